Source: an optimization exercise on an open RTL-to-GDS flow (aim: small area). Production flows keep margins and buffers that such runs may drop. At most, simulation tests tie the RTL to the original design; equivalence was not proved. Runs are listed by start time; runs that overlapped did not see each other's results, and the first one shown may already differ from the original design. Not every run is shown, and edits may drop behaviour that the tests do not exercise. Function not checked in runs 4 to 6, 11 and 12: the RTL went through the layout flow alone. In runs 6, 7, 9, 12 to 15, 18 and 19 the design's own scripts or RTL, not TritonCTS, make the clock network. The clock port is modelled as an ideal driver, which makes a skipped or thinned clock tree look cheaper than it is; a real chip needs a root buffer or a tree. Power is estimated from default activity; no workload was simulated.

## flow/design.v

```verilog
`timescale 1ns / 1ps
module game (
    clk,
    rst,
    btnR,
    btnS,
    J1,
    J2,
    J3,
    J4,
    J7,
    J8,
    J9,
    J10,
    an,
    seg
);
    input J7;
    input J8;
    input J9;
    input J10;
    output J1;
    output J2;
    output J3;
    output J4;
    input clk;
    input rst;
    input btnR;
    input btnS;
    output reg [3:0] an;
    output reg [6:0] seg;
    reg rst_db;
    reg [3:0] s;
    reg [6:0] q;
    reg [4:0] h;
    wire restart  = rst | btnR;
    wire s_end    = &s;
    wire q_end    = (q == 7'd124);
    wire hold_end = rst_db & (q == 7'd8) & (s == 4'd7);
    always @(posedge clk) begin
        if (restart)
            rst_db <= 1'b1;
        else if (hold_end)
            rst_db <= 1'b0;
        if (restart | hold_end) begin
            s <= 4'd0;
            q <= 7'd0;
        end else begin
            s <= s + 4'd1;
            if (s_end)
                q <= q_end ? 7'd0 : q + 7'd1;
        end
        if (rst_db)
            h <= 5'd0;
        else if (s_end & q_end)
            h <= (h[4] & h[2]) ? (h ^ 5'd3) : h + 5'd1;
    end
    wire scan_hi   = h[0] ^ q[0];
    wire fastRise  = ~rst_db & s_end & ~scan_hi;
    wire fastFall  = ~rst_db & s_end & scan_hi;
    wire dphase    = ~(h[4] & h[2]);
    wire blank     = ~rst_db & (h[1] ^ h[0]);
    reg [1:0] dig;
    always @(posedge clk) begin
        if (restart)
            dig <= 2'd0;
        else if (fastRise)
            dig <= dig + 2'd1;
    end
    reg [1:0] jcol;    
    reg jf;            
    always @(posedge clk) begin
        if (rst) begin
            jcol <= 2'd0;
            jf <= 1'b0;
        end else if (fastRise) begin
            if (jf)
                jcol <= jcol + 2'd1;
            jf <= 1'b1;
        end
    end
    assign J1 = (jcol != 2'd0);
    assign J2 = (jcol != 2'd1);
    assign J3 = (jcol != 2'd2);
    assign J4 = (jcol != 2'd3);
    reg       kvalid;
    reg [3:0] knum;
    always @(*) begin
        kvalid = 1'b1;
        knum = 4'd0;
        case ({jcol, J7, J8, J9, J10})
            6'b11_1110: knum = 4'd1;
            6'b11_1101: knum = 4'd4;
            6'b11_1011: knum = 4'd7;
            6'b11_0111: knum = 4'd0;
            6'b10_1110: knum = 4'd2;
            6'b10_1101: knum = 4'd5;
            6'b10_1011: knum = 4'd8;
            6'b01_1110: knum = 4'd3;
            6'b01_1101: knum = 4'd6;
            6'b01_1011: knum = 4'd9;
            default:    kvalid = 1'b0;
        endcase
    end
    reg        kv;       
    reg [3:0]  cv;       
    reg [15:0] value;
    reg [6:0]  timer;
    reg        vready;
    wire full  = ~(value[15] & value[14]);    
    wire cvF   = cv[3] & cv[2];
    wire ge110 = timer[6] & timer[5] & timer[3] & timer[2] & timer[1];
    wire ge111 = ge110 & timer[0];
    wire ge30  = timer[6] | timer[5] | (timer[4] & timer[3] & timer[2] & timer[1]);
    wire shift = fastRise & ~full & ~kv & ge110 & ~cvF;
    always @(posedge clk) begin
        if (rst) begin
            kv <= 1'b0;
            cv <= 4'hF;
        end else if (rst_db) begin
            if (~kv)
                cv <= 4'hF;
        end else if (fastFall) begin
            kv <= kvalid;
            if (kvalid)
                cv <= knum;
        end else if (shift) begin
            cv <= 4'hF;
        end
    end
    always @(posedge clk) begin
        if (rst | rst_db) begin
            value <= 16'hFFFF;
            vready <= 1'b0;
            timer <= 7'd0;
        end else if (fastRise) begin
            if (full) begin
                timer <= timer + 7'd1;
                if (ge30)
                    vready <= 1'b1;
            end else if (kv) begin
                timer <= 7'd0;
            end else if (ge110 & ~cvF) begin
                value <= {value[11:0], cv};
                timer <= 7'd0;
            end else if (ge111) begin
                timer <= 7'd0;
            end else begin
                timer <= timer + 7'd1;
            end
        end
    end
    reg [4:0] l1;
    reg [3:0] l3;
    reg       lv;        
    reg [4:0] s1;        
    reg [1:0] s3;        
    reg [3:0] g3;
    always @(*) begin
        case (l3)
            4'd4:    g3 = 4'd2;
            4'd9:    g3 = 4'd4;
            4'd3:    g3 = 4'd9;
            4'd6:    g3 = 4'd9;
            default: g3 = 4'd6;
        endcase
    end
    always @(posedge clk) begin
        if (rst) begin
            l1 <= 5'd7;
            l3 <= 4'd6;
            lv <= 1'b0;
        end else begin
            l1 <= {l1[3:0], l1[4] ^ l1[1]};
            l3 <= {l3[2:0], l3[3] ^ l3[2]};
            if (l1 == 5'd28)
                lv <= 1'b1;
        end
        if (rst_db) begin
            s1 <= lv ? l1 : 5'd0;
            s3 <= g3[2:1];
        end
    end
    reg [3:0] r1, r4;
    always @(*) begin
        case (s1)
            5'd15, 5'd31, 5'd30, 5'd28, 5'd25, 5'd19, 5'd6: r1 = 4'd7;
            5'd13, 5'd26, 5'd20, 5'd9:                      r1 = 4'd6;
            5'd18, 5'd4:                                    r1 = 4'd9;
            5'd8:                                           r1 = 4'd4;
            5'd16, 5'd1:                                    r1 = 4'd8;
            5'd2:                                           r1 = 4'd1;
            5'd5:                                           r1 = 4'd2;
            5'd7:                                           r1 = 4'd3;
            default:                                        r1 = 4'd5;
        endcase
        case (s1)
            5'd0:                                           r4 = 4'd0;
            5'd15, 5'd31, 5'd30, 5'd28, 5'd3, 5'd7:         r4 = 4'd5;
            5'd25, 5'd19, 5'd6, 5'd13, 5'd26, 5'd20, 5'd9:  r4 = 4'd7;
            5'd18:                                          r4 = 4'd3;
            5'd14, 5'd29:                                   r4 = 4'd8;
            5'd27:                                          r4 = 4'd1;
            5'd22:                                          r4 = 4'd2;
            5'd12:                                          r4 = 4'd4;
            5'd24, 5'd17:                                   r4 = 4'd9;
            default:                                        r4 = 4'd6;
        endcase
    end
    wire r3n = ~(s3[1] | s3[0]);
    wire [15:0] randInt = {r4, r3n, s3, r3n, 4'd7, r1};
    wire correct = (value == randInt);
    reg [3:0] bcd;
    always @(*) begin
        bcd = 4'hF;
        an = 4'b1111;
        if (blank) begin
            an = 4'b1111;
        end else if (dphase | ~vready) begin
            case (dig)
                2'd0: begin an = 4'b0111; bcd = dphase ? randInt[15:12] : value[15:12]; end
                2'd1: begin an = 4'b1011; bcd = dphase ? randInt[11:8]  : value[11:8];  end
                2'd2: begin an = 4'b1101; bcd = dphase ? randInt[7:4]   : value[7:4];   end
                2'd3: begin an = 4'b1110; bcd = dphase ? randInt[3:0]   : value[3:0];   end
            endcase
        end else if (correct) begin
            case (dig)
                2'd0: begin an = 4'b0111; bcd = 4'hA; end
                2'd1: begin an = 4'b1011; bcd = 4'hB; end
                2'd2: begin an = 4'b1101; bcd = 4'hC; end
                2'd3: begin an = 4'b1111; bcd = 4'h0; end
            endcase
        end else begin
            case (dig)
                2'd0: begin an = 4'b0111; bcd = 4'hD; end
                2'd1: begin an = 4'b1011; bcd = 4'hE; end
                default: begin an = 4'b1111; bcd = 4'h0; end
            endcase
        end
    end
    always @(*) begin
        case (bcd)
            4'h0: seg = 7'b1000000;
            4'h1: seg = 7'b1111001;
            4'h2: seg = 7'b0100100;
            4'h3: seg = 7'b0110000;
            4'h4: seg = 7'b0011001;
            4'h5: seg = 7'b0010010;
            4'h6: seg = 7'b0000010;
            4'h7: seg = 7'b1111000;
            4'h8: seg = 7'b0000000;
            4'h9: seg = 7'b0010000;
            4'hA: seg = 7'b0010001;
            4'hB: seg = 7'b0000110;
            4'hC: seg = 7'b0010010;
            4'hD: seg = 7'b1001000;
            4'hE: seg = 7'b1000000;
            default: seg = 7'b1111111;
        endcase
    end
endmodule
```

## flow/run.sh

```bash
#!/bin/bash
# synth_recipe.tcl (not shown) runs the flow's synth.tcl, then flattens the netlist and writes it again
# the make line also repeats each setting of config.mk as NAME=value (left out here)
make -C /OpenROAD-flow-scripts/flow DESIGN_CONFIG=/design/flow/config.mk WORK_HOME=/design/flow/orfs CLKGATE_MAP_FILE= SYNTH_SCRIPT=/design/flow/synth_recipe.tcl finish
```

## flow/config.mk

```make
export PLATFORM = sky130hd
export DESIGN_NAME = game
export DESIGN_NICKNAME = game
export VERILOG_FILES = /design/flow/design.v
export SDC_FILE = /design/flow/constraint.sdc
export NUM_CORES = 4
export LEC_CHECK = 0
export CAP_MARGIN = 20
export CORE_MARGIN = 2
export CORE_UTILIZATION = 40
export SLEW_MARGIN = 20
```

## flow/constraint.sdc

```tcl
create_clock -name core_clock -period 10.0 [get_ports {clk}]
set_input_delay 2.0000 -clock core_clock [delete_from_list [all_inputs] [get_ports {clk}]]
set_output_delay 2.0000 -clock core_clock [all_outputs]
set_load 0.01 [all_outputs]
```

==> impl_metrics.tcl, run 1 <==
set metrics [dict create \
    crit_slowest_cell "clkdlybuf4s50_1" \
    setup.worst_path.class "reg -> out" \
    synth_seq_cells 76 \
    drive_gt1_share_pct 7.720 \
    cts_resized 0 \
    crit_arrival_ns 3.53 \
    cts_max_path_buffers 2 \
    htreeDepth 3 \
    cpMostUsedCell "inv_1" \
    timing.fmax_mhz 180.9 \
    cts.clk_slew.worst_paths_ns 0.06 \
    synth_cell_type_count 69 \
    grt_start_max_net_pins 34 \
    path_buf_inv 3 \
    wl_um 9407 \
    post-cts-setup-buffers 0 \
    period_share_pct 55.27 \
    status "complete, no violations" \
    vias_per_cell 5.352 \
    fp.dieH_um 110.2 \
    tightest_slew_ns 0.7099 \
    postSynthCellCount 541 \
    rsz0062_at_grt "no" \
    ir_drop_v 0.00008936 \
    finalPower_mw 0.6929 \
    clock-sinks 76 \
    fin_tns_setup_ns 0 \
    fin_crit_ns 5.527 \
    min_path_type "reg -> reg" \
    drt-initial-drc-count 211 \
    fin_skew_ns 0.004936 \
    die_area_um2 12150 \
    rows 38 \
    path_max_fanout 6 \
    numCtsBuffers 9 \
    start_util_pct 41.26 \
    yosys_warnings 1 \
    clock_latency_ns 0.33 \
    cpPeakStageDelay_ns 0.55 \
    port-buffer-count 21 \
    pin_count 23 \
    async_flop_share_pct 0 \
    core_area_um2 10940 \
    syn_area_per_cell_um2 8.340 \
    gp_congestion 0.8663 \
    ant_nets 0 \
    maxCapViolations 0 \
    cp-end-kind "output pin" \
    final_max_slew_viol_count 0 \
    setup_viol 0 \
    syn_area_um2 4512 \
    worst_setup_path_start_kind "flop" \
    grt_use_total_pct 16.47 \
    die_w_um 110.2 \
    drc 0 \
    relSlewSlack_pct 52.31 \
    area_growth_pct 14.25 \
    hold_violations 0 \
    vias 3730 \
    dpl.hpwl_um 6817 \
    syn-num-nets 583 \
    synth_flop_cell "dfxtp_1" \
    overflow 0 \
    grt_pass1_wl_um 15860 \
    nFillCells 1066 \
    hold_buffers 0 \
    cp_cell_sequence "o32a_1, nor4_4, a211oi_1, o21ai_0, inv_1, ha_1, inv_1, a21oi_1, a31oi_1, clkdlybuf4s50_1" \
    ctsRootBufferMaster "clkbuf_16" \
    cp_top_family "compound AO/OA/AOI/OAI gates" \
    wl_per_cell_um 13.50 \
    critPathRequiredTime_ns 8.00 \
    powerDensity_nw_per_um2 134.4 \
    p_leak_nw 2.100 \
    ys_seq_area_share_pct 35.27 \
    cts_tree "built" \
    n_antenna_cell 0 \
    first_global_vias 3493 \
    layout.nets 594 \
    synth_edf_count 7 \
    antenna_found_initial 0 \
    drt-pass1-iter-count 4 \
]
-- through the flow --
stage | hold slack (ns) | util, % | setup slack, ns | cells | area [µm²]
finish | 0.4464 | 47.14 | 4.473 | 697 | 5155
detailed placement | 0.4375 | 43.99 | 4.840 | 680 | 4811
global placement | 0.4329 | 43.99 | 4.847 | 680 | 4811
CTS | 0.4507 | 47.07 | 4.473 | 696 | 5147
global route | 0.4749 | 47.14 | 4.235 | 697 | 5155
floorplan | 0.4179 | - | 5.667 | 541 | 4512
-- path summary, 6_finish.rpt --
| check | cells past startpoint | start | slack (ns) | end |
|---|---|---|---|---|
| min reg2reg | 1 | s[0] | 0.45 | s[0] |
| max reg2reg | 7 | s[0] | 7.64 | cv[2] |
| min | 1 | s[0] | 0.45 | s[0] |
| max | 10 | s3[0] | 4.47 | seg[6] |
-- flip-flops by register name, summed over array words and instances (netlist names), 2 cells and up --
| name | count |
|---|---|
| value | 16 |
| q | 7 |
| timer | 7 |
| h | 5 |
| l1 | 5 |
| s1 | 5 |
| cv | 4 |
| l3 | 4 |
| r1 | 4 |
| r4 | 4 |
| s | 4 |
| dig | 2 |
| jcol | 2 |
| s3 | 2 |
-- report_power, final --
group	switching [mW]	leakage, nW	total [mW]	internal [mW]
combinational	0.00905	1.29	0.0183	0.00925
clock	0.120	0.166	0.359	0.239
sequential	0.00412	0.640	0.315	0.311
total	0.134	2.10	0.693	0.559
-- metal layers --
layer	vias up	track usage [%]	share of wire, %
met3	23	3.233	3.7
met4	0	7.589	2.5
met2	75	26.25	46
met1	1726	21.48	48
li1	1906	-	-
met5	-	0	0
-- cells in the mapped netlist (5+ instances only) --
| library cell | n | area, µm² |
|---|---|---|
| nand3_1 | 31 | 155.2 |
| or2_2 | 6 | 37.54 |
| edfxtp_1 | 7 | 210.2 |
| and2_1 | 8 | 50.05 |
| o21a_1 | 5 | 37.54 |
| ha_1 | 34 | 425.4 |
| xnor2_1 | 19 | 166.4 |
| xor2_1 | 11 | 96.34 |
| nand2b_1 | 6 | 37.54 |
| nand2_1 | 66 | 247.7 |
| nand4_1 | 7 | 43.79 |
| dfxtp_1 | 69 | 1381 |
| and3_1 | 12 | 75.07 |
| mux2_2 | 5 | 56.30 |
| nor3_1 | 10 | 50.05 |
| a21oi_1 | 27 | 135.1 |
| clkbuf_1 | 19 | 71.32 |
| o21ai_0 | 30 | 150.1 |
| nor2b_1 | 8 | 50.05 |
| mux2i_1 | 12 | 120.1 |
| inv_1 | 30 | 112.6 |
| nor2_1 | 46 | 172.7 |
-- cells in the final DEF (no fill, tap or decap), types with 9 or more instances in the layout --
cell type / count
o21ai_0: 29
mux2i_1: 12
inv_1: 30
dfxtp_1: 69
nand2_1: 66
nor2_1: 46
xnor2_1: 19
and3_1: 12
nor3_1: 10
ha_1: 34
xor2_1: 11
clkbuf_16: 9
a21oi_1: 27
nand3_1: 31
clkdlybuf4s50_1: 21
-- area by class of cell --
class / instances / area (µm²) / area share (%)
Clock buffer: 13 / 270.3 / 5.243
Multi-Input combinational cell: 410 / 2699 / 52.35
Tap cell: 140 / 175.2 / 3.398
Sequential cell: 76 / 1592 / 30.87
Clock inverter: 3 / 66.31 / 1.286
Inverter: 30 / 112.6 / 2.184
Timing Repair Buffer: 25 / 240.2 / 4.660
-- worst register-to-register path, delay by kind of cell (launching register included) --
family,cells,cell delay [ns]
AOI/OAI and AO/OA,3,0.54
and+or+nand+nor,3,1.13
adders and majority gates,1,0.24
DFF,1,0.35
-- logic make-up (layout without fill, tap and decap cells) --
family,count (synthesis),count (layout),share of synthesized area (%)
compound gates,106,106,15.42
fa+ha+maj,34,34,9.429
flops,76,76,35.27
simple gates,222,222,24.76
xor+xnor,30,30,5.824
buf+inv,55,71,5.047
mux,18,18,4.243
==> inputs of run 2 (changes only) <==
--- a/flow/config.mk
+++ b/flow/config.mk
@@ -7,5 +7,9 @@
 export LEC_CHECK = 0
 export CAP_MARGIN = 20
 export CORE_MARGIN = 2
-export CORE_UTILIZATION = 40
+export CORE_UTILIZATION = 75
+export CTS_BUF_LIST = sky130_fd_sc_hd__clkbuf_8
+export CTS_CLUSTER_DIAMETER = 500
+export CTS_CLUSTER_SIZE = 100
+export PLACE_DENSITY = 0.85
 export SLEW_MARGIN = 20
==> run 2 against run 1 <==
Still clean on timing, DRC and antenna; power shrank 16%; clock power shrank about 30%; synthesized area is the same; non-clock buffer count shrank 1; clock skew grew 0.013 ns; via count grew 3.8%; sequential power is essentially flat; first-iteration DRC count grew 39%.
==> impl_metrics.tcl, run 2 <==
set metrics [dict create \
    status "complete, no violations" \
    cp_cell_sequence "xnor2_1, nand4_1, nor4_4, a211oi_1, o21ai_0, inv_1, ha_1, inv_1, a21oi_1, a31oi_1, clkdlybuf4s50_1" \
    yosys.area.top_type "dfxtp_1" \
    worst_slack_ns 4.393 \
    dp_cells 615 \
    synthTopCellsByCount "69 x dfxtp_1, 66 x nand2_1, 46 x nor2_1" \
    post-cts-setup-buffers 0 \
    core_area_um2 5851 \
    fin_crit_ns 5.607 \
    syn-num-nets 583 \
    top_regs "value x16, q x7, timer x7" \
    timing.fmax_mhz 178.3 \
    rsz0062_at_grt "no" \
    r2r_start "s[0]" \
    hp-start "s[0]" \
    crit_arrival_ns 3.61 \
    synth_cell_type_count 69 \
    cts_max_path_buffers 2 \
    wl_um 9908 \
    regMostFlops "value" \
    timing.hold.ws_ns 0.4549 \
    clock_latency_ns 0.36 \
    setup_viol 0 \
    final_cell_mix "69 x dfxtp_1, 66 x nand2_1, 46 x nor2_1" \
    postSynthCellCount 541 \
    largest_reg_flops 16 \
    drive_gt1_share_pct 7.734 \
    wl_per_cell_um 15.70 \
    grt_pass1_wl_um 15970 \
    cpPeakStageDelay_ns 0.56 \
    drt-initial-drc-count 294 \
    grt_start_max_net_pins 34 \
    cts_tree "built" \
    vias 3870 \
    synth_top_cells_by_area "dfxtp_1 31%, ha_1 9.4%, nand2_1 5.5%" \
    rows 28 \
    syn_area_um2 4512 \
    die_w_um 81.56 \
    vias_per_cell 6.133 \
    ir_drop_v 0.0001021 \
    cpMostUsedCell "inv_1" \
    dpl.hpwl_um 6742 \
    start_util_pct 77.12 \
    pin_count 23 \
    grt_use_total_pct 30.96 \
    critPathRequiredTime_ns 8.00 \
    ys_seq_area_share_pct 35.27 \
    fp.dieH_um 81.56 \
    final_max_slew_viol_count 0 \
    die_area_um2 6652 \
    ant_nets 0 \
    antenna_found_initial 0 \
    design_area_um2 4942 \
    htreeDepth 3 \
    async_flop_share_pct 0 \
    cts_resized 0 \
    synth_edf_count 7 \
    powerDensity_nw_per_um2 118.0 \
    period_share_pct 56.07 \
    finalPower_mw 0.5832 \
    gp_congestion 0.9519 \
    relSlewSlack_pct 29.26 \
    tightest_slew_ns 1.057 \
    post_dp_cell_area_um2 4730 \
    drc 0 \
    area_growth_pct 9.540 \
    wl_met2_um 4873 \
    ctsRootBufferMaster "clkbuf_8" \
    setup.worst_path.class "reg -> out" \
    synth_seq_cells 76 \
    startpoint "s3[0]" \
    wl_met1_um 4342 \
    syn_area_per_cell_um2 8.340 \
    numCtsBuffers 9 \
    worst_setup_path_start_kind "flop" \
    clock-sinks 76 \
    layout.cells.non_filler 631 \
    maxCapViolations 0 \
    layout_commonest_cell "dfxtp_1" \
    yosysMostFrequentCell "dfxtp_1" \
    overflow 0 \
    yosys_warnings 1 \
    wl_met3_um 463 \
    hold_violations 0 \
    cp-end-kind "output pin" \
    first_global_vias 3499 \
    dp_worst_setup_slack_ns 4.863 \
    synth_top_cell_area_share_pct 30.62 \
    path_max_fanout 6 \
    path_buf_inv 3 \
    n_antenna_cell 0 \
    hold_buffers 0 \
    top_layer "met4" \
    p_leak_nw 2.034 \
    cts.clk_slew.worst_paths_ns 0.09 \
    crit_slowest_cell "clkdlybuf4s50_1" \
    fin_tns_setup_ns 0 \
    layout.nets 593 \
    nFillCells 355 \
    synth_flop_cell "dfxtp_1" \
    fin_skew_ns 0.01811 \
    post-route-util_pct 84.47 \
    min_path_type "reg -> reg" \
    port-buffer-count 21 \
    cp_top_family "compound AO/OA/AOI/OAI gates" \
    drt-pass1-iter-count 7 \
]
-- run 2: changes by cell type in the layout (fill, tap and decap cells not counted) --
cell and change:
buf_4 -1, bufinv_16 -1, clkbuf_1 -1, clkbuf_16 -9, clkbuf_8 +6, clkinvlp_4 +1
inv_4 -1, inv_6 +2, inv_8 +3
-- run 2: cell type report --
class	count	area, µm²	area share [%]
Inverter	30	112.6	2.278
Clock buffer	9	123.9	2.506
Clock inverter	7	88.84	1.797
Sequential cell	76	1592	32.20
Timing Repair Buffer	24	232.7	4.709
Multi-Input combinational cell	410	2699	54.61
Tap cell	75	93.84	1.899
-- run 2: where the power goes --
| group | internal, mW | total, mW | switching [mW] |
|---|---|---|---|
| logic | 0.00926 | 0.0186 | 0.00936 |
| registers | 0.310 | 0.315 | 0.00442 |
| clock network | 0.122 | 0.250 | 0.128 |
| total | 0.442 | 0.583 | 0.141 |
-- run 2: worst reg2reg max path, cell delays in order, from the launching register on --
cell and delay (ns):
dfxtp_1 0.36, ha_1 0.27, nand3_2 0.14, nor2_2 0.16, nand2_2 0.16, or4_4 0.69, a21oi_4 0.25, nor2b_1 0.10
a211o_1 0.29
-- run 2: per-layer routing --
layer,track usage (%),up-vias
met3,5.165,30
li1,-,1897
met5,0,-
met1,39.09,1816
met2,52.46,127
met4,12.88,0
-- run 2: final timing paths --
path	to	slack (ns)	depth (start not counted)
hold / removal	s[0]	0.45	1
setup reg to reg	cv[1]	7.46	8
hold reg to reg	s[0]	0.45	1
setup / recovery	seg[6]	4.39	11
-- run 2: logic make-up after synthesis --
logic type / count (synthesis) / synth area share (%)
adder cells (fa/ha/maj): 34 / 9.429
buffers and inverters: 55 / 5.047
flip-flops: 76 / 35.27
XOR/XNOR: 30 / 5.824
multiplexers: 18 / 4.243
AO/OA/AOI/OAI: 106 / 15.42
AND/OR/NAND/NOR: 222 / 24.76
==> inputs of run 3 (changes only) <==
==> flow/config.mk (replaced) <==
export PLATFORM = sky130hd
export DESIGN_NAME = game
export DESIGN_NICKNAME = game
export VERILOG_FILES = /design/flow/design.v
export SDC_FILE = /design/flow/constraint.sdc
export NUM_CORES = 4
export LEC_CHECK = 0
export CAP_MARGIN = 20
export CORE_MARGIN = 2
export CORE_UTILIZATION = 40
export CTS_BUF_LIST = sky130_fd_sc_hd__clkbuf_4
export CTS_CLUSTER_DIAMETER = 200
export CTS_CLUSTER_SIZE = 40
export SLEW_MARGIN = 20
==> run 3 against run 2 <==
Register-to-register slack better by 0.17 ns; synthesized area is the same; non-clock buffer count is 1 higher; first-iteration DRC count is 33% lower; maximum frequency is 0.17% lower; hold slack gained 0.0039 ns; flip-flop and latch count did not move; cell count up 10%; synthesized cell count unchanged; global-route usage shrank 15 points; largest cell class unchanged; wire length shrank 5.6%; combinational power is essentially flat.
==> impl_metrics.tcl, run 3 <==
set metrics [dict create \
    hp-start "s[0]" \
    cts_max_path_buffers 2 \
    cts_tree "built" \
    n_antenna_cell 0 \
    numCtsBuffers 9 \
    vias_per_cell 5.383 \
    syn-num-nets 583 \
    pin_count 23 \
    drive_gt1_share_pct 7.361 \
    syn_area_per_cell_um2 8.340 \
    gp_congestion 0.8663 \
    cp-end-kind "output pin" \
    powerDensity_nw_per_um2 108.6 \
    overflow 0 \
    clock-sinks 76 \
    final_cell_mix "69 x dfxtp_1, 66 x nand2_1, 46 x nor2_1" \
    critPathRequiredTime_ns 8.00 \
    rows 38 \
    antenna_found_initial 0 \
    holdPathStages 1 \
    fp.dieH_um 110.2 \
    fin_tns_setup_ns 0 \
    min_path_type "reg -> reg" \
    p_leak_nw 2.017 \
    rr_endpoint "cv[1]" \
    async_flop_share_pct 0 \
    r2r_start "s[0]" \
    worst_setup_path_start_kind "flop" \
    drt-initial-drc-count 197 \
    grt_use_total_pct 16.40 \
    layout.nets 594 \
    die_w_um 110.2 \
    ant_nets 0 \
    synth_top_cell_area_share_pct 30.62 \
    crit_arrival_ns 3.62 \
    htreeDepth 3 \
    yosysMostFrequentCell "dfxtp_1" \
    grt_pass1_wl_um 15840 \
    dpl.hpwl_um 6817 \
    path_max_fanout 6 \
    largest_reg_flops 16 \
    wl_um 9350 \
    grt_start_max_net_pins 34 \
    setup_viol 0 \
    die_area_um2 12150 \
    reg2reg_slack_ns 7.63 \
    timing.fmax_mhz 178.0 \
    ir_drop_v 0.00005353 \
    layout_commonest_cell "dfxtp_1" \
    hold_buffers 0 \
    hold_violations 0 \
    dp_cells 680 \
    final_max_slew_viol_count 0 \
    fin_crit_ns 5.617 \
    ys_seq_area_share_pct 35.27 \
    synth_seq_cells 76 \
    yosys_warnings 1 \
    synth_flop_cell "dfxtp_1" \
    relSlewSlack_pct 52.83 \
    period_share_pct 56.17 \
    start_util_pct 41.26 \
    synth_edf_count 7 \
    min_to "s[0]" \
    core_area_um2 10940 \
    vias 3752 \
    post-cts-setup-buffers 0 \
    synthTopCellsByCount "69 x dfxtp_1, 66 x nand2_1, 46 x nor2_1" \
    top_regs "value x16, q x7, timer x7" \
    layout.cells.non_filler 697 \
    cts_resized 0 \
    drt-pass1-iter-count 5 \
    maxCapViolations 0 \
    rsz0062_at_grt "no" \
    port-buffer-count 21 \
    area_growth_pct 10.18 \
    synth_cell_type_count 69 \
    fin_skew_ns 0.01293 \
    yosys.area.top_type "dfxtp_1" \
    clock_latency_ns 0.42 \
    first_global_vias 3478 \
    reg2reg_depth 7 \
    postSynthCellCount 541 \
    setup.worst_path.class "reg -> out" \
    status "complete, no violations" \
    regMostFlops "value" \
    syn_area_um2 4512 \
    drc 0 \
    ctsRootBufferMaster "clkbuf_4" \
    tightest_slew_ns 0.7021 \
    wl_per_cell_um 13.41 \
    cts.clk_slew.worst_paths_ns 0.12 \
    startpoint "s3[0]" \
    synth_top_cells_by_area "dfxtp_1 31%, ha_1 9.4%, nand2_1 5.5%" \
]
-- run 3: cell counts after synthesis --
No cell type changed its count.
-- run 3: layer usage --
metal  track usage [%]  vias up  wire [µm]  share of wire, %
li1                  -     1904          -                 -
met1             21.51     1748       4438                47
met2             26.07       85       4350                47
met3             3.233       15        396               4.2
met4             7.321        0        164               1.8
met5                 0        -          0                 0
-- run 3: critical path, stage by stage (launching register included) --
cell	delay, ns
edfxtp_1	0.51
o32a_1	0.44
nor4_4	0.41
a211oi_1	0.14
o21ai_0	0.47
inv_1	0.17
ha_1	0.24
inv_1	0.05
a21oi_1	0.05
a31oi_1	0.16
clkdlybuf4s50_1	0.55
-- run 3: report_power, final --
| part | leakage [nW] | total (mW) | internal, mW | switching (mW) |
|---|---|---|---|---|
| Sequential | 0.640 | 0.315 | 0.311 | 0.00403 |
| Combinational | 1.29 | 0.0183 | 0.00925 | 0.00900 |
| Clock | 0.0834 | 0.207 | 0.102 | 0.105 |
| Total | 2.02 | 0.540 | 0.422 | 0.118 |
-- run 3: stage by stage --
| step | hold WS [ns] | utilization, % | area [µm²] | total power, mW | setup WS, ns |
|---|---|---|---|---|---|
| after global placement | 0.4329 | 43.99 | 4811 | 0.3392 | 4.847 |
| final | 0.4588 | 45.46 | 4971 | 0.5398 | 4.383 |
| after CTS | 0.4629 | 45.39 | 4964 | 0.5478 | 4.333 |
| after detailed placement | 0.4375 | 43.99 | 4811 | 0.3400 | 4.840 |
| after floorplan | 0.4179 | - | 4512 | 0.3332 | 5.667 |
| after global routing | 0.4848 | 45.46 | 4971 | 0.5644 | 4.094 |
-- run 3: how the worst max path moves through the flow --
stage          endpoint  slack (ns)  cells past startpoint
6_report         seg[6]        4.38                     10
3_5_place_dp     seg[6]        4.84                     10
3_3_place_gp     seg[6]        4.85                     10
5_1_grt          seg[6]        4.09                     11
2_1_floorplan    seg[4]        5.67                      8
4_1_cts          seg[6]        4.33                     10
-- run 3: logic make-up (layout without fill, tap and decap cells) --
kind of cell             after synthesis  after routing  synth area share (%)
buffers and inverters                 55             71                 5.047
AO/OA/AOI/OAI                        106            106                 15.42
AND/OR/NAND/NOR                      222            222                 24.76
flip-flops                            76             76                 35.27
adder cells (fa/ha/maj)               34             34                 9.429
XOR/XNOR                              30             30                 5.824
multiplexers                          18             18                 4.243
-- run 3: final cells by class --
| type | instances | area, µm² |
|---|---|---|
| Fill cell | 1095 | 5964 |
| Multi-Input combinational cell | 410 | 2699 |
| Sequential cell | 76 | 1592 |
| Timing Repair Buffer | 25 | 240.2 |
| Tap cell | 140 | 175.2 |
| Inverter | 30 | 112.6 |
| Clock inverter | 6 | 77.57 |
| Clock buffer | 10 | 75.07 |
==> inputs of run 4 (changes only) <==
==> flow/design.v (replaced) <==
`timescale 1ns / 1ps
module game (
    clk,
    rst,
    btnR,
    btnS,
    J1,
    J2,
    J3,
    J4,
    J7,
    J8,
    J9,
    J10,
    an,
    seg
);
    input J7;
    input J8;
    input J9;
    input J10;
    output J1;
    output J2;
    output J3;
    output J4;
    input clk;
    input rst;
    input btnR;
    input btnS;
    output reg [3:0] an;
    output reg [6:0] seg;
    reg rst_db;
    reg [10:0] r;      
    reg [4:0] h;
    wire [3:0] s = r[3:0];
    wire [6:0] q = r[10:4];
    wire restart  = rst | btnR;
    wire s_end    = &s;
    wire r_end    = (q == 7'd124) & s_end;
    wire hold_end = rst_db & (q == 7'd8) & (s == 4'd7);
    wire sat      = h[4] & h[2];
    wire h_inc    = r_end & ~rst_db;
    always @(posedge clk) begin
        if (restart)
            rst_db <= 1'b1;
        else if (hold_end)
            rst_db <= 1'b0;
        if (restart | hold_end | r_end)
            r <= 11'd0;
        else
            r <= r + 11'd1;
        if (rst_db)
            h <= 5'd0;
        else begin
            h[0] <= h[0] ^ h_inc;
            h[1] <= h[1] ^ (h_inc & (h[0] | sat));
            h[4:2] <= h[4:2] + {2'b00, h_inc & h[0] & h[1] & ~sat};
        end
    end
    wire scan_hi   = h[0] ^ q[0];
    wire fastRise  = ~rst_db & s_end & ~scan_hi;
    wire fastFall  = ~rst_db & s_end & scan_hi;
    wire dphase    = ~sat;
    wire blank     = ~rst_db & (h[1] ^ h[0]);
    reg [1:0] dig;
    always @(posedge clk) begin
        if (restart)
            dig <= 2'd0;
        else
            dig <= dig + {1'b0, fastRise};
    end
    reg [1:0] jcol;    
    reg jf;            
    always @(posedge clk) begin
        if (rst) begin
            jcol <= 2'd0;
            jf <= 1'b0;
        end else begin
            jcol <= jcol + {1'b0, fastRise & jf};
            jf <= jf | fastRise;
        end
    end
    assign J1 = (jcol != 2'd0);
    assign J2 = (jcol != 2'd1);
    assign J3 = (jcol != 2'd2);
    assign J4 = (jcol != 2'd3);
    wire [5:0] kkey = {jcol, J7, J8, J9, J10};
    wire kvalid =
        (kkey == 6'b11_1110) |
        (kkey == 6'b11_1101) |
        (kkey == 6'b11_1011) |
        (kkey == 6'b11_0111) |
        (kkey == 6'b10_1110) |
        (kkey == 6'b10_1101) |
        (kkey == 6'b10_1011) |
        (kkey == 6'b01_1110) |
        (kkey == 6'b01_1101) |
        (kkey == 6'b01_1011);
    wire [3:0] knum =
        (kkey == 6'b11_1110) ? 4'd1 :
        (kkey == 6'b11_1101) ? 4'd4 :
        (kkey == 6'b11_1011) ? 4'd7 :
        (kkey == 6'b10_1110) ? 4'd2 :
        (kkey == 6'b10_1101) ? 4'd5 :
        (kkey == 6'b10_1011) ? 4'd8 :
        (kkey == 6'b01_1110) ? 4'd3 :
        (kkey == 6'b01_1101) ? 4'd6 :
        (kkey == 6'b01_1011) ? 4'd9 :
        4'd0;
    reg        kv;       
    reg [3:0]  cv;       
    reg [15:0] value;
    reg [6:0]  timer;
    reg        vready;
    wire full  = ~(value[15] & value[14]);    
    wire cvF   = cv[3] & cv[2];
    wire ge110 = timer[6] & timer[5] & timer[3] & timer[2] & timer[1];
    wire ge111 = ge110 & timer[0];
    wire ge30  = timer[6] | timer[5] | (timer[4] & timer[3] & timer[2] & timer[1]);
    wire shift = fastRise & ~full & ~kv & ge110 & ~cvF;
    always @(posedge clk) begin
        if (rst) begin
            kv <= 1'b0;
            cv <= 4'hF;
        end else if (rst_db) begin
            if (~kv)
                cv <= 4'hF;
        end else if (fastFall) begin
            kv <= kvalid;
            if (kvalid)
                cv <= knum;
        end else if (shift) begin
            cv <= 4'hF;
        end
    end
    wire tclr = ~full & (kv | (ge110 & ~cvF) | ge111);
    always @(posedge clk) begin
        if (rst | rst_db) begin
            value <= 16'hFFFF;
            vready <= 1'b0;
            timer <= 7'd0;
        end else begin
            if (fastRise & tclr)
                timer <= 7'd0;
            else
                timer <= timer + {6'd0, fastRise};
            if (fastRise & full & ge30)
                vready <= 1'b1;
            if (shift)
                value <= {value[11:0], cv};
        end
    end
    reg [4:0] l1;
    reg [3:0] l3;
    reg       lv;        
    reg [4:0] s1;        
    reg [1:0] s3;        
    wire [1:0] g3 = (l3 == 4'd4) ? 2'b01 :
                    (l3 == 4'd9) ? 2'b10 :
                    (l3 == 4'd3 || l3 == 4'd6) ? 2'b00 : 2'b11;
    always @(posedge clk) begin
        if (rst) begin
            l1 <= 5'd7;
            l3 <= 4'd6;
            lv <= 1'b0;
        end else begin
            l1 <= {l1[3:0], l1[4] ^ l1[1]};
            l3 <= {l3[2:0], l3[3] ^ l3[2]};
            if (l1 == 5'd28)
                lv <= 1'b1;
        end
        if (rst_db) begin
            s1 <= lv ? l1 : 5'd0;
            s3 <= g3;
        end
    end
    wire [3:0] r1 =
        (s1 == 5'd15 || s1 == 5'd31 || s1 == 5'd30 || s1 == 5'd28 || s1 == 5'd25 || s1 == 5'd19 || s1 == 5'd6) ? 4'd7 :
        (s1 == 5'd13 || s1 == 5'd26 || s1 == 5'd20 || s1 == 5'd9) ? 4'd6 :
        (s1 == 5'd18 || s1 == 5'd4) ? 4'd9 :
        (s1 == 5'd8) ? 4'd4 :
        (s1 == 5'd16 || s1 == 5'd1) ? 4'd8 :
        (s1 == 5'd2) ? 4'd1 :
        (s1 == 5'd5) ? 4'd2 :
        (s1 == 5'd7) ? 4'd3 :
        4'd5;
    wire [3:0] r4 =
        (s1 == 5'd0) ? 4'd0 :
        (s1 == 5'd15 || s1 == 5'd31 || s1 == 5'd30 || s1 == 5'd28 || s1 == 5'd3 || s1 == 5'd7) ? 4'd5 :
        (s1 == 5'd25 || s1 == 5'd19 || s1 == 5'd6 || s1 == 5'd13 || s1 == 5'd26 || s1 == 5'd20 || s1 == 5'd9) ? 4'd7 :
        (s1 == 5'd18) ? 4'd3 :
        (s1 == 5'd14 || s1 == 5'd29) ? 4'd8 :
        (s1 == 5'd27) ? 4'd1 :
        (s1 == 5'd22) ? 4'd2 :
        (s1 == 5'd12) ? 4'd4 :
        (s1 == 5'd24 || s1 == 5'd17) ? 4'd9 :
        4'd6;
    wire r3n = ~(s3[1] | s3[0]);
    wire [15:0] randInt = {r4, r3n, s3, r3n, 4'd7, r1};
    reg [3:0] rd, vd;
    always @(*) begin
        case (dig)
            2'd0: begin rd = randInt[15:12]; vd = value[15:12]; end
            2'd1: begin rd = randInt[11:8];  vd = value[11:8];  end
            2'd2: begin rd = randInt[7:4];   vd = value[7:4];   end
            default: begin rd = randInt[3:0]; vd = value[3:0]; end
        endcase
    end
    reg miss;
    always @(posedge clk) begin
        if (rst | rst_db)
            miss <= 1'b0;
        else if (full & (rd != vd))
            miss <= 1'b1;
    end
    wire correct = ~miss;
    reg [3:0] bcd;
    always @(*) begin
        bcd = 4'hF;
        an = 4'b1111;
        if (blank) begin
            an = 4'b1111;
        end else if (dphase | ~vready) begin
            bcd = dphase ? rd : vd;
            case (dig)
                2'd0: an = 4'b0111;
                2'd1: an = 4'b1011;
                2'd2: an = 4'b1101;
                2'd3: an = 4'b1110;
            endcase
        end else if (correct) begin
            case (dig)
                2'd0: begin an = 4'b0111; bcd = 4'hA; end
                2'd1: begin an = 4'b1011; bcd = 4'hB; end
                2'd2: begin an = 4'b1101; bcd = 4'hC; end
                2'd3: begin an = 4'b1111; bcd = 4'h0; end
            endcase
        end else begin
            case (dig)
                2'd0: begin an = 4'b0111; bcd = 4'hD; end
                2'd1: begin an = 4'b1011; bcd = 4'hE; end
                default: begin an = 4'b1111; bcd = 4'h0; end
            endcase
        end
    end
    always @(*) begin
        seg =
            (bcd == 4'h0) ? 7'b1000000 :
            (bcd == 4'h1) ? 7'b1111001 :
            (bcd == 4'h2) ? 7'b0100100 :
            (bcd == 4'h3) ? 7'b0110000 :
            (bcd == 4'h4) ? 7'b0011001 :
            (bcd == 4'h5) ? 7'b0010010 :
            (bcd == 4'h6) ? 7'b0000010 :
            (bcd == 4'h7) ? 7'b1111000 :
            (bcd == 4'h8) ? 7'b0000000 :
            (bcd == 4'h9) ? 7'b0010000 :
            (bcd == 4'hA) ? 7'b0010001 :
            (bcd == 4'hB) ? 7'b0000110 :
            (bcd == 4'hC) ? 7'b0010010 :
            (bcd == 4'hD) ? 7'b1001000 :
            (bcd == 4'hE) ? 7'b1000000 :
            7'b1111111;
    end
endmodule
==> flow/flow/run.sh (new file) <==
#!/bin/bash
# Standard layout, with small port buffers and a clock tree without dummy loads.
export BUFFER_PORTS_ARGS="-buffer_cell sky130_fd_sc_hd__buf_1"
export CTS_ARGS="-sink_clustering_enable -repair_clock_nets -dont_use_dummy_load -buf_list sky130_fd_sc_hd__clkbuf_8"
bash standard.sh > standard.log 2>&1
==> flow/standard.sh (new file) <==
#!/bin/bash
# synth_recipe.tcl (not shown) runs the flow's synth.tcl, then flattens the netlist and writes it again
# the make line also repeats each setting of config.mk as NAME=value (left out here)
make -C /OpenROAD-flow-scripts/flow DESIGN_CONFIG=/design/flow/config.mk WORK_HOME=/design/flow/orfs CLKGATE_MAP_FILE= SYNTH_SCRIPT=/design/flow/synth_recipe.tcl "${@:-finish}"
==> flow/config.mk (replaced) <==
export PLATFORM = sky130hd
export DESIGN_NAME = game
export DESIGN_NICKNAME = game
export VERILOG_FILES = /design/flow/design.v
export SDC_FILE = /design/flow/constraint.sdc
export NUM_CORES = 4
export LEC_CHECK = 0
export CAP_MARGIN = 20
export CORE_MARGIN = 2
export CORE_UTILIZATION = 70
export SLEW_MARGIN = 20
removed: flow/run.sh
==> run 4 against run 3 <==
Sequential power shrank 9.2%; synthesized area fell by 15%; hold slack better by 0.00080 ns; first-iteration DRC count is 6.6% lower; clock power fell by 19%; utilization increased by 32 points; via count is 18% lower; setup slack improved by 0.55 ns.
==> impl_metrics.tcl, run 4 <==
set metrics [dict create \
    status "complete, no violations" \
    layout.nets 464 \
    cts_resized 0 \
    cts_tree "built" \
    vias_per_cell 6.002 \
    drc 0 \
    area_growth_pct 4.653 \
    grt_pass1_wl_um 12840 \
    fin_skew_ns 0.02420 \
    clock_latency_ns 0.34 \
    synth_top_cell_area_share_pct 32.50 \
    port-buffer-count 21 \
    largest_reg_flops 16 \
    synth_cell_type_count 64 \
    finalPower_mw 0.4658 \
    cts.clk_slew.worst_paths_ns 0.06 \
    ir_drop_v 0.00009641 \
    antenna_found_initial 0 \
    layout_commonest_cell "dfxtp_1" \
    final_cell_mix "62 x dfxtp_1, 45 x nand2_1, 43 x nor2_1" \
    post-cts-setup-buffers 0 \
    first_global_vias 2871 \
    worst_slack_ns 4.934 \
    async_flop_share_pct 0 \
    rows 26 \
    dpl.hpwl_um 5142 \
    die_area_um2 6062 \
    final_max_slew_viol_count 0 \
    period_share_pct 50.66 \
    dp_worst_setup_slack_ns 5.321 \
    path_max_fanout 19 \
    tightest_slew_ns 0.9578 \
    synthTopCellsByCount "62 x dfxtp_1, 45 x nand2_1, 44 x nor2_1" \
    synth_top_cells_by_area "dfxtp_1 33%, edfxtp_1 5.5%, mux2i_1 4.7%" \
    timing.hold.ws_ns 0.4596 \
    cp-end-kind "output pin" \
    setup_viol 0 \
    rsz0062_at_grt "no" \
    cpPeakStageDelay_ns 0.81 \
    critPathRequiredTime_ns 8.00 \
    pin_count 23 \
    fin_crit_ns 5.066 \
    clock-sinks 69 \
    drt-pass1-iter-count 5 \
    syn-num-nets 454 \
    p_leak_nw 1.548 \
    synth_flop_cell "dfxtp_1" \
    top_regs "value x16, r x11, timer x7" \
    grt_start_max_net_pins 25 \
    synth_seq_cells 69 \
    core_area_um2 5172 \
    regMostFlops "value" \
    yosysMostFrequentCell "dfxtp_1" \
    relSlewSlack_pct 35.96 \
    fin_tns_setup_ns 0 \
    worst_setup_path_start_kind "flop" \
    timing.fmax_mhz 197.4 \
    yosys_warnings 1 \
    die_w_um 77.86 \
    crit_arrival_ns 3.07 \
    crit_slowest_cell "dfxtp_1" \
    syn_area_per_cell_um2 8.779 \
    cts_max_path_buffers 2 \
    start_util_pct 73.83 \
    synth_edf_count 7 \
    drive_gt1_share_pct 6.546 \
    drt-initial-drc-count 184 \
    fp.dieH_um 77.86 \
    postSynthCellCount 435 \
    post-route-util_pct 77.26 \
    wl_um 7363 \
    gp_congestion 0.8588 \
    wl_per_cell_um 14.35 \
    ant_nets 0 \
    grt_use_total_pct 26.45 \
    hold_buffers 0 \
    syn_area_um2 3819 \
    cp_cell_sequence "nand2_1, nor2_1, nand4_1, a32oi_1, o211ai_2, xor2_1, inv_1, o22ai_1, buf_1" \
    overflow 0 \
    powerDensity_nw_per_um2 116.6 \
    min_path_type "reg -> reg" \
    hold_violations 0 \
    yosys.area.top_type "dfxtp_1" \
    n_antenna_cell 0 \
    ys_seq_area_share_pct 38.01 \
    ctsRootBufferMaster "clkbuf_8" \
    setup.worst_path.class "reg -> out" \
    vias 3079 \
    htreeDepth 3 \
    maxCapViolations 0 \
    numCtsBuffers 9 \
]
## run 4: cell count changes after synthesis, sizes merged, moves of 7 or more
cell and delta:
ha -23, buf +9, xnor2 -9, and3 -8
nand2 -23, dfxtp -7, o21ai -17, nand2b +7
a21oi -10, nand3 -15, xor2 +9, clkbuf -11
inv -16
## run 4: power by group
part / total [mW] / internal [mW] / leakage, nW / switching [mW]
logic: 0.0131 / 0.00551 / 0.899 / 0.00757
clock network: 0.167 / 0.0800 / 0.0647 / 0.0867
registers: 0.286 / 0.283 / 0.584 / 0.00301
## run 4: logic make-up after synthesis
group                      Yosys count  synth area share (%)
and+or+nand+nor                    184                 24.41
AOI/OAI and AO/OA                   83                 16.02
DFF                                 69                 38.01
buffers and inverters               37                 4.587
xor gates and xnor gates            30                 6.881
muxes                               21                 6.487
adders and majority gates           11                 3.604
## run 4: worst paths after layout
| path | from | end | slack [ns] | cells after the start |
|---|---|---|---|---|
| setup / recovery | dig[1] | seg[0] | 4.93 | 9 |
| hold / removal | r[0] | r[0] | 0.46 | 1 |
| setup reg to reg | r[0] | cv[0] | 6.97 | 8 |
| hold reg to reg | r[0] | r[0] | 0.46 | 1 |
## run 4: area by class of cell
| class | instances | area (µm²) |
|---|---|---|
| well taps | 70 | 87.58 |
| multi-input cells | 329 | 2195 |
| flip-flops and latches | 69 | 1451 |
| fillers | 354 | 1176 |
| repair buffers | 22 | 86.33 |
| inverters | 14 | 52.55 |
| clock buffers | 9 | 123.9 |
## run 4: metal layers
| layer | GRT usage (%) | vias to the layer above | wire (µm) |
|---|---|---|---|
| met3 | 5.698 | 17 | 356 |
| li1 | - | 1546 | - |
| met4 | 9.464 | 0 | 146 |
| met5 | 0 | - | 0 |
| met2 | 43.28 | 98 | 3530 |
| met1 | 34.45 | 1418 | 3330 |
## run 4: critical path, delay by kind of cell, from the launching register on
kind | cells | cell delay [ns]
AO/OA/AOI/OAI | 3 | 0.70
XOR/XNOR | 1 | 0.31
buffers and inverters | 2 | 0.26
flip-flops | 1 | 0.81
AND/OR/NAND/NOR | 3 | 0.65
## run 4: stage by stage
stage	instance area [µm²]	cells
floorplan	3819	435
global placement	3870	504
detailed placement	3870	504
CTS	3994	513
global route	3996	513
finish	3996	513
==> inputs of run 5 (changes only) <==
==> flow/flow/run.sh (replaced) <==
#!/bin/bash
# Layout flow: the standard flow with three changes:
#  - synthesis maps logic with an area-oriented ABC script (flow/area.abc);
#    everything else in synthesis (registers, names) is the standard flow's own script;
#  - port buffers use the smallest buffer cell;
#  - the clock tree uses no dummy loads.
set -euo pipefail
W=$PWD
{ head -n 1 synth_recipe.tcl; cat flow/abc_override.tcl; tail -n +2 synth_recipe.tcl; } > area_synth.tcl
sed "s#SYNTH_SCRIPT=[^ ]*#SYNTH_SCRIPT=$W/area_synth.tcl#" standard.sh > area_standard.sh
export AREA_ABC_SCRIPT=$W/flow/area.abc
export BUFFER_PORTS_ARGS="-buffer_cell sky130_fd_sc_hd__buf_1"
export CTS_ARGS="-sink_clustering_enable -repair_clock_nets -dont_use_dummy_load -buf_list sky130_fd_sc_hd__clkbuf_8 -sink_clustering_size 40 -sink_clustering_max_diameter 200"
bash area_standard.sh > standard.log 2>&1
==> flow/flow/abc_override.tcl (new file) <==
# Map with an area-oriented ABC script instead of the standard speed script.
proc abc {args} {
  set i [lsearch -exact $args -script]
  if { $i >= 0 } {
    lset args [expr {$i + 1}] $::env(AREA_ABC_SCRIPT)
  }
  yosys abc {*}$args
}
==> flow/flow/area.abc (new file) <==
strash
dch -f
amap
strash
dch -f
amap
topo
stime -c
==> run 5 against run 4 <==
Register-to-register slack about the same; global-route usage up 3.9 points; hold slack worse by 0.020 ns; clock-buffer cell count unchanged; utilization up 1.5 points; via count up 6.7%; critical path type unchanged.
==> impl_metrics.tcl, run 5 <==
set metrics [dict create \
    fin_crit_ns 6.467 \
    post-cts-setup-buffers 0 \
    rsz0062_at_grt "no" \
    yosys.area.top_type "dfxtp_1" \
    rows 25 \
    hold_violations 0 \
    antenna_found_initial 0 \
    synth.area.mux_share_pct 0 \
    synth_edf_count 7 \
    p_int_mw 0.3668 \
    first_global_vias 2924 \
    grt_use_total_pct 30.34 \
    die_w_um 73.88 \
    final_cell_mix "79 x nor2_1, 71 x clkinv_1, 62 x dfxtp_1" \
    pin_count 23 \
    synth_flop_cell "dfxtp_1" \
    powerDensity_nw_per_um2 125.0 \
    synth-compound-area-share_pct 22.55 \
    drc 0 \
    die_area_um2 5458 \
    synth_seq_cells 69 \
    drt-initial-drc-count 330 \
    clock_latency_ns 0.35 \
    switching_power_mw 0.09830 \
    synth_top_cells_by_area "dfxtp_1 36%, nor2_1 8.7%, clkinv_1 7.8%" \
    fin_tns_setup_ns 0 \
    yosys.area_share.adder_pct 4.026 \
    path_max_fanout 12 \
    relSlewSlack_pct 37.07 \
    ir_drop_v 0.00008917 \
    vias 3285 \
    synth_xor_area_share_pct 0 \
    dpl.hpwl_um 5767 \
    wl_um 7719 \
    fp.dieH_um 73.88 \
    gp_congestion 0.9274 \
    seq_power_share_pct 61.3 \
    htreeDepth 3 \
    setup.worst_path.class "reg -> out" \
    pwr-share-comb_pct 2.5 \
    regMostFlops "value" \
    grt_pass1_wl_um 12850 \
    grt_start_max_net_pins 19 \
    ctsRootBufferMaster "clkbuf_8" \
    syn_area_um2 3418 \
    postSynthCellCount 440 \
    clock-sinks 69 \
    period_share_pct 64.67 \
    power.share.clock_pct 36.1 \
    start_util_pct 72.37 \
    async_flop_share_pct 0 \
    synthTopCellsByCount "79 x nor2_1, 71 x clkinv_1, 62 x dfxtp_1" \
    synth_top_cell_area_share_pct 36.31 \
    switching_share_pct 21.14 \
    numCtsBuffers 9 \
    yosys_warnings 1 \
    synth_cell_type_count 39 \
    worst_setup_path_start_kind "flop" \
    vias_per_cell 6.095 \
    cts.clk_slew.worst_paths_ns 0.06 \
    layout.nets 493 \
    synth-simple-area-share_pct 23.17 \
    status "complete, no violations" \
    fin_skew_ns 0.02525 \
    overflow 0 \
    area_growth_pct 8.821 \
    layout_commonest_cell "nor2_1" \
    cts_resized 0 \
    min_path_type "reg -> reg" \
    n_antenna_cell 0 \
    cts_max_path_buffers 2 \
    ant_nets 0 \
    drive_gt1_share_pct 2.331 \
    core_area_um2 4723 \
    crit_arrival_ns 4.47 \
    syn-num-nets 459 \
    synth_top_family_by_area "simple AND/OR/NAND/NOR gates" \
    maxCapViolations 0 \
    timing.fmax_mhz 154.6 \
    cp-end-kind "output pin" \
    nFillCells 325 \
    finalPower_mw 0.4651 \
    ys_seq_area_share_pct 42.46 \
    wl_per_cell_um 14.32 \
    reg2reg_slack_ns 6.98 \
    critPathRequiredTime_ns 8.00 \
    p_leak_nw 1.298 \
    top_regs "value x16, r x11, timer x7" \
    drt-pass1-iter-count 5 \
    largest_reg_flops 16 \
    tightest_slew_ns 0.9202 \
    setup_viol 0 \
    cts_tree "built" \
    yosysMostFrequentCell "nor2_1" \
    port-buffer-count 21 \
    final_max_slew_viol_count 0 \
    hold_buffers 0 \
    syn_area_per_cell_um2 7.769 \
]
-- run 5: cell families (layout without fill, tap and decap cells) --
kind of cell    count (synthesis)  count (layout)
flops                          69              69
compound gates                112             112
buf+inv                        71             103
fa+ha+maj                      11              11
simple gates                  177             177
-- run 5: cell type report --
class                           instances  area [µm²]  area share [%]
Tap cell                               67       83.83           2.254
Sequential cell                        69        1451           39.02
Multi-Input combinational cell        300        1700           45.71
Inverter                               71       266.5           7.164
Clock buffer                            9       123.9           3.330
Timing Repair Buffer                   23       93.84           2.523
-- run 5: stage by stage --
stage	setup WS [ns]	instance area (µm²)	hold slack [ns]	util, %	std cells
floorplan	4.732	3418	0.4133	-	440
global placement	3.860	3596	0.4233	76.13	530
detailed placement	3.933	3596	0.4335	76.13	530
CTS	3.596	3720	0.4417	78.76	539
global route	3.089	3720	0.4488	78.76	539
finish	3.533	3720	0.4391	78.76	539
-- run 5: power by group through the flow --
stage / Clock, mW / Sequential (mW) / Combinational [mW]
global route: 0.183 / 0.285 / 0.0132
global placement: 0 / 0.291 / 0.0109
detailed placement: 0 / 0.291 / 0.0117
CTS: 0.169 / 0.285 / 0.0117
floorplan: 0 / 0.290 / 0.00722
finish: 0.168 / 0.285 / 0.0118
-- run 5: per-layer routing --
metal	up-vias	share of wire [%]	global-route usage, %
met1	1480	44	39.40
met3	21	6.6	7.545
met5	-	0	0
li1	1652	-	-
met2	132	47	48.31
met4	0	2.5	12.12
-- run 5: final timing paths --
kind / startpoint / endpoint / depth (start not counted)
max: s1[4] / seg[1] / 13
min reg2reg: l1[3] / l1[4] / 2
min: l1[3] / l1[4] / 2
max reg2reg: s1[4] / miss / 11
-- run 5: worst max-delay path: stages (launching register included) --
cell and delay (ns):
edfxtp_1 0.49, clkinv_1 0.34, a211oi_1 0.43, a21oi_1 0.11, nand2_1 0.10, nor3_1 0.05
a2111oi_0 0.53, clkinv_1 0.22, a2111oi_0 0.88, clkinv_1 0.33, a31oi_1 0.29, nor2_1 0.06
a21oi_1 0.14, buf_1 0.17
==> inputs of run 6 (changes only) <==
==> flow/flow/run.sh (replaced) <==
#!/bin/bash
# Layout flow: the standard flow with three changes:
#  - synthesis maps logic with an area-oriented ABC script (flow/area.abc);
#    everything else in synthesis (registers, names) is the standard flow's own script;
#  - port buffers use the smallest buffer cell;
#  - the clock is distributed by four clock buffers, each driving the
#    registers of one quadrant (flow/clock_buffers.tcl replaces ORFS's
#    clock tree synthesis); the clock port drives only those four buffers.
set -euo pipefail
W=$PWD
{ head -n 1 synth_recipe.tcl; cat flow/abc_override.tcl; tail -n +2 synth_recipe.tcl; } > area_synth.tcl
sed "s#SYNTH_SCRIPT=[^ ]*#SYNTH_SCRIPT=$W/area_synth.tcl#" standard.sh > area_standard.sh
export AREA_ABC_SCRIPT=$W/flow/area.abc
export BUFFER_PORTS_ARGS="-buffer_cell sky130_fd_sc_hd__buf_1"
export PRE_CTS_TCL=$W/flow/clock_buffers.tcl
export CLK_BUF_CELL=sky130_fd_sc_hd__clkbuf_8
export CLK_BUF_COUNT=4
bash area_standard.sh > standard.log 2>&1
==> flow/flow/clock_buffers.tcl (new file) <==
proc clock_tree_synthesis { args } {
  set block [ord::get_db_block]
  set db [ord::get_db]
  set master [$db findMaster $::env(CLK_BUF_CELL)]
  set ngroups $::env(CLK_BUF_COUNT)
  foreach clk [all_clocks] {
    foreach src [get_property $clk sources] {
      set pname [get_full_name $src]
      set net [[$block findBTerm $pname] getNet]
      set sinks {}
      foreach it [$net getITerms] {
        set bb [[$it getInst] getBBox]
        lappend sinks [list [expr {([$bb xMin] + [$bb xMax]) / 2}] [expr {([$bb yMin] + [$bb yMax]) / 2}] $it]
      }
      # split the sinks into ngroups groups: halves by x, then each half by y
      set groups [list $sinks]
      set axis 0
      while { [llength $groups] < $ngroups } {
        set next {}
        foreach grp $groups {
          set grp [lsort -integer -index $axis $grp]
          set m [expr {[llength $grp] / 2}]
          lappend next [lrange $grp 0 [expr {$m - 1}]] [lrange $grp $m end]
        }
        set groups $next
        set axis [expr {1 - $axis}]
      }
      for { set g 0 } { $g < [llength $groups] } { incr g } {
        set group [lindex $groups $g]
        if { [llength $group] == 0 } { continue }
        set buf [odb::dbInst_create $block $master clkbuf_${g}_$pname]
        set newnet [odb::dbNet_create $block clknet_${g}_$pname]
        $newnet setSigType CLOCK
        set sx 0; set sy 0
        foreach s $group {
          set it [lindex $s 2]
          $it disconnect
          $it connect $newnet
          set sx [expr {$sx + [lindex $s 0]}]
          set sy [expr {$sy + [lindex $s 1]}]
        }
        foreach it [$buf getITerms] {
          set mt [$it getMTerm]
          if { [$mt getSigType] == "POWER" || [$mt getSigType] == "GROUND" } { continue }
          if { [$mt getIoType] == "INPUT" } { $it connect $net } else { $it connect $newnet }
        }
        set k [llength $group]
        $buf setLocation [expr {$sx / $k}] [expr {$sy / $k}]
        $buf setPlacementStatus PLACED
        puts "clock buffer [$buf getName] ([$master getName]) drives $k sinks of $pname"
      }
    }
  }
  set_propagated_clock [all_clocks]
}
==> run 6 against run 5 <==
Still clean on timing, DRC and antenna; sequential power is essentially flat; global-route usage shrank 2.0 points; power shrank 14%; clock power shrank 39%; design area shrank 1.9%.
==> impl_metrics.tcl, run 6 <==
set metrics [dict create \
    vias 3256 \
    cp-end-kind "output pin" \
    worst_slack_ns 3.641 \
    gp_congestion 0.9274 \
    clock_latency_ns 0.16 \
    grt_pass1_wl_um 12630 \
    grt_start_max_net_pins 19 \
    syn_area_um2 3418 \
    tightest_slew_ns 0.9507 \
    path_max_fanout 12 \
    drive_gt1_share_pct 1.285 \
    dp_worst_setup_slack_ns 3.933 \
    post-cts-setup-buffers 0 \
    fin_skew_ns 0.01083 \
    yosys.area.top_type "dfxtp_1" \
    hold_buffers 0 \
    regMostFlops "value" \
    core_area_um2 4723 \
    layout.nets 488 \
    final_max_slew_viol_count 0 \
    synthTopCellsByCount "79 x nor2_1, 71 x clkinv_1, 62 x dfxtp_1" \
    syn_area_per_cell_um2 7.769 \
    cpPeakStageDelay_ns 0.90 \
    relSlewSlack_pct 34.98 \
    synth_flop_cell "dfxtp_1" \
    syn-num-nets 459 \
    wl_um 7519 \
    timing.hold.ws_ns 0.4441 \
    switching_power_mw 0.07538 \
    seq_power_share_pct 71.4 \
    synth_top_cells_by_area "dfxtp_1 36%, nor2_1 8.7%, clkinv_1 7.8%" \
    ant_nets 0 \
    cts.clk_slew.worst_paths_ns 0.11 \
    synth_top_cell_area_share_pct 36.31 \
    rsz0062_at_grt "no" \
    wl_per_cell_um 14.08 \
    power.share.clock_pct 25.6 \
    cp_cell_sequence "clkinv_1, a211oi_1, a21oi_1, nand2_1, nor3_1, a2111oi_0, clkinv_1, a2111oi_0, clkinv_1, a31oi_1, nor2_1, a21oi_1, buf_1" \
    yosys_warnings 1 \
    nFillCells 341 \
    post_dp_cell_area_um2 3596 \
    async_flop_share_pct 0 \
    fin_crit_ns 6.359 \
    status "complete, no violations" \
    post-route-util_pct 77.30 \
    powerDensity_nw_per_um2 109.3 \
    switching_share_pct 18.90 \
    vias_per_cell 6.097 \
    p_leak_nw 1.262 \
    synth_edf_count 7 \
    antenna_found_initial 0 \
    period_share_pct 63.59 \
    setup.worst_path.class "reg -> out" \
    grt_use_total_pct 28.35 \
    crit_arrival_ns 4.36 \
    worst_setup_path_start_kind "flop" \
    synth_seq_cells 69 \
    setup_viol 0 \
    start_util_pct 72.37 \
    cpMostUsedCell "clkinv_1" \
    p_int_mw 0.3235 \
    final_cell_mix "79 x nor2_1, 71 x clkinv_1, 62 x dfxtp_1" \
    drt-initial-drc-count 311 \
    dpl.hpwl_um 5767 \
    multi_input_area_um2 1700 \
    cts_resized 0 \
    min_path_type "reg -> reg" \
    dp_cells 530 \
    die_w_um 73.88 \
    area_growth_pct 6.808 \
    ys_seq_area_share_pct 42.46 \
    finalPower_mw 0.3989 \
    crit_slowest_cell "a2111oi_0" \
    drt-pass1-iter-count 5 \
    first_global_vias 2915 \
    hold_violations 0 \
    drc 0 \
    maxCapViolations 0 \
    seq_area_um2 1451 \
    n_antenna_cell 0 \
    synth_cell_type_count 39 \
    largest_reg_flops 16 \
    timing.fmax_mhz 157.2 \
    port-buffer-count 21 \
    pwr-share-comb_pct 2.9 \
    postSynthCellCount 440 \
    top_regs "value x16, r x11, timer x7" \
    overflow 0 \
    ir_drop_v 0.0001032 \
    design_area_um2 3651 \
    critPathRequiredTime_ns 8.00 \
    layout.cells.non_filler 534 \
    rows 25 \
    layout_commonest_cell "nor2_1" \
    fp.dieH_um 73.88 \
    pin_count 23 \
    die_area_um2 5458 \
    yosysMostFrequentCell "nor2_1" \
    fin_tns_setup_ns 0 \
]
run 6: cell counts after synthesis:
Identical to the previous run, type by type.
run 6: path summary, 6_finish.rpt:
kind                                to  start  slack (ns)  cells past startpoint
worst max-delay path            seg[1]  s1[4]        3.64                     13
worst min-delay path             l1[4]  l1[3]        0.44                      2
worst max register to register    miss  s1[4]        7.02                     11
worst min register to register   l1[4]  l1[3]        0.44                      2
run 6: critical path, delay by kind of cell, from the launching register on:
kind                   cells  cell delay (ns)
DFF                        1             0.51
and+or+nand+nor            3             0.21
buffers and inverters      4             1.05
AOI/OAI and AO/OA          6             2.44
run 6: layout make-up:
type	count	share of cell area (%)
flip-flops and latches	69	39.75
multi-input cells	300	46.57
inverters	71	7.300
well taps	67	2.296
plain buffers	4	1.508
repair buffers	23	2.570
run 6: cell families (layout without fill, tap and decap cells):
kind of cell,Yosys count,in the layout,synth area share [%]
AOI/OAI and AO/OA,112,112,22.55
and+or+nand+nor,177,177,23.17
buffers and inverters,71,98,7.797
adders and majority gates,11,11,4.026
DFF,69,69,42.46
run 6: per-layer routing:
metal / part of all wire (%) / track usage, %
met5: 0 / 0
met3: 6.2 / 2.058
met1: 43 / 38.42
met2: 48 / 49.21
met4: 2.3 / 6.667
run 6: power groups by stage:
stage	Combinational, mW	Clock [mW]	Sequential, mW
finish	0.0117	0.102	0.285
global route	0.0133	0.114	0.285
CTS	0.0117	0.104	0.285
detailed placement	0.0117	0	0.291
global placement	0.0109	0	0.291
floorplan	0.00722	0	0.290
==> inputs of run 7 (changes only) <==
--- a/flow/design.v
+++ b/flow/design.v
@@ -36,8 +36,8 @@
     wire [6:0] q = r[10:4];
     wire restart  = rst | btnR;
     wire s_end    = &s;
-    wire r_end    = (q == 7'd124) & s_end;
-    wire hold_end = rst_db & (q == 7'd8) & (s == 4'd7);
+    wire r_end    = (&r[10:6]) & s_end;      
+    wire hold_end = rst_db & r_end;
     wire sat      = h[4] & h[2];
     wire h_inc    = r_end & ~rst_db;
     always @(posedge clk) begin
@@ -45,7 +45,9 @@
             rst_db <= 1'b1;
         else if (hold_end)
             rst_db <= 1'b0;
-        if (restart | hold_end | r_end)
+        if (restart)
+            r <= 11'd1864;
+        else if (r_end)
             r <= 11'd0;
         else
             r <= r + 11'd1;
@@ -111,12 +113,11 @@
     reg [3:0]  cv;       
     reg [15:0] value;
     reg [6:0]  timer;
-    reg        vready;
     wire full  = ~(value[15] & value[14]);    
     wire cvF   = cv[3] & cv[2];
     wire ge110 = timer[6] & timer[5] & timer[3] & timer[2] & timer[1];
     wire ge111 = ge110 & timer[0];
-    wire ge30  = timer[6] | timer[5] | (timer[4] & timer[3] & timer[2] & timer[1]);
+    wire vready = full & (&timer[4:0]);
     wire shift = fastRise & ~full & ~kv & ge110 & ~cvF;
     always @(posedge clk) begin
         if (rst) begin
@@ -137,15 +138,12 @@
     always @(posedge clk) begin
         if (rst | rst_db) begin
             value <= 16'hFFFF;
-            vready <= 1'b0;
             timer <= 7'd0;
         end else begin
             if (fastRise & tclr)
                 timer <= 7'd0;
             else
-                timer <= timer + {6'd0, fastRise};
-            if (fastRise & full & ge30)
-                vready <= 1'b1;
+                timer <= timer + {6'd0, fastRise & ~vready};
             if (shift)
                 value <= {value[11:0], cv};
         end
==> run 7 against run 6 <==
Critical path type unchanged; clock power about the same; hold slack got worse by 0.0013 ns; global-route usage decreased by 2.7 points; clock skew increased by 0.00083 ns; flip-flop and latch count decreased by 1; largest power group unchanged; die area decreased by 1.9%; wire length decreased by 9.0%; combinational power decreased by 5%; first-iteration DRC count decreased by 26%; critical endpoint is now seg[0]; sequential power decreased by 1%; utilization decreased by 0.81 points; register-to-register slack got worse by 0.12 ns.
==> impl_metrics.tcl, run 7 <==
set metrics [dict create \
    critPathRequiredTime_ns 8.00 \
    fin_tns_setup_ns 0 \
    period_share_pct 63.03 \
    yosysMostFrequentCell "nor2_1" \
    first_global_vias 2653 \
    pin_count 23 \
    cts.clk_slew.worst_paths_ns 0.09 \
    yosys.area.top_type "dfxtp_1" \
    final_max_slew_viol_count 0 \
    switching_power_mw 0.07489 \
    holdPathStages 2 \
    gp_congestion 0.9614 \
    seq_power_share_pct 71.3 \
    design_area_um2 3565 \
    post-cts-setup-buffers 0 \
    ir_drop_v 0.0001255 \
    overflow 0 \
    relSlewSlack_pct 43.64 \
    grt_start_max_net_pins 21 \
    cpMostUsedCell "nor2_1" \
    synth_top_cells_by_area "dfxtp_1 36%, nor2_1 9.3%, clkinv_1 6.7%" \
    die_w_um 73.18 \
    async_flop_share_pct 0 \
    path_depth 17 \
    synth_top_cell_area_share_pct 36.46 \
    finalPower_mw 0.3944 \
    fin_skew_ns 0.01165 \
    reg2reg_slack_ns 6.90 \
    drive_gt1_share_pct 1.339 \
    worst_setup_path_start_kind "flop" \
    synthTopCellsByCount "83 x nor2_1, 61 x dfxtp_1, 60 x clkinv_1" \
    path_buf_inv 4 \
    postSynthCellCount 422 \
    p_int_mw 0.3195 \
    grt_pass1_wl_um 11390 \
    synth_cell_type_count 37 \
    cp_cell_sequence "clkinv_1, nor2_1, clkinv_1, nor2_1, nor2_1, o32ai_1, nor2_1, nor4b_1, a2111oi_0, o22ai_1, nor3_1, clkinv_1, nand2_1, o21ai_0, a22oi_1, a31oi_1, buf_1" \
    dpl.hpwl_um 5328 \
    reg2reg_depth 14 \
    wl_um 6843 \
    core_area_um2 4661 \
    final_cell_mix "83 x nor2_1, 61 x dfxtp_1, 60 x clkinv_1" \
    hold_buffers 0 \
    syn-num-nets 441 \
    min_path_type "reg -> reg" \
    cts_resized 0 \
    start_util_pct 71.87 \
    drt-initial-drc-count 231 \
    power.share.clock_pct 25.9 \
    drt-pass1-iter-count 5 \
    yosys_warnings 1 \
    switching_share_pct 18.99 \
    powerDensity_nw_per_um2 110.6 \
    vias 3145 \
    timing.fmax_mhz 158.7 \
    cp_top_family "simple AND/OR/NAND/NOR gates" \
    syn_area_um2 3349 \
    layout_commonest_cell "nor2_1" \
    grt_use_total_pct 25.68 \
    fin_crit_ns 6.303 \
    synth_edf_count 7 \
    vias_per_cell 6.265 \
    post_dp_cell_area_um2 3510 \
    syn_area_per_cell_um2 7.937 \
    cpPeakStageDelay_ns 0.75 \
    setup_viol 0 \
    clock_latency_ns 0.16 \
    top_regs "value x16, r x11, timer x7" \
    synth_seq_cells 68 \
    rows 25 \
    n_antenna_cell 0 \
    regMostFlops "value" \
    area_growth_pct 6.425 \
    largest_reg_flops 16 \
    path_max_fanout 7 \
    synth_flop_cell "dfxtp_1" \
    layout.cells.non_filler 502 \
    fp.dieH_um 73.18 \
    tightest_slew_ns 0.8241 \
    drc 0 \
    wl_per_cell_um 13.63 \
    crit_slowest_cell "a2111oi_0" \
    layout.nets 469 \
    status "complete, no violations" \
    maxCapViolations 0 \
    hold_violations 0 \
    p_leak_nw 1.221 \
    pwr-share-comb_pct 2.8 \
    ys_seq_area_share_pct 42.73 \
    setup.worst_path.class "reg -> out" \
    ant_nets 0 \
    rsz0062_at_grt "no" \
    antenna_found_initial 0 \
    die_area_um2 5355 \
    dp_cells 498 \
    crit_arrival_ns 4.30 \
    cp-end-kind "output pin" \
    port-buffer-count 21 \
]
run 7: cell count changes after synthesis, moves of 5 or more:
| cell | delta |
|---|---|
| a21oi_1 | -7 |
| a221o_1 | +6 |
| clkinv_1 | -11 |
| nand3_1 | -6 |
| o21ai_0 | +5 |
| o221ai_1 | -8 |
run 7: path summary, 6_finish.rpt:
| kind | from | to |
|---|---|---|
| worst max-delay path | s1[0] | seg[0] |
| worst min-delay path | l1[3] | l1[4] |
| worst max register to register | s1[0] | miss |
| worst min register to register | l1[3] | l1[4] |
run 7: worst min-delay path, cell delays in order, from the launching register on:
cell	delay (ns)
dfxtp_1	0.31
clkinv_1	0.05
nor2_1	0.05
run 7: cells by family after synthesis:
kind of cell    Yosys count  synth area share (%)
simple gates            166                 22.08
flops                    68                 42.73
fa+ha+maj                11                 4.109
compound gates          117                 24.36
buf+inv                  60                 6.724
run 7: metal layers:
metal / vias to the layer above / wire length, µm / global-route usage, % / part of all wire [%]
li1: 1589 / - / - / -
met1: 1443 / 2992 / 35.73 / 44
met2: 104 / 3366 / 45.05 / 49
met3: 9 / 407 / 1.105 / 5.9
met4: 0 / 76 / 4.115 / 1.1
met5: - / 0 / 0 / 0
run 7: power groups by stage:
stage	Sequential (mW)	Combinational (mW)	Clock (mW)
CTS	0.281	0.0112	0.104
global route	0.282	0.0130	0.110
global placement	0.287	0.0107	0
detailed placement	0.287	0.0111	0
finish	0.281	0.0111	0.102
floorplan	0.287	0.00726	0
run 7: cell type report:
class                           count  area [µm²]
Tap cell                           54       67.56
Timing Repair Buffer               22       86.33
Fill cell                         360        1096
Sequential cell                    68        1431
Inverter                           60       225.2
Multi-Input combinational cell    294        1699
Buffer                              4       55.05
run 7: per-stage QoR:
| stage | hold WS (ns) | utilization (%) | worst slack (ns) |
|---|---|---|---|
| final | 0.4427 | 76.48 | 3.697 |
| after global routing | 0.4737 | 76.48 | 3.174 |
| after CTS | 0.4496 | 76.48 | 3.756 |
| after detailed placement | 0.4366 | 75.30 | 3.938 |
| after global placement | 0.4252 | 75.30 | 4.139 |
| after floorplan | 0.4127 | - | 4.686 |
==> inputs of run 8 (changes only) <==
--- a/flow/design.v
+++ b/flow/design.v
@@ -116,7 +116,6 @@
     wire full  = ~(value[15] & value[14]);    
     wire cvF   = cv[3] & cv[2];
     wire ge110 = timer[6] & timer[5] & timer[3] & timer[2] & timer[1];
-    wire ge111 = ge110 & timer[0];
     wire vready = full & (&timer[4:0]);
     wire shift = fastRise & ~full & ~kv & ge110 & ~cvF;
     always @(posedge clk) begin
@@ -134,7 +133,7 @@
             cv <= 4'hF;
         end
     end
-    wire tclr = ~full & (kv | (ge110 & ~cvF) | ge111);
+    wire tclr = ~full & (kv | (ge110 & ~cvF));
     always @(posedge clk) begin
         if (rst | rst_db) begin
             value <= 16'hFFFF;
@@ -212,34 +211,19 @@
             miss <= 1'b1;
     end
     wire correct = ~miss;
+    wire show = dphase | ~vready;
     reg [3:0] bcd;
     always @(*) begin
-        bcd = 4'hF;
-        an = 4'b1111;
-        if (blank) begin
-            an = 4'b1111;
-        end else if (dphase | ~vready) begin
+        an[3] = ~(~blank & (dig == 2'd0));
+        an[2] = ~(~blank & (dig == 2'd1));
+        an[1] = ~(~blank & (dig == 2'd2) & (show | correct));
+        an[0] = ~(~blank & (dig == 2'd3) & show);
+        if (show)
             bcd = dphase ? rd : vd;
-            case (dig)
-                2'd0: an = 4'b0111;
-                2'd1: an = 4'b1011;
-                2'd2: an = 4'b1101;
-                2'd3: an = 4'b1110;
-            endcase
-        end else if (correct) begin
-            case (dig)
-                2'd0: begin an = 4'b0111; bcd = 4'hA; end
-                2'd1: begin an = 4'b1011; bcd = 4'hB; end
-                2'd2: begin an = 4'b1101; bcd = 4'hC; end
-                2'd3: begin an = 4'b1111; bcd = 4'h0; end
-            endcase
-        end else begin
-            case (dig)
-                2'd0: begin an = 4'b0111; bcd = 4'hD; end
-                2'd1: begin an = 4'b1011; bcd = 4'hE; end
-                default: begin an = 4'b1111; bcd = 4'h0; end
-            endcase
-        end
+        else if (correct)
+            bcd = dig[1] ? 4'h5 : {3'b101, dig[0]};      
+        else
+            bcd = dig[0] ? 4'h0 : 4'hD;                  
     end
     always @(*) begin
         seg =
--- a/flow/config.mk
+++ b/flow/config.mk
@@ -7,5 +7,5 @@
 export LEC_CHECK = 0
 export CAP_MARGIN = 20
 export CORE_MARGIN = 2
-export CORE_UTILIZATION = 70
+export CORE_UTILIZATION = 88
 export SLEW_MARGIN = 20
==> run 8 against run 7 <==
The flow now stops in 3_1_place_gp_skip_io; synthesized area grew 0.26%; synthesized cell count grew 4.0%.
==> impl_metrics.tcl, run 8 <==
set metrics [dict create \
    synth_top_cell_area_share_pct 36.36 \
    syn-num-nets 458 \
    synth.area.mux_share_pct 0 \
    ys_seq_area_share_pct 42.62 \
    postSynthCellCount 439 \
    synthTopCellsByCount "80 x nor2_1, 71 x clkinv_1, 61 x dfxtp_1" \
    synth_flop_cell "dfxtp_1" \
    synth_cell_type_count 32 \
    yosysMostFrequentCell "nor2_1" \
    fp.dieH_um 65.78 \
    synth_seq_cells 68 \
    synth_xor_area_share_pct 0 \
    yosys.area.top_type "dfxtp_1" \
    synth_top_family_by_area "compound AO/OA/AOI/OAI gates" \
    yosys_warnings 1 \
    synth-simple-area-share_pct 21.72 \
    lastStage "3_1_place_gp_skip_io" \
    synth-compound-area-share_pct 23.62 \
    error "[ERROR GPL-0301] Utilization 106.466 % exceeds 100%." \
    yosys.area_share.adder_pct 4.098 \
    rows 22 \
    syn_area_um2 3358 \
    synth_top_cells_by_area "dfxtp_1 36%, nor2_1 8.9%, clkinv_1 7.9%" \
    status "did not finish" \
    start_util_pct 91.73 \
    async_flop_share_pct 0 \
    syn_area_per_cell_um2 7.650 \
    synth_edf_count 7 \
    die_w_um 65.78 \
]
-- run 8: cell types whose count changed after synthesis, moves of 4 or more --
cell / change
nor3_1: -4
o21ai_0: +8
nand2_1: +11
o221ai_1: +15
or3_1: +4
a221o_1: -13
clkinv_1: +11
-- run 8: kinds of logic after synthesis --
family / after synthesis
compound gates: 120
fa+ha+maj: 11
buf+inv: 71
flops: 68
simple gates: 169
==> inputs of run 9 (changes only) <==
--- a/flow/config.mk
+++ b/flow/config.mk
@@ -7,5 +7,5 @@
 export LEC_CHECK = 0
 export CAP_MARGIN = 20
 export CORE_MARGIN = 2
-export CORE_UTILIZATION = 88
+export CORE_UTILIZATION = 80
 export SLEW_MARGIN = 20
==> run 9 against run 8 <==
The run now finishes clean; synthesized area unchanged; synthesized cell count unchanged.
==> impl_metrics.tcl, run 9 <==
set metrics [dict create \
    cts.clk_slew.worst_paths_ns 0.10 \
    path_max_fanout 5 \
    critPathRequiredTime_ns 8.00 \
    cpPeakStageDelay_ns 0.39 \
    dp_cells 511 \
    wl_met3_um 494 \
    vias_per_cell 6.452 \
    async_flop_share_pct 0 \
    powerDensity_nw_per_um2 112.2 \
    synth_cell_type_count 32 \
    cts_resized 0 \
    gp_congestion 0.9595 \
    clock_latency_ns 0.16 \
    maxCapViolations 0 \
    largest_reg_flops 16 \
    setup_viol 0 \
    drt-pass1-iter-count 5 \
    rr_endpoint "cv[0]" \
    synthTopCellsByCount "80 x nor2_1, 71 x clkinv_1, 61 x dfxtp_1" \
    final_max_slew_viol_count 0 \
    fp.dieH_um 68.79 \
    startpoint "s1[1]" \
    final_cell_mix "80 x nor2_1, 71 x clkinv_1, 61 x dfxtp_1" \
    hp-start "l1[2]" \
    switching_power_mw 0.07899 \
    syn-num-nets 458 \
    wl_per_cell_um 14.93 \
    overflow 0 \
    wl_met1_um 3126 \
    synth_seq_cells 68 \
    seq_area_um2 1431 \
    crit_arrival_ns 3.26 \
    core_area_um2 4029 \
    period_share_pct 52.63 \
    fin_crit_ns 5.263 \
    postSynthCellCount 439 \
    cp-end-kind "output pin" \
    yosys.area.top_type "dfxtp_1" \
    status "complete, no violations" \
    design_area_um2 3562 \
    pwr-share-comb_pct 3.1 \
    dpl.hpwl_um 5591 \
    post-cts-setup-buffers 0 \
    first_global_vias 2888 \
    yosysMostFrequentCell "nor2_1" \
    grt_start_max_net_pins 18 \
    top_layer "met4" \
    power.share.clock_pct 26.3 \
    grt_pass1_wl_um 12110 \
    die_area_um2 4732 \
    dp_worst_setup_slack_ns 4.968 \
    p_leak_nw 1.257 \
    drive_gt1_share_pct 1.075 \
    antenna_found_initial 0 \
    multi_input_area_um2 1660 \
    relSlewSlack_pct 41.64 \
    ir_drop_v 0.0001121 \
    rsz0062_at_grt "no" \
    layout.nets 486 \
    port-buffer-count 21 \
    top_regs "value x16, r x11, timer x7" \
    layout_commonest_cell "nor2_1" \
    ys_seq_area_share_pct 42.62 \
    pin_count 23 \
    reg2reg_depth 6 \
    syn_area_per_cell_um2 7.650 \
    cp_cell_sequence "clkinv_1, nor2_1, clkinv_1, o21a_1, o32ai_1, a311oi_1, nand3_1, o22ai_1, nor3_1, o221ai_1, nor2_1, nor2_1, nor2_1, a21oi_1, nor2_1, buf_1" \
    switching_share_pct 19.76 \
    reg2reg_slack_ns 6.79 \
    synth_edf_count 7 \
    synth_flop_cell "dfxtp_1" \
    crit_path_end "seg[0]" \
    drt-initial-drc-count 259 \
    setup.worst_path.class "reg -> out" \
    synth_top_cells_by_area "dfxtp_1 36%, nor2_1 8.9%, clkinv_1 7.9%" \
    timing.fmax_mhz 190.0 \
    synth_top_cell_area_share_pct 36.36 \
    grt_use_total_pct 32.93 \
    post_dp_cell_area_um2 3507 \
    wl_um 7691 \
    start_util_pct 83.35 \
    ant_nets 0 \
    syn_area_um2 3358 \
    fin_skew_ns 0.006812 \
    nFillCells 221 \
    min_path_type "reg -> reg" \
    hold_violations 0 \
    post-route-util_pct 88.42 \
    die_w_um 68.79 \
    r2r_start "timer[1]" \
    rows 23 \
    seq_power_share_pct 70.6 \
    tightest_slew_ns 0.8694 \
    crit_slowest_cell "edfxtp_1" \
    fin_tns_setup_ns 0 \
    drc 0 \
    p_int_mw 0.3207 \
    wl_met2_um 3804 \
    area_growth_pct 6.073 \
    cpMostUsedCell "nor2_1" \
    yosys_warnings 1 \
    n_antenna_cell 0 \
    vias 3323 \
    worst_slack_ns 4.737 \
    layout.cells.non_filler 515 \
    regMostFlops "value" \
    hold_buffers 0 \
    worst_setup_path_start_kind "flop" \
]
-- run 9: cell counts after synthesis --
No cell type changed its count.
-- run 9: final cells by class --
type	count	share of cell area, %
Multi-Input combinational cell	300	46.61
Sequential cell	68	40.18
Tap cell	50	1.756
Inverter	71	7.482
Timing Repair Buffer	22	2.424
Buffer	4	1.545
-- run 9: cells by family (layout without fill, tap and decap cells) --
family | count (synthesis) | in the layout | synth area share, %
simple gates | 169 | 169 | 21.72
compound gates | 120 | 120 | 23.62
buf+inv | 71 | 97 | 7.936
flops | 68 | 68 | 42.62
fa+ha+maj | 11 | 11 | 4.098
-- run 9: stage by stage --
| step | power [mW] | hold slack [ns] |
|---|---|---|
| 2_1_floorplan | 0.2957 | 0.4133 |
| 3_3_place_gp | 0.2998 | 0.4275 |
| 3_5_place_dp | 0.3006 | 0.4325 |
| 4_1_cts | 0.3973 | 0.4469 |
| 5_1_grt | 0.4108 | 0.4715 |
| 6_report | 0.3997 | 0.4465 |
-- run 9: worst min path at each step --
stage,cells past startpoint,endpoint,slack (ns)
global route,2,l1[3],0.47
global placement,1,r[0],0.43
CTS,2,l1[3],0.45
finish,2,l1[3],0.45
floorplan,2,l1[4],0.41
detailed placement,2,l1[3],0.43
-- run 9: power groups by stage --
stage,registers [mW],logic (mW),clock network (mW)
after floorplan,0.288,0.00789,0
after global placement,0.288,0.0115,0
after detailed placement,0.288,0.0121,0
after CTS,0.282,0.0122,0.103
after global routing,0.283,0.0145,0.113
final,0.282,0.0124,0.105
-- run 9: worst max-delay path, delay by kind of cell (launching register included) --
| family | cells | cell delay [ns] |
|---|---|---|
| AO/OA/AOI/OAI | 6 | 0.98 |
| AND/OR/NAND/NOR | 7 | 1.31 |
| flip-flops | 1 | 0.39 |
| buffers and inverters | 3 | 0.43 |
-- run 9: layer usage --
layer	global-route usage, %	vias up
met2	61.30	184
met5	0	-
li1	-	1604
met1	37.57	1492
met4	14.22	0
met3	4.058	43
==> inputs of run 10 (changes only) <==
--- a/flow/design.v
+++ b/flow/design.v
@@ -30,40 +30,34 @@
     output reg [3:0] an;
     output reg [6:0] seg;
     reg rst_db;
-    reg [10:0] r;      
-    reg [4:0] h;
-    wire [3:0] s = r[3:0];
-    wire [6:0] q = r[10:4];
-    wire restart  = rst | btnR;
-    wire s_end    = &s;
-    wire r_end    = (&r[10:6]) & s_end;      
-    wire hold_end = rst_db & r_end;
-    wire sat      = h[4] & h[2];
-    wire h_inc    = r_end & ~rst_db;
+    reg [10:0] r;
+    reg p;
+    reg [3:0] hh;
+    wire restart = rst | btnR;
+    wire r_end   = &r;
+    wire s_end   = &r[3:0];
+    wire dphase  = ~(hh[3] & hh[1]);             
     always @(posedge clk) begin
         if (restart)
             rst_db <= 1'b1;
-        else if (hold_end)
+        else if (r_end)
             rst_db <= 1'b0;
         if (restart)
-            r <= 11'd1864;
-        else if (r_end)
-            r <= 11'd0;
+            r <= 11'd1912;
         else
-            r <= r + 11'd1;
-        if (rst_db)
-            h <= 5'd0;
-        else begin
-            h[0] <= h[0] ^ h_inc;
-            h[1] <= h[1] ^ (h_inc & (h[0] | sat));
-            h[4:2] <= h[4:2] + {2'b00, h_inc & h[0] & h[1] & ~sat};
-        end
-    end
-    wire scan_hi   = h[0] ^ q[0];
+            r <= (r + 11'd1) | {5'd0, r_end, r_end, 4'd0};
+        if (rst_db) begin
+            p <= 1'b0;
+            hh <= 4'd0;
+        end else begin
+            p <= p ^ r_end;
+            hh <= hh + {3'd0, r_end & p & dphase};
+        end
+    end
+    wire scan_hi   = ~(p ^ r[4]);
     wire fastRise  = ~rst_db & s_end & ~scan_hi;
     wire fastFall  = ~rst_db & s_end & scan_hi;
-    wire dphase    = ~sat;
-    wire blank     = ~rst_db & (h[1] ^ h[0]);
+    wire blank     = ~rst_db & dphase & (hh[0] ^ p);
     reg [1:0] dig;
     always @(posedge clk) begin
         if (restart)
@@ -149,25 +143,22 @@
     end
     reg [4:0] l1;
     reg [3:0] l3;
-    reg       lv;        
     reg [4:0] s1;        
     reg [1:0] s3;        
     wire [1:0] g3 = (l3 == 4'd4) ? 2'b01 :
                     (l3 == 4'd9) ? 2'b10 :
                     (l3 == 4'd3 || l3 == 4'd6) ? 2'b00 : 2'b11;
+    wire l3z = ~|l3;
     always @(posedge clk) begin
         if (rst) begin
             l1 <= 5'd7;
-            l3 <= 4'd6;
-            lv <= 1'b0;
+            l3 <= 4'd0;
         end else begin
             l1 <= {l1[3:0], l1[4] ^ l1[1]};
-            l3 <= {l3[2:0], l3[3] ^ l3[2]};
-            if (l1 == 5'd28)
-                lv <= 1'b1;
+            l3 <= {l3[2:0], l3[3] ^ l3[2]} | {1'b0, {3{l3z & (l1 == 5'd28)}}};
         end
         if (rst_db) begin
-            s1 <= lv ? l1 : 5'd0;
+            s1 <= l3z ? 5'd0 : l1;
             s3 <= g3;
         end
     end
@@ -241,7 +232,7 @@
             (bcd == 4'hB) ? 7'b0000110 :
             (bcd == 4'hC) ? 7'b0010010 :
             (bcd == 4'hD) ? 7'b1001000 :
-            (bcd == 4'hE) ? 7'b1000000 :
+            (bcd == 4'hE) ? 7'b1111111 :
             7'b1111111;
     end
 endmodule
==> flow/flow/run.sh (replaced) <==
#!/bin/bash
# Layout flow: the standard flow with three changes:
#  - synthesis maps logic with an area-oriented ABC script (flow/area.abc),
#    and leaves adders to ABC too (no separate half/full adder cells);
#    everything else in synthesis (registers, names) is the standard flow's own script;
#  - port buffers use the smallest buffer cell;
#  - the clock is distributed by four clock buffers, each driving the
#    registers of one quadrant (flow/clock_buffers.tcl replaces ORFS's
#    clock tree synthesis); the clock port drives only those four buffers.
set -euo pipefail
W=$PWD
{ head -n 1 synth_recipe.tcl; cat flow/abc_override.tcl; tail -n +2 synth_recipe.tcl; } > area_synth.tcl
sed "s#SYNTH_SCRIPT=[^ ]*#SYNTH_SCRIPT=$W/area_synth.tcl ADDER_MAP_FILE=#" standard.sh > area_standard.sh
export AREA_ABC_SCRIPT=$W/flow/area.abc
export BUFFER_PORTS_ARGS="-buffer_cell sky130_fd_sc_hd__buf_1"
export PRE_CTS_TCL=$W/flow/clock_buffers.tcl
export CLK_BUF_CELL=sky130_fd_sc_hd__clkbuf_8
export CLK_BUF_COUNT=4
bash area_standard.sh > standard.log 2>&1
==> flow/flow/area.abc (replaced) <==
strash
dch -f
map -a
mfs
strash
dch -f
map -a
mfs
strash
dch -f
amap
strash
dch -f
amap
topo
stime -c
==> run 10 against run 9 <==
The flow now stops in 3_3_place_gp; synthesized cell count down 3.9%; synthesized area down 5.6%.
==> impl_metrics.tcl, run 10 <==
set metrics [dict create \
    syn_area_per_cell_um2 7.513 \
    rows 22 \
    yosysMostFrequentCell "nor2_1" \
    ys_seq_area_share_pct 44.51 \
    synth_top_cell_area_share_pct 37.88 \
    error "[ERROR GPL-0301] Utilization 101.232 % exceeds 100%." \
    die_w_um 66.96 \
    synth_flop_cell "dfxtp_1" \
    lastStage "3_3_place_gp" \
    syn_area_um2 3171 \
    start_util_pct 84.69 \
    yosys_warnings 1 \
    synth_edf_count 7 \
    pin_count 23 \
    yosys.area.top_type "dfxtp_1" \
    port-buffer-count 21 \
    synthTopCellsByCount "95 x nor2_1, 64 x clkinv_1, 60 x dfxtp_1" \
    async_flop_share_pct 0 \
    synth_top_cells_by_area "dfxtp_1 38%, nor2_1 11%, clkinv_1 7.6%" \
    syn-num-nets 430 \
    synth_seq_cells 67 \
    synth_cell_type_count 37 \
    fp.dieH_um 66.96 \
    status "did not finish" \
    postSynthCellCount 422 \
]
run 10: cells by family after synthesis:
family / after synthesis / synth area share, %
simple gates: 181 / 24.78
flops: 67 / 44.51
compound gates: 109 / 22.85
buf+inv: 64 / 7.577
xor+xnor: 1 / 0.2763
==> inputs of run 11 (changes only) <==
--- a/flow/design.v
+++ b/flow/design.v
@@ -127,16 +127,19 @@
             cv <= 4'hF;
         end
     end
-    wire tclr = ~full & (kv | (ge110 & ~cvF));
+    wire tclr = kv | (ge110 & ~cvF);
     always @(posedge clk) begin
         if (rst | rst_db) begin
             value <= 16'hFFFF;
             timer <= 7'd0;
         end else begin
-            if (fastRise & tclr)
+            if (full) begin
+                timer[4:0] <= timer[4:0] + {4'd0, fastRise & ~vready};
+                timer[6] <= timer[6] | miss;
+            end else if (fastRise & tclr)
                 timer <= 7'd0;
             else
-                timer <= timer + {6'd0, fastRise & ~vready};
+                timer <= timer + {6'd0, fastRise};
             if (shift)
                 value <= {value[11:0], cv};
         end
@@ -194,14 +197,8 @@
             default: begin rd = randInt[3:0]; vd = value[3:0]; end
         endcase
     end
-    reg miss;
-    always @(posedge clk) begin
-        if (rst | rst_db)
-            miss <= 1'b0;
-        else if (full & (rd != vd))
-            miss <= 1'b1;
-    end
-    wire correct = ~miss;
+    wire miss = (rd != vd);
+    wire correct = ~timer[6];
     wire show = dphase | ~vready;
     reg [3:0] bcd;
     always @(*) begin
==> run 11 against run 10 <==
The flow again stops in 3_3_place_gp; synthesized cell count increased by 1.9%; synthesized area increased by 0.63%.
==> impl_metrics.tcl, run 11 <==
set metrics [dict create \
    synth_edf_count 7 \
    synth_top_cell_area_share_pct 37.02 \
    status "did not finish" \
    lastStage "3_3_place_gp" \
    yosys_warnings 1 \
    syn-num-nets 438 \
    synth_flop_cell "dfxtp_1" \
    async_flop_share_pct 0 \
    die_w_um 67.15 \
    syn_area_per_cell_um2 7.420 \
    yosysMostFrequentCell "nor2_1" \
    fp.dieH_um 67.15 \
    ys_seq_area_share_pct 43.61 \
    start_util_pct 85.23 \
    synth_seq_cells 66 \
    port-buffer-count 21 \
    synthTopCellsByCount "94 x nor2_1, 69 x clkinv_1, 59 x dfxtp_1" \
    synth_top_cells_by_area "dfxtp_1 37%, nor2_1 11%, clkinv_1 8.1%" \
    postSynthCellCount 430 \
    error "[ERROR GPL-0301] Utilization 102.088 % exceeds 100%." \
    syn_area_um2 3191 \
    yosys.area.top_type "dfxtp_1" \
    rows 22 \
    synth_cell_type_count 34 \
    pin_count 23 \
]
run 11: cell types whose count changed after synthesis, sizes merged, moves of 2 or more:
cell,previous run,this run
o2111ai,2,0
a211oi,8,6
o221ai,8,15
nor3,21,29
a2111oi,1,4
clkinv,64,69
nand2,31,35
o21ai,30,26
o21a,1,3
o22ai,11,8
nor2b,3,0
a221o,5,2
o31ai,3,0
run 11: kinds of logic after synthesis:
logic type / after synthesis / synth area share [%]
compound gates: 105 / 22.43
buf+inv: 69 / 8.118
flops: 66 / 43.61
simple gates: 190 / 25.84
==> inputs of run 12 (changes only) <==
--- a/flow/config.mk
+++ b/flow/config.mk
@@ -7,5 +7,5 @@
 export LEC_CHECK = 0
 export CAP_MARGIN = 20
 export CORE_MARGIN = 2
-export CORE_UTILIZATION = 80
+export CORE_UTILIZATION = 70
 export SLEW_MARGIN = 20
==> run 12 against run 11 <==
The run now finishes clean; synthesized cell count is the same; synthesized area is the same.
==> impl_metrics.tcl, run 12 <==
set metrics [dict create \
    yosys_warnings 1 \
    gp_congestion 0.9172 \
    final_max_slew_viol_count 0 \
    grt_start_max_net_pins 19 \
    die_area_um2 5114 \
    worst_setup_path_start_kind "flop" \
    largest_reg_flops 16 \
    tightest_slew_ns 1.057 \
    cp-end-kind "output pin" \
    synth_top_cell_area_share_pct 37.02 \
    layout.nets 465 \
    cts_resized 0 \
    switching_share_pct 18.99 \
    post_dp_cell_area_um2 3334 \
    reg2reg_depth 9 \
    grt_pass1_wl_um 11920 \
    maxCapViolations 0 \
    cp_cell_sequence "clkinv_1, nand2_1, o22a_1, o21ai_0, nor4_1, o32ai_1, a221oi_1, clkinv_1, nor2_1, a21oi_1, a221oi_1, buf_1" \
    regMostFlops "value" \
    drc 0 \
    rows 24 \
    holdPathStages 2 \
    postSynthCellCount 430 \
    powerDensity_nw_per_um2 112.5 \
    min_path_type "reg -> reg" \
    wl_um 6661 \
    pin_count 23 \
    overflow 0 \
    rsz0062_at_grt "no" \
    final_cell_mix "94 x nor2_1, 69 x clkinv_1, 59 x dfxtp_1" \
    setup.worst_path.class "reg -> out" \
    synth_flop_cell "dfxtp_1" \
    syn-num-nets 438 \
    synth_seq_cells 66 \
    p_int_mw 0.3090 \
    yosysMostFrequentCell "nor2_1" \
    vias 3047 \
    fin_skew_ns 0.009273 \
    fin_tns_setup_ns 0 \
    wl_per_cell_um 13.14 \
    seq_area_um2 1391 \
    layout_commonest_cell "nor2_1" \
    ant_nets 0 \
    core_area_um2 4384 \
    hold_violations 0 \
    seq_power_share_pct 70.5 \
    rr_endpoint "cv[2]" \
    synth_top_cells_by_area "dfxtp_1 37%, nor2_1 11%, clkinv_1 8.1%" \
    multi_input_area_um2 1540 \
    top_regs "value x16, r x11, timer x7" \
    ir_drop_v 0.0001048 \
    syn_area_per_cell_um2 7.420 \
    cpPeakStageDelay_ns 0.74 \
    fin_crit_ns 5.850 \
    synth_cell_type_count 34 \
    drt-pass1-iter-count 5 \
    timing.hold.ws_ns 0.4436 \
    critPathRequiredTime_ns 8.00 \
    reg2reg_slack_ns 6.65 \
    switching_power_mw 0.07243 \
    drt-initial-drc-count 275 \
    p_leak_nw 1.178 \
    start_util_pct 72.77 \
    async_flop_share_pct 0 \
    cts.clk_slew.worst_paths_ns 0.10 \
    design_area_um2 3390 \
    status "complete, no violations" \
    port-buffer-count 21 \
    r2r_start "r[0]" \
    area_growth_pct 6.235 \
    drive_gt1_share_pct 0.8791 \
    syn_area_um2 3191 \
    min_to "l1[3]" \
    n_antenna_cell 0 \
    relSlewSlack_pct 29.54 \
    dpl.hpwl_um 5116 \
    vias_per_cell 6.010 \
    setup_viol 0 \
    crit_arrival_ns 3.85 \
    period_share_pct 58.50 \
    nFillCells 326 \
    die_w_um 71.51 \
    timing.fmax_mhz 170.9 \
    fp.dieH_um 71.51 \
    first_global_vias 2892 \
    hold_buffers 0 \
    path_max_fanout 10 \
    synth_edf_count 7 \
    ys_seq_area_share_pct 43.61 \
    grt_use_total_pct 27.53 \
    power.share.clock_pct 26.3 \
    yosys.area.top_type "dfxtp_1" \
    post-cts-setup-buffers 0 \
    synthTopCellsByCount "94 x nor2_1, 69 x clkinv_1, 59 x dfxtp_1" \
    pwr-share-comb_pct 3.2 \
    hp-start "l1[2]" \
    antenna_found_initial 0 \
    crit_slowest_cell "a221oi_1" \
    clock_latency_ns 0.16 \
]
[run 12: worst max-delay path: cells and delay by family, from the launching register on]
kind | cells | cell delay [ns]
AO/OA/AOI/OAI | 6 | 1.63
buffers and inverters | 3 | 0.76
AND/OR/NAND/NOR | 3 | 0.72
flip-flops | 1 | 0.57
[run 12: cell families (layout without fill, tap and decap cells)]
kind of cell | after synthesis | after routing | share of synthesized area (%)
DFF | 66 | 66 | 43.61
buffers and inverters | 69 | 94 | 8.118
and+or+nand+nor | 190 | 190 | 25.84
AOI/OAI and AO/OA | 105 | 105 | 22.43
[run 12: how the worst max path moves through the flow]
stage,from,to,depth (start not counted)
floorplan,s1[1],seg[5],11
global placement,s1[3],seg[4],16
detailed placement,s1[3],seg[4],16
CTS,s1[3],seg[4],16
global route,s1[3],seg[4],16
finish,s1[1],seg[4],12
[run 12: power by group through the flow]
stage	Combinational (mW)	Sequential (mW)	Clock [mW]
floorplan	0.00771	0.275	0
global placement	0.0116	0.275	0
detailed placement	0.0120	0.275	0
CTS	0.0120	0.269	0.101
global route	0.0138	0.269	0.111
finish	0.0120	0.269	0.100
[run 12: area by class of cell]
class / count / area share, %
multi-input combinational: 295 / 45.44
sequential: 66 / 41.05
inverter: 69 / 7.641
timing repair buffer: 21 / 2.326
tap: 52 / 1.920
buffer: 4 / 1.624
[run 12: metal layers]
layer	global-route usage (%)	vias to the layer above	part of all wire, %
li1	-	1578	-
met1	36.65	1361	45
met2	50.31	94	48
met3	1.828	14	5.5
met4	4.193	0	1.6
met5	0	-	0
[run 12: metrics by stage]
step	setup slack (ns)	util (%)	power, mW	instances
after CTS	4.271	77.31	0.3820	507
final	4.150	77.31	0.3814	507
after global placement	4.474	76.06	0.2866	503
after floorplan	4.959	-	0.2825	430
after global routing	3.734	77.31	0.3941	507
after detailed placement	4.470	76.06	0.2871	503
==> inputs of run 13 (changes only) <==
--- a/flow/design.v
+++ b/flow/design.v
@@ -127,19 +127,16 @@
             cv <= 4'hF;
         end
     end
-    wire tclr = kv | (ge110 & ~cvF);
+    wire tclr = ~full & (kv | (ge110 & ~cvF));
     always @(posedge clk) begin
         if (rst | rst_db) begin
             value <= 16'hFFFF;
             timer <= 7'd0;
         end else begin
-            if (full) begin
-                timer[4:0] <= timer[4:0] + {4'd0, fastRise & ~vready};
-                timer[6] <= timer[6] | miss;
-            end else if (fastRise & tclr)
+            if (fastRise & tclr)
                 timer <= 7'd0;
             else
-                timer <= timer + {6'd0, fastRise};
+                timer <= timer + {6'd0, fastRise & ~vready};
             if (shift)
                 value <= {value[11:0], cv};
         end
@@ -197,8 +194,14 @@
             default: begin rd = randInt[3:0]; vd = value[3:0]; end
         endcase
     end
-    wire miss = (rd != vd);
-    wire correct = ~timer[6];
+    reg miss;
+    always @(posedge clk) begin
+        if (rst | rst_db)
+            miss <= 1'b0;
+        else if (full & (rd != vd))
+            miss <= 1'b1;
+    end
+    wire correct = ~miss;
     wire show = dphase | ~vready;
     reg [3:0] bcd;
     always @(*) begin
==> run 13 against run 12 <==
Still clean on timing, DRC and antenna; design area fell by 0.37%; synthesized area fell by 0.63%; wire length rose by 1.3%; synthesized cell count shrank 1.9%; combinational power shrank 9%; via count is 0.26% lower; critical path type unchanged; critical endpoint is now seg[2].
==> impl_metrics.tcl, run 13 <==
set metrics [dict create \
    status "complete, no violations" \
    synthTopCellsByCount "95 x nor2_1, 64 x clkinv_1, 60 x dfxtp_1" \
    dpl.hpwl_um 5109 \
    clock_latency_ns 0.16 \
    vias 3039 \
    pin_count 23 \
    rsz0062_at_grt "no" \
    fin_crit_ns 5.411 \
    p_leak_nw 1.103 \
    cts.clk_slew.worst_paths_ns 0.10 \
    layout_commonest_cell "nor2_1" \
    fin_skew_ns 0.01138 \
    async_flop_share_pct 0 \
    die_area_um2 5084 \
    syn-num-nets 430 \
    largest_reg_flops 16 \
    ir_drop_v 0.0001262 \
    antenna_found_initial 0 \
    syn_area_um2 3171 \
    ys_seq_area_share_pct 44.51 \
    ant_nets 0 \
    fp.dieH_um 71.30 \
    synth_flop_cell "dfxtp_1" \
    yosys.area.top_type "dfxtp_1" \
    crit_arrival_ns 3.41 \
    area_growth_pct 6.511 \
    cp-end-kind "output pin" \
    yosysMostFrequentCell "nor2_1" \
    min_path_type "reg -> reg" \
    regMostFlops "value" \
    core_area_um2 4354 \
    die_w_um 71.30 \
    gp_congestion 0.8904 \
    tightest_slew_ns 0.9660 \
    first_global_vias 2817 \
    yosys_warnings 1 \
    crit_slowest_cell "a222oi_1" \
    path_buf_inv 4 \
    grt_pass1_wl_um 11900 \
    hold_violations 0 \
    grt_start_max_net_pins 19 \
    synth_seq_cells 67 \
    post-cts-setup-buffers 0 \
    cpPeakStageDelay_ns 0.59 \
    fin_tns_setup_ns 0 \
    cp_cell_sequence "clkinv_1, or2_0, nor2_1, a21oi_1, nor2_1, nor3_1, nand3_1, nand2_1, o2111ai_1, a222oi_1, clkinv_1, nor2_1, clkinv_1, a221oi_1, buf_1" \
    setup_viol 0 \
    finalPower_mw 0.3856 \
    period_share_pct 54.11 \
    n_antenna_cell 0 \
    vias_per_cell 6.078 \
    hold_buffers 0 \
    relSlewSlack_pct 33.93 \
    overflow 0 \
    postSynthCellCount 422 \
    cp_top_family "compound AO/OA/AOI/OAI gates" \
    synth_edf_count 7 \
    critPathRequiredTime_ns 8.00 \
    timing.fmax_mhz 184.8 \
    post-route-util_pct 77.56 \
    final_max_slew_viol_count 0 \
    layout.nets 458 \
    worst_setup_path_start_kind "flop" \
    synth_top_cells_by_area "dfxtp_1 38%, nor2_1 11%, clkinv_1 7.6%" \
    grt_use_total_pct 27.37 \
    path_max_fanout 5 \
    wl_um 6748 \
    nFillCells 330 \
    port-buffer-count 21 \
    drc 0 \
    syn_area_per_cell_um2 7.513 \
    setup.worst_path.class "reg -> out" \
    synth_top_cell_area_share_pct 37.88 \
    wl_per_cell_um 13.50 \
    powerDensity_nw_per_um2 114.2 \
    start_util_pct 72.82 \
    drive_gt1_share_pct 1.116 \
    final_cell_mix "95 x nor2_1, 64 x clkinv_1, 60 x dfxtp_1" \
    top_regs "value x16, r x11, timer x7" \
    drt-initial-drc-count 186 \
    maxCapViolations 0 \
    synth_cell_type_count 37 \
    timing.hold.ws_ns 0.4312 \
    cts_resized 0 \
    rows 24 \
    drt-pass1-iter-count 5 \
]
-- run 13: per-stage QoR --
step	worst slack, ns	cells	instance area [µm²]
after floorplan	5.261	422	3171
after global placement	4.848	496	3322
after detailed placement	4.841	496	3322
after CTS	4.643	500	3377
after global routing	4.240	500	3377
final	4.589	500	3377
-- run 13: power by group --
group	switching, mW	total, mW	internal [mW]
combinational	0.00741	0.0109	0.00351
sequential	0.000890	0.273	0.272
clock	0.0646	0.102	0.0371
total	0.0729	0.386	0.313
-- run 13: final cells by class --
type / instances / area [µm²] / area share, %
timing repair buffer: 22 / 86.33 / 2.557
sequential: 67 / 1411 / 41.79
tap: 52 / 65.06 / 1.927
multi-input combinational: 291 / 1519 / 44.98
buffer: 4 / 55.05 / 1.630
inverter: 64 / 240.2 / 7.114
-- run 13: final timing paths --
path	startpoint	to	slack, ns	depth (start not counted)
setup / recovery	s1[3]	seg[2]	4.59	15
hold / removal	l1[2]	l1[3]	0.43	2
setup reg to reg	r[1]	timer[6]	7.13	11
hold reg to reg	l1[2]	l1[3]	0.43	2
-- run 13: layer usage --
layer  up-vias  GRT usage (%)  routed length [µm]
met5         -              0                   0
met4         0          7.128                  85
met3        10          1.547                 294
met2        84          47.94                3399
met1      1408          37.17                2969
li1       1537              -                   -
-- run 13: worst register-to-register path: stages (launching register included) --
cell and delay (ns):
dfxtp_1 0.36, and3_1 0.21, nand2_1 0.13, nor3_1 0.48, clkinv_1 0.27, nor2_1 0.18
and2_0 0.23, and3_1 0.25, nand2_1 0.09, nor2_1 0.17, nand2_1 0.10, a221oi_1 0.30
-- run 13: cell families (layout without fill, tap and decap cells) --
| logic type | after synthesis | in the layout | synth area share, % |
|---|---|---|---|
| buffers and inverters | 64 | 90 | 7.577 |
| DFF | 67 | 67 | 44.51 |
| xor gates and xnor gates | 1 | 1 | 0.2763 |
| and+or+nand+nor | 181 | 181 | 24.78 |
| AOI/OAI and AO/OA | 109 | 109 | 22.85 |
==> inputs of run 14 (changes only) <==
--- a/flow/design.v
+++ b/flow/design.v
@@ -104,33 +104,34 @@
         (kkey == 6'b01_1011) ? 4'd9 :
         4'd0;
     reg        kv;       
-    reg [3:0]  cv;       
-    reg [15:0] value;
+    reg [3:0]  cv_n;     
+    reg [15:0] value_n;              
+    wire [15:0] value = ~value_n;
     reg [6:0]  timer;
     wire full  = ~(value[15] & value[14]);    
-    wire cvF   = cv[3] & cv[2];
+    wire cvF   = ~(cv_n[3] | cv_n[2]);
     wire ge110 = timer[6] & timer[5] & timer[3] & timer[2] & timer[1];
     wire vready = full & (&timer[4:0]);
     wire shift = fastRise & ~full & ~kv & ge110 & ~cvF;
     always @(posedge clk) begin
         if (rst) begin
             kv <= 1'b0;
-            cv <= 4'hF;
+            cv_n <= 4'h0;
         end else if (rst_db) begin
             if (~kv)
-                cv <= 4'hF;
+                cv_n <= 4'h0;
         end else if (fastFall) begin
             kv <= kvalid;
             if (kvalid)
-                cv <= knum;
+                cv_n <= ~knum;
         end else if (shift) begin
-            cv <= 4'hF;
+            cv_n <= 4'h0;
         end
     end
     wire tclr = ~full & (kv | (ge110 & ~cvF));
     always @(posedge clk) begin
         if (rst | rst_db) begin
-            value <= 16'hFFFF;
+            value_n <= 16'h0000;
             timer <= 7'd0;
         end else begin
             if (fastRise & tclr)
@@ -138,7 +139,7 @@
             else
                 timer <= timer + {6'd0, fastRise & ~vready};
             if (shift)
-                value <= {value[11:0], cv};
+                value_n <= {value_n[11:0], cv_n};
         end
     end
     reg [4:0] l1;
@@ -212,9 +213,9 @@
         if (show)
             bcd = dphase ? rd : vd;
         else if (correct)
-            bcd = dig[1] ? 4'h5 : {3'b101, dig[0]};      
+            bcd = dig[1] ? 4'h5 : dig[0] ? 4'hE : 4'hD;    
         else
-            bcd = dig[0] ? 4'h0 : 4'hD;                  
+            bcd = dig[0] ? 4'h0 : 4'hA;                  
     end
     always @(*) begin
         seg =
@@ -228,11 +229,11 @@
             (bcd == 4'h7) ? 7'b1111000 :
             (bcd == 4'h8) ? 7'b0000000 :
             (bcd == 4'h9) ? 7'b0010000 :
-            (bcd == 4'hA) ? 7'b0010001 :
-            (bcd == 4'hB) ? 7'b0000110 :
-            (bcd == 4'hC) ? 7'b0010010 :
-            (bcd == 4'hD) ? 7'b1001000 :
-            (bcd == 4'hE) ? 7'b1111111 :
+            (bcd == 4'hA) ? 7'b1001000 :
+            (bcd == 4'hB) ? 7'b0000000 :
+            (bcd == 4'hC) ? 7'b0000000 :
+            (bcd == 4'hD) ? 7'b0010001 :
+            (bcd == 4'hE) ? 7'b0000110 :
             7'b1111111;
     end
 endmodule
==> run 14 against run 13 <==
Sequential power barely moved; still clean on timing, DRC and antenna; clock power barely moved; global-route usage fell by 1.6 points; highest routed layer unchanged.
==> impl_metrics.tcl, run 14 <==
set metrics [dict create \
    status "complete, no violations" \
    hold_buffers 0 \
    path_max_fanout 6 \
    cts.clk_slew.worst_paths_ns 0.10 \
    powerDensity_nw_per_um2 116.1 \
    dpl.hpwl_um 4842 \
    top_regs "value_n x16, r x11, timer x7" \
    yosysMostFrequentCell "nor2_1" \
    first_global_vias 2649 \
    synth_edf_count 7 \
    reg2reg_slack_ns 6.56 \
    fin_skew_ns 0.004055 \
    crit_arrival_ns 3.72 \
    layout_commonest_cell "nor2_1" \
    synth_top_cell_area_share_pct 38.85 \
    n_antenna_cell 0 \
    synth-compound-area-share_pct 21.37 \
    postSynthCellCount 410 \
    worst_slack_ns 4.284 \
    nFillCells 323 \
    setup_viol 0 \
    wl_um 6340 \
    wl_per_cell_um 12.99 \
    drive_gt1_share_pct 1.147 \
    worst_setup_path_start_kind "flop" \
    area_growth_pct 6.677 \
    grt_start_max_net_pins 19 \
    cp_cell_sequence "clkinv_1, nor2_1, clkinv_1, o32a_1, o32ai_1, nor4_1, o21a_1, or3_1, a211oi_1, o21ai_0, or3_1, o21ai_0, buf_1" \
    critPathRequiredTime_ns 8.00 \
    ant_nets 0 \
    rsz0062_at_grt "no" \
    period_share_pct 57.16 \
    tightest_slew_ns 0.8547 \
    syn_area_per_cell_um2 7.541 \
    synth_top_family_by_area "simple AND/OR/NAND/NOR gates" \
    syn_area_um2 3092 \
    vias_per_cell 6.049 \
    vias 2952 \
    yosys.area_share.adder_pct 0 \
    regMostFlops "value_n" \
    hold_violations 0 \
    setup.worst_path.class "reg -> out" \
    cpPeakStageDelay_ns 0.59 \
    rows 24 \
    maxCapViolations 0 \
    async_flop_share_pct 0 \
    yosys.area.top_type "dfxtp_1" \
    fin_tns_setup_ns 0 \
    gp_congestion 0.8891 \
    port-buffer-count 21 \
    start_util_pct 72.00 \
    cts_resized 0 \
    layout.nets 446 \
    final_cell_mix "106 x nor2_1, 60 x dfxtp_1, 45 x clkinv_1" \
    die_area_um2 4965 \
    clock_latency_ns 0.15 \
    synth_seq_cells 67 \
    core_area_um2 4294 \
    timing.fmax_mhz 174.9 \
    syn-num-nets 418 \
    die_w_um 70.46 \
    path_buf_inv 3 \
    synthTopCellsByCount "106 x nor2_1, 60 x dfxtp_1, 45 x clkinv_1" \
    grt_use_total_pct 25.72 \
    p_leak_nw 1.087 \
    fin_crit_ns 5.716 \
    min_path_type "reg -> reg" \
    drt-initial-drc-count 170 \
    synth_xor_area_share_pct 0 \
    ys_seq_area_share_pct 45.65 \
    antenna_found_initial 0 \
    synth_top_cells_by_area "dfxtp_1 39%, nor2_1 13%, edfxtp_1 6.8%" \
    crit_slowest_cell "a211oi_1" \
    seq_area_um2 1411 \
    drc 0 \
    multi_input_area_um2 1511 \
    largest_reg_flops 16 \
    synth_cell_type_count 34 \
    overflow 0 \
    grt_pass1_wl_um 11050 \
    drt-pass1-iter-count 5 \
    synth-simple-area-share_pct 27.52 \
    cp_top_family "compound AO/OA/AOI/OAI gates" \
    synth.area.mux_share_pct 0 \
    ir_drop_v 0.0001199 \
    dp_worst_setup_slack_ns 4.535 \
    final_max_slew_viol_count 0 \
    synth_flop_cell "dfxtp_1" \
    relSlewSlack_pct 42.49 \
    pin_count 23 \
    yosys_warnings 1 \
    cp-end-kind "output pin" \
    fp.dieH_um 70.46 \
    post-cts-setup-buffers 0 \
]
==> run 14: cell types whose count changed after synthesis, sizes merged, moves of 2 or more <==
cell | before | now
nor3 | 21 | 19
o221ai | 8 | 2
a221o | 5 | 0
a31oi | 5 | 3
o2111ai | 2 | 0
clkinv | 64 | 45
nor2 | 95 | 106
nand2 | 31 | 33
a211oi | 8 | 12
o22ai | 11 | 28
o21ai | 30 | 19
or3 | 4 | 6
nand4 | 2 | 4
==> run 14: stage by stage <==
stage	hold WS, ns	std cells	power (mW)	instance area, µm²	util, %
finish	0.4474	488	0.3829	3298	76.81
global route	0.4799	488	0.3948	3298	76.81
CTS	0.4523	488	0.3846	3298	76.81
detailed placement	0.4389	484	0.2893	3243	75.52
global placement	0.4317	484	0.2889	3243	75.52
floorplan	0.4150	410	0.2850	3092	-
==> run 14: per-layer routing <==
layer / vias to the layer above / GRT usage, % / wire (µm)
met2: 99 / 45.60 / 2988
met1: 1333 / 36.06 / 2991
met3: 6 / 1.299 / 302
met4: 0 / 2.564 / 57
li1: 1514 / - / -
met5: - / 0 / 0
==> run 14: cell type report <==
type / instances / area share, %
multi-input cells: 298 / 45.83
flip-flops and latches: 67 / 42.79
inverters: 45 / 5.121
repair buffers: 22 / 2.618
well taps: 52 / 1.973
plain buffers: 4 / 1.669
==> run 14: cell families after synthesis <==
group | Yosys count
AOI/OAI and AO/OA | 102
buffers and inverters | 45
DFF | 67
and+or+nand+nor | 196
==> run 14: final timing paths <==
path	from	to	depth (start not counted)
hold reg to reg	l1[0]	l1[1]	2
hold / removal	l1[0]	l1[1]	2
setup reg to reg	r[0]	cv_n[2]	12
setup / recovery	s1[1]	seg[0]	13
==> run 14: tightest hold or removal path: stages (launching register included) <==
cell and delay (ns):
dfxtp_1 0.31, clkinv_1 0.06, nand2_1 0.04
==> run 14: where the power goes <==
group	switching [mW]	internal [mW]	leakage, nW
registers	0.000826	0.272	0.562
clock network	0.0627	0.0371	0.0288
logic	0.00723	0.00308	0.496
==> inputs of run 15 (changes only) <==
--- a/flow/config.mk
+++ b/flow/config.mk
@@ -8,4 +8,5 @@
 export CAP_MARGIN = 20
 export CORE_MARGIN = 2
 export CORE_UTILIZATION = 70
+export GPL_TIMING_DRIVEN = 0
 export SLEW_MARGIN = 20
==> run 15 against run 14 <==
Still clean; critical path depth fell by 1; sequential share of layout area shrank 0.065 points; wire length up 2.7%; largest cell class unchanged.
==> impl_metrics.tcl, run 15 <==
set metrics [dict create \
    design_area_um2 3303 \
    first_global_vias 2723 \
    syn_area_um2 3092 \
    regMostFlops "value_n" \
    grt_pass1_wl_um 11440 \
    cp_cell_sequence "clkinv_1, nor2_1, clkinv_1, o32ai_1, nor4_1, o21a_1, or3_1, a211oi_1, o21ai_0, or3_1, o21ai_0, buf_1" \
    timing.hold.ws_ns 0.4467 \
    drt-pass1-iter-count 5 \
    status "complete, no violations" \
    critPathRequiredTime_ns 8.00 \
    layout.nets 446 \
    synth_top_cells_by_area "dfxtp_1 39%, nor2_1 13%, edfxtp_1 6.8%" \
    gp_congestion 0.8702 \
    ir_drop_v 0.0001420 \
    fin_tns_setup_ns 0 \
    tightest_slew_ns 0.8173 \
    post_dp_cell_area_um2 3248 \
    wl_um 6514 \
    post-cts-setup-buffers 0 \
    syn-num-nets 418 \
    final_cell_mix "106 x nor2_1, 60 x dfxtp_1, 45 x clkinv_1" \
    port-buffer-count 21 \
    worst_setup_path_start_kind "flop" \
    antenna_found_initial 0 \
    path_buf_inv 3 \
    dpl.hpwl_um 4954 \
    synth_flop_cell "dfxtp_1" \
    top_regs "value_n x16, r x11, timer x7" \
    final_max_slew_viol_count 0 \
    postSynthCellCount 410 \
    cp-end-kind "output pin" \
    pin_count 23 \
    layout.cells.non_filler 488 \
    min_path_type "reg -> reg" \
    clock_latency_ns 0.16 \
    fp.dieH_um 70.46 \
    synthTopCellsByCount "106 x nor2_1, 60 x dfxtp_1, 45 x clkinv_1" \
    drc 0 \
    start_util_pct 72.00 \
    fin_skew_ns 0.01049 \
    drive_gt1_share_pct 1.376 \
    area_growth_pct 6.839 \
    ys_seq_area_share_pct 45.65 \
    vias_per_cell 6.127 \
    timing.fmax_mhz 174.0 \
    synth_top_cell_area_share_pct 38.85 \
    synth_seq_cells 67 \
    cts.clk_slew.worst_paths_ns 0.10 \
    setup_viol 0 \
    hold_buffers 0 \
    rows 24 \
    syn_area_per_cell_um2 7.541 \
    dp_cells 484 \
    cp_top_family "compound AO/OA/AOI/OAI gates" \
    grt_use_total_pct 26.58 \
    async_flop_share_pct 0 \
    cts_resized 0 \
    crit_slowest_cell "a211oi_1" \
    wl_per_cell_um 13.35 \
    yosysMostFrequentCell "nor2_1" \
    nFillCells 336 \
    cpPeakStageDelay_ns 0.64 \
    hold_violations 0 \
    synth_cell_type_count 34 \
    relSlewSlack_pct 45.01 \
    setup.worst_path.class "reg -> out" \
    p_leak_nw 1.087 \
    overflow 0 \
    vias 2990 \
    post-route-util_pct 76.92 \
    n_antenna_cell 0 \
    yosys_warnings 1 \
    largest_reg_flops 16 \
    core_area_um2 4294 \
    layout_commonest_cell "nor2_1" \
    die_area_um2 4965 \
    drt-initial-drc-count 275 \
    ant_nets 0 \
    yosys.area.top_type "dfxtp_1" \
    maxCapViolations 0 \
    powerDensity_nw_per_um2 116.7 \
    crit_arrival_ns 3.75 \
    grt_start_max_net_pins 19 \
    die_w_um 70.46 \
    rsz0062_at_grt "no" \
    period_share_pct 57.46 \
    fin_crit_ns 5.746 \
    path_max_fanout 6 \
    synth_edf_count 7 \
]
run 15: cell count changes in the layout (fill, tap and decap cells not counted):
cell | previous run | this run
nor3_1 | 19 | 18
nor3_2 | 0 | 1
run 15: metrics by stage:
step	setup WS [ns]	power, mW
2_1_floorplan	5.090	0.2850
3_3_place_gp	4.612	0.2889
3_5_place_dp	4.498	0.2895
4_1_cts	4.297	0.3853
5_1_grt	3.901	0.3972
6_report	4.254	0.3856
run 15: cell type report:
type                       instances  area, µm²  area share, %
buffer                             4      55.05          1.667
timing repair buffer              22      86.33          2.614
tap                               52      65.06          1.970
multi-input combinational        298       1516          45.91
inverter                          45      168.9          5.114
sequential                        67       1411          42.73
run 15: logic make-up (layout without fill, tap and decap cells):
family / Yosys count / after routing / synth area share (%)
AO/OA/AOI/OAI: 102 / 102 / 21.37
buffers and inverters: 45 / 71 / 5.463
flip-flops: 67 / 67 / 45.65
AND/OR/NAND/NOR: 196 / 196 / 27.52
run 15: layer usage:
layer,GRT usage (%),routed length [µm],vias up
met3,1.732,389,5
li1,-,-,1518
met1,35.78,2990,1355
met5,0,0,-
met4,3.846,55,0
met2,47.90,3078,112
run 15: worst paths after layout:
check / startpoint / endpoint / slack (ns) / cells past startpoint
worst max-delay path: s1[0] / seg[0] / 4.25 / 12
worst min-delay path: l1[2] / l1[3] / 0.45 / 2
worst max register to register: r[0] / cv_n[0] / 6.36 / 12
worst min register to register: l1[2] / l1[3] / 0.45 / 2
run 15: power breakdown:
group / internal [mW] / total (mW) / leakage [nW] / switching (mW)
combinational: 0.00308 / 0.0105 / 0.496 / 0.00743
sequential: 0.272 / 0.273 / 0.562 / 0.000810
clock: 0.0371 / 0.102 / 0.0288 / 0.0651
total: 0.312 / 0.386 / 1.09 / 0.0734
run 15: tightest hold or removal path, delay by kind of cell, from the launching register on:
kind	cells	cell delay (ns)
AND/OR/NAND/NOR	1	0.04
buffers and inverters	1	0.05
flip-flops	1	0.32
==> inputs of run 16 (changes only) <==
--- a/flow/config.mk
+++ b/flow/config.mk
@@ -6,7 +6,8 @@
 export NUM_CORES = 4
 export LEC_CHECK = 0
 export CAP_MARGIN = 20
+export CELL_PAD_IN_SITES_DETAIL_PLACEMENT = 0
+export CELL_PAD_IN_SITES_GLOBAL_PLACEMENT = 0
 export CORE_MARGIN = 2
-export CORE_UTILIZATION = 70
-export GPL_TIMING_DRIVEN = 0
+export CORE_UTILIZATION = 90
 export SLEW_MARGIN = 20
==> run 16 against run 15 <==
The flow now stops in 3_1_place_gp_skip_io; synthesized cell count unchanged; synthesized area unchanged.
==> impl_metrics.tcl, run 16 <==
set metrics [dict create \
    synthTopCellsByCount "106 x nor2_1, 60 x dfxtp_1, 45 x clkinv_1" \
    synth_cell_type_count 34 \
    async_flop_share_pct 0 \
    synth_xor_area_share_pct 0 \
    status "did not finish" \
    yosys.area.top_type "dfxtp_1" \
    ys_seq_area_share_pct 45.65 \
    start_util_pct 93.39 \
    postSynthCellCount 410 \
    synth.area.mux_share_pct 0 \
    synth-simple-area-share_pct 27.52 \
    syn_area_per_cell_um2 7.541 \
    error "[ERROR GPL-0301] Utilization 109.878 % exceeds 100%." \
    yosys_warnings 1 \
    yosysMostFrequentCell "nor2_1" \
    die_w_um 62.61 \
    synth_seq_cells 67 \
    synth_flop_cell "dfxtp_1" \
    synth_edf_count 7 \
    synth_top_family_by_area "simple AND/OR/NAND/NOR gates" \
    synth_top_cell_area_share_pct 38.85 \
    rows 21 \
    synth-compound-area-share_pct 21.37 \
    fp.dieH_um 62.61 \
    yosys.area_share.adder_pct 0 \
    synth_top_cells_by_area "dfxtp_1 39%, nor2_1 13%, edfxtp_1 6.8%" \
    syn-num-nets 418 \
    syn_area_um2 3092 \
    lastStage "3_1_place_gp_skip_io" \
]
## run 16: cell counts after synthesis
No cell type changed its count.
## run 16: kinds of logic after synthesis
kind of cell | Yosys count
flops | 67
buf+inv | 45
compound gates | 102
simple gates | 196
==> inputs of run 17 (changes only) <==
--- a/flow/config.mk
+++ b/flow/config.mk
@@ -9,5 +9,5 @@
 export CELL_PAD_IN_SITES_DETAIL_PLACEMENT = 0
 export CELL_PAD_IN_SITES_GLOBAL_PLACEMENT = 0
 export CORE_MARGIN = 2
-export CORE_UTILIZATION = 90
+export CORE_UTILIZATION = 82
 export SLEW_MARGIN = 20
==> run 17 against run 16 <==
The run fails in 3_3_place_gp; synthesized area unchanged; synthesized cell count unchanged.
==> impl_metrics.tcl, run 17 <==
set metrics [dict create \
    synth_edf_count 7 \
    synth_flop_cell "dfxtp_1" \
    rows 22 \
    async_flop_share_pct 0 \
    synthTopCellsByCount "106 x nor2_1, 60 x dfxtp_1, 45 x clkinv_1" \
    yosys.area.top_type "dfxtp_1" \
    synth_seq_cells 67 \
    syn_area_per_cell_um2 7.541 \
    synth_top_cell_area_share_pct 38.85 \
    port-buffer-count 21 \
    synth_cell_type_count 34 \
    yosysMostFrequentCell "nor2_1" \
    postSynthCellCount 410 \
    ys_seq_area_share_pct 45.65 \
    pin_count 23 \
    syn_area_um2 3092 \
    start_util_pct 85.09 \
    error "[ERROR GPL-0301] Utilization 102.188 % exceeds 100%." \
    fp.dieH_um 65.41 \
    syn-num-nets 418 \
    lastStage "3_3_place_gp" \
    die_w_um 65.41 \
    status "did not finish" \
    yosys_warnings 1 \
    synth_top_cells_by_area "dfxtp_1 39%, nor2_1 13%, edfxtp_1 6.8%" \
]
## run 17: cell counts after synthesis
No cell type changed its count.
## run 17: kinds of logic after synthesis
kind of cell / synth area share, %
AO/OA/AOI/OAI: 21.37
flip-flops: 45.65
AND/OR/NAND/NOR: 27.52
buffers and inverters: 5.463
==> inputs of run 18 (changes only) <==
--- a/flow/flow/run.sh
+++ b/flow/flow/run.sh
@@ -1,6 +1,7 @@
 #!/bin/bash
 # Layout flow: the standard flow with three changes:
-#  - synthesis maps logic with an area-oriented ABC script (flow/area.abc),
+#  - synthesis restructures and maps logic with an area-oriented ABC
+#    script (flow/area.abc: deep AIG synthesis, then area mapping),
 #    and leaves adders to ABC too (no separate half/full adder cells);
 #    everything else in synthesis (registers, names) is the standard flow's own script;
 #  - port buffers use the smallest buffer cell;
--- a/flow/flow/area.abc
+++ b/flow/flow/area.abc
@@ -1,3 +1,7 @@
+strash
+&get -n
+&deepsyn -T 120 -J 200
+&put
 strash
 dch -f
 map -a
==> flow/config.mk (replaced) <==
export PLATFORM = sky130hd
export DESIGN_NAME = game
export DESIGN_NICKNAME = game
export VERILOG_FILES = /design/flow/design.v
export SDC_FILE = /design/flow/constraint.sdc
export NUM_CORES = 4
export LEC_CHECK = 0
export CAP_MARGIN = 20
export CORE_MARGIN = 2
export CORE_UTILIZATION = 70
export SLEW_MARGIN = 20
==> run 18 against run 17 <==
The run now finishes clean; synthesized area fell by 3.2%; synthesized cell count fell by 3.7%.
==> impl_metrics.tcl, run 18 <==
set metrics [dict create \
    layout.nets 430 \
    overflow 0 \
    seq_power_share_pct 70.5 \
    synthTopCellsByCount "80 x nor2_1, 60 x dfxtp_1, 58 x clkinv_1" \
    fp.dieH_um 69.39 \
    n_antenna_cell 0 \
    p_leak_nw 1.055 \
    p_int_mw 0.3131 \
    syn_area_per_cell_um2 7.577 \
    yosysMostFrequentCell "nor2_1" \
    cp_top_family "compound AO/OA/AOI/OAI gates" \
    hold_violations 0 \
    core_area_um2 4058 \
    period_share_pct 58.29 \
    dp_cells 466 \
    cts.clk_slew.worst_paths_ns 0.10 \
    synth_top_family_by_area "simple AND/OR/NAND/NOR gates" \
    drt-initial-drc-count 196 \
    ys_seq_area_share_pct 47.16 \
    grt_pass1_wl_um 10940 \
    port-buffer-count 21 \
    cpPeakStageDelay_ns 0.48 \
    relSlewSlack_pct 25.63 \
    regMostFlops "value_n" \
    path_buf_inv 4 \
    dpl.hpwl_um 4745 \
    layout_commonest_cell "nor2_1" \
    ant_nets 0 \
    grt_most_used_layer "met2" \
    cpMostUsedCell "clkinv_1" \
    gp_congestion 0.8878 \
    tightest_slew_ns 1.087 \
    hold_buffers 0 \
    hp-start "l1[3]" \
    status "complete, no violations" \
    rsz0062_at_grt "no" \
    crit_arrival_ns 3.83 \
    synth_edf_count 7 \
    rows 23 \
    grt_use_total_pct 26.21 \
    setup.worst_path.class "reg -> out" \
    post-cts-setup-buffers 0 \
    pwr-share-comb_pct 3.2 \
    r2r_start "s1[0]" \
    setup_viol 0 \
    finalPower_mw 0.3869 \
    fin_crit_ns 5.829 \
    fin_tns_setup_ns 0 \
    timing.fmax_mhz 171.6 \
    syn-num-nets 403 \
    post_dp_cell_area_um2 3134 \
    synth_xor_area_share_pct 0 \
    synth-simple-area-share_pct 25.42 \
    vias 2833 \
    worst_setup_path_start_kind "flop" \
    rr_endpoint "miss" \
    met1_usage_pct 36.63 \
    powerDensity_nw_per_um2 121.3 \
    switching_power_mw 0.07384 \
    synth-compound-area-share_pct 20.15 \
    reg2reg_slack_ns 6.94 \
    drt-pass1-iter-count 11 \
    switching_share_pct 19.08 \
    synth_top_cell_area_share_pct 40.13 \
    wl_um 6309 \
    grtUsageMet2_pct 44.23 \
    maxCapViolations 0 \
    synth_flop_cell "dfxtp_1" \
    drive_gt1_share_pct 0.9524 \
    antenna_found_initial 0 \
    yosys.area.top_type "dfxtp_1" \
    design_area_um2 3189 \
    area_growth_pct 6.564 \
    drc 0 \
    wl_per_cell_um 13.42 \
    crit_slowest_cell "a211oi_1" \
    pin_count 23 \
    yosys_warnings 1 \
    timing.hold.ws_ns 0.4502 \
    postSynthCellCount 395 \
    async_flop_share_pct 0 \
    grt_use_met3_pct 1.453 \
    cts_resized 0 \
    largest_reg_flops 16 \
    cp-end-kind "output pin" \
    power.share.clock_pct 26.3 \
    vias_per_cell 6.028 \
    reg2reg_depth 15 \
    die_area_um2 4814 \
    synth.area.mux_share_pct 0 \
    syn_area_um2 2993 \
    min_to "l1[4]" \
    start_util_pct 73.76 \
    first_global_vias 2540 \
    min_path_type "reg -> reg" \
    critPathRequiredTime_ns 8.00 \
    ir_drop_v 0.0001113 \
    holdPathStages 2 \
    synth_cell_type_count 27 \
    top_regs "value_n x16, r x11, timer x7" \
    synth_top_cells_by_area "dfxtp_1 40%, nor2_1 10%, clkinv_1 7.3%" \
    final_max_slew_viol_count 0 \
    cp_cell_sequence "clkinv_1, nor4_1, nor4_1, clkinv_1, o211ai_1, a31oi_1, o21bai_1, or2_0, nor2b_1, nor3_1, clkinv_1, a211oi_1, o21ai_0, o21ai_0, o22ai_1, o21bai_1, buf_1" \
    final_cell_mix "80 x nor2_1, 60 x dfxtp_1, 58 x clkinv_1" \
    nFillCells 317 \
    synth_seq_cells 67 \
    path_max_fanout 9 \
    clock_latency_ns 0.16 \
    grt_start_max_net_pins 18 \
    fin_skew_ns 0.008828 \
    yosys.area_share.adder_pct 0 \
    layout.cells.non_filler 470 \
    die_w_um 69.39 \
]
-- run 18: cell types whose count changed after synthesis, sizes merged, moves of 3 or more --
cell,before,now
nor2,106,80
clkinv,45,58
and2,3,6
o21ai,19,25
nor3,19,24
nand2,33,30
nand4,4,0
-- run 18: how the worst max path moves through the flow --
stage,from,to,cells past startpoint
floorplan,s1[4],seg[4],16
global placement,s1[4],seg[4],17
detailed placement,s1[4],seg[4],17
CTS,s1[4],seg[4],17
global route,s1[4],seg[4],17
finish,s1[4],seg[4],17
-- run 18: power by group through the flow --
stage	clock, mW	sequential (mW)	combinational [mW]
3_3_place_gp	0	0.279	0.0117
3_5_place_dp	0	0.279	0.0122
2_1_floorplan	0	0.279	0.00765
4_1_cts	0.103	0.273	0.0123
6_report	0.102	0.273	0.0124
5_1_grt	0.112	0.273	0.0140
-- run 18: worst register-to-register path: stages (launching register included) --
cell and delay (ns):
edfxtp_1 0.37, clkinv_1 0.14, nor2_1 0.30, nor4_1 0.11, nor4_1 0.42, clkinv_1 0.13
o211ai_1 0.11, a31oi_1 0.13, o21bai_1 0.18, or2_0 0.23, nor2b_1 0.16, nor3_1 0.12
a21oi_1 0.24, a31oi_1 0.15, nor2_1 0.14, nor2_1 0.05
-- run 18: logic make-up (layout without fill, tap and decap cells) --
logic type             Yosys count  in the layout
buffers and inverters           58             83
DFF                             67             67
AOI/OAI and AO/OA               98             98
and+or+nand+nor                172            172
-- run 18: cell type report --
class	instances	area, µm²	share of cell area (%)
buffer	4	55.05	1.726
inverter	58	217.7	6.826
multi-input combinational	270	1364	42.76
sequential	67	1411	44.25
tap	50	62.56	1.962
timing repair buffer	21	78.83	2.472
-- run 18: metrics by stage --
stage,util [%],setup slack (ns)
3_3_place_gp,77.24,4.477
2_1_floorplan,-,4.921
4_1_cts,78.60,4.266
6_report,78.60,4.171
5_1_grt,78.60,3.787
3_5_place_dp,77.24,4.496
-- run 18: metal layers --
metal / part of all wire, % / wire length (µm)
met5: 0 / 0
met4: 3.0 / 188
met3: 5.4 / 338
met2: 46 / 2898
met1: 46 / 2884
==> inputs of run 19 (changes only) <==
--- a/flow/config.mk
+++ b/flow/config.mk
@@ -6,6 +6,8 @@
 export NUM_CORES = 4
 export LEC_CHECK = 0
 export CAP_MARGIN = 20
+export CELL_PAD_IN_SITES_DETAIL_PLACEMENT = 0
+export CELL_PAD_IN_SITES_GLOBAL_PLACEMENT = 0
 export CORE_MARGIN = 2
-export CORE_UTILIZATION = 70
+export CORE_UTILIZATION = 76
 export SLEW_MARGIN = 20
==> run 19 against run 18 <==
Cell count decreased by 0.43%; flip-flop and latch count unchanged; via count increased by 2.8%; design area about the same; critical path depth unchanged; sequential power about the same; synthesized cell count unchanged; critical path type unchanged; largest cell class unchanged.
==> impl_metrics.tcl, run 19 <==
set metrics [dict create \
    p_leak_nw 1.055 \
    top_layer "met4" \
    synth-compound-area-share_pct 20.15 \
    status "complete, no violations" \
    min_to "value_n[1]" \
    postSynthCellCount 395 \
    grt_pass1_wl_um 11320 \
    drc 0 \
    post-route-util_pct 85.76 \
    reg2reg_slack_ns 7.02 \
    layout.nets 430 \
    wl_met3_um 419 \
    holdPathStages 2 \
    post_dp_cell_area_um2 3132 \
    rows 22 \
    pin_count 23 \
    critPathRequiredTime_ns 8.00 \
    wl_per_cell_um 14.73 \
    syn_area_um2 2993 \
    cp_cell_sequence "clkinv_1, nor4_1, nor4_1, clkinv_1, o211ai_1, a31oi_1, o21bai_1, or2_0, nor2b_1, nor3_1, clkinv_1, a211oi_1, o21ai_0, o21ai_0, nand3_1, o22ai_1, buf_1" \
    dpl.hpwl_um 5058 \
    vias 2911 \
    core_area_um2 3716 \
    design_area_um2 3187 \
    min_path_type "reg -> reg" \
    wl_met2_um 3319 \
    yosys.area.top_type "dfxtp_1" \
    synth_cell_type_count 27 \
    synth-simple-area-share_pct 25.42 \
    tightest_slew_ns 1.077 \
    vias_per_cell 6.220 \
    hold_buffers 0 \
    regMostFlops "value_n" \
    powerDensity_nw_per_um2 122.7 \
    relSlewSlack_pct 26.34 \
    fin_tns_setup_ns 0 \
    period_share_pct 59.73 \
    antenna_found_initial 0 \
    rsz0062_at_grt "no" \
    yosys.area_share.adder_pct 0 \
    grt_use_total_pct 31.90 \
    synth_xor_area_share_pct 0 \
    ant_nets 0 \
    fp.dieH_um 66.76 \
    timing.fmax_mhz 167.4 \
    die_w_um 66.76 \
    syn_area_per_cell_um2 7.577 \
    yosysMostFrequentCell "nor2_1" \
    start_util_pct 80.54 \
    synth_top_cell_area_share_pct 40.13 \
    path_buf_inv 4 \
    crit_slowest_cell "a211oi_1" \
    crit_arrival_ns 3.97 \
    reg2reg_depth 15 \
    first_global_vias 2618 \
    rr_endpoint "miss" \
    worst_setup_path_start_kind "flop" \
    synth_top_cells_by_area "dfxtp_1 40%, nor2_1 10%, clkinv_1 7.3%" \
    cpPeakStageDelay_ns 0.48 \
    largest_reg_flops 16 \
    gp_congestion 0.9736 \
    wl_um 6893 \
    syn-num-nets 403 \
    drt-pass1-iter-count 8 \
    top_regs "value_n x16, r x11, timer x7" \
    path_max_fanout 9 \
    r2r_start "s1[4]" \
    fin_skew_ns 0.01002 \
    hold_violations 0 \
    setup.worst_path.class "reg -> out" \
    synth_flop_cell "dfxtp_1" \
    wl_met1_um 2958 \
    synthTopCellsByCount "80 x nor2_1, 60 x dfxtp_1, 58 x clkinv_1" \
    grt_start_max_net_pins 18 \
    synth_top_family_by_area "simple AND/OR/NAND/NOR gates" \
    cpMostUsedCell "clkinv_1" \
    yosys_warnings 1 \
    final_max_slew_viol_count 0 \
    cp_top_family "compound AO/OA/AOI/OAI gates" \
    final_cell_mix "80 x nor2_1, 60 x dfxtp_1, 58 x clkinv_1" \
    overflow 0 \
    ir_drop_v 0.0001025 \
    post-cts-setup-buffers 0 \
    setup_viol 0 \
    clock_latency_ns 0.16 \
    drt-initial-drc-count 343 \
    port-buffer-count 21 \
    synth.area.mux_share_pct 0 \
    async_flop_share_pct 0 \
    n_antenna_cell 0 \
    ys_seq_area_share_pct 47.16 \
    maxCapViolations 0 \
    drive_gt1_share_pct 0.9524 \
    area_growth_pct 6.480 \
    cts_resized 0 \
    layout_commonest_cell "nor2_1" \
    finalPower_mw 0.3910 \
    fin_crit_ns 5.973 \
    dp_worst_setup_slack_ns 4.374 \
    synth_edf_count 7 \
    hp-start "cv_n[1]" \
    synth_seq_cells 67 \
    cp-end-kind "output pin" \
    die_area_um2 4456 \
    cts.clk_slew.worst_paths_ns 0.11 \
    worst_slack_ns 4.027 \
]
-- run 19: cell counts in the layout (fill, tap and decap cells not counted) --
Identical to the previous run, type by type.
-- run 19: routing by layer --
layer	vias up	track usage, %
met2	148	55.38
li1	1432	-
met5	-	0
met1	1305	43.01
met3	26	2.027
met4	0	9.184
-- run 19: worst max path at each step --
stage	start	endpoint	slack, ns	cells after the start
after floorplan	s1[4]	seg[4]	4.92	16
after global placement	s1[4]	seg[4]	4.48	17
after detailed placement	s1[4]	seg[4]	4.37	17
after CTS	s1[4]	seg[3]	4.13	17
after global routing	s1[4]	seg[3]	3.49	17
final	s1[4]	seg[3]	4.03	17
-- run 19: stage by stage --
stage          std cells  hold WS (ns)
3_5_place_dp         464        0.4570
4_1_cts              468        0.4681
6_report             468        0.4650
2_1_floorplan        395        0.4153
3_3_place_gp         464        0.4271
5_1_grt              468        0.4904
-- run 19: kinds of logic (layout without fill, tap and decap cells) --
logic type / count (synthesis) / in the layout
compound gates: 98 / 98
simple gates: 172 / 172
buf+inv: 58 / 83
flops: 67 / 67
-- run 19: power breakdown --
part	internal [mW]	switching, mW
sequential	0.272	0.000941
clock	0.0372	0.0678
combinational	0.00394	0.00899
total	0.313	0.0778
-- run 19: cell type report --
class                      count  area [µm²]
buffer                         4       55.05
fill                         208       529.3
inverter                      58       217.7
multi-input combinational    270        1364
sequential                    67        1411
tap                           48       60.06
timing repair buffer          21       78.83
-- run 19: worst reg2reg max path: stages, from the launching register on --
cell	delay, ns
edfxtp_1	0.43
clkinv_1	0.23
nor4_1	0.42
nor4_1	0.15
clkinv_1	0.07
o211ai_1	0.08
a31oi_1	0.23
o21bai_1	0.15
or2_0	0.16
nor2b_1	0.08
nor3_1	0.30
clkinv_1	0.15
o22ai_1	0.19
a31oi_1	0.10
nor2_1	0.11
nor2_1	0.04

-- afterwards: timing with drivers on the ports --
How much do the figures lean on ideal ports? The routed layouts below were timed once more, with nothing changed but the port constraints. Step 1 assumes that a clkbuf_16 drives the clock port and a buf_2 every other input. Step 2 adds t to the input delays and takes it off the output delays; t is the mean of the earliest and latest rising clock arrival at the registers after step 1. Input paths then give back, and output paths get back, about the clock's delay inside the block. a / b / c = no drivers / after step 1 / after step 2; a / b = the first two.
run | shift t [ns] | setup slack, ns | worst slew at a driven data input, ns
run 1 | 0.367 | 4.473 / 4.435 / 4.802 | 0.03
run 2 | 0.384 | 4.393 / 4.359 / 4.743 | 0.03
run 3 | 0.442 | 4.383 / 4.353 / 4.794 | 0.03
run 4 | 0.358 | 4.934 / 4.905 / 5.263 | 0.03
run 5 | 0.361 | 3.533 / 3.505 / 3.867 | 0.03
run 6 | 0.214 | 3.641 / 3.583 / 3.797 | 0.03
run 7 | 0.214 | 3.697 / 3.639 / 3.853 | 0.03
run 9 | 0.214 | 4.737 / 4.681 / 4.895 | 0.03
run 12 | 0.211 | 4.150 / 4.091 / 4.302 | 0.03
run 13 | 0.209 | 4.589 / 4.533 / 4.742 | 0.03
run 14 | 0.208 | 4.284 / 4.227 / 4.435 | 0.03
run 15 | 0.213 | 4.254 / 4.194 / 4.408 | 0.03
run 18 | 0.209 | 4.171 / 4.115 / 4.324 | 0.03
run 19 | 0.210 | 4.027 / 3.974 / 4.184 | 0.03
After both steps setup and hold are still met in every run listed.
